Background: an optimization exercise with open tools, aiming at small area. Do not read the settings as production practice.
Where RTL was checked, it was by simulation tests only, not by an equivalence proof against the original.
Order is by start time. A run may have started before the one above it ended, and the first run may already hold edits.
Some runs may be left out. An edit can pass the tests and still lose a function that they never use.
Only the layout flow was run in runs 3 and 4; the RTL was not checked for function there.
The clock cells of runs 8 to 13 come from the design's own scripts or RTL, not from TritonCTS.
The flow treats the clock pin as an ideal source. Dropping or thinning the clock tree relies on that and would not hold on a real chip.
No activity file was given, so power comes from the tool's default toggle rates.

File: flow/config.mk
export PLATFORM = sky130hd
export DESIGN_NAME = direc
export DESIGN_NICKNAME = direc
export VERILOG_FILES = /design/flow/design.v
export SDC_FILE = /design/flow/constraint.sdc
export NUM_CORES = 4
export LEC_CHECK = 0
export CAP_MARGIN = 20
export CORE_MARGIN = 2
export CORE_UTILIZATION = 40
export SLEW_MARGIN = 20
File: flow/constraint.sdc
create_clock -name core_clock -period 5.0 [get_ports {clk}]
set_input_delay 1.0000 -clock core_clock [delete_from_list [all_inputs] [get_ports {clk}]]
set_output_delay 1.0000 -clock core_clock [all_outputs]
set_load 0.01 [all_outputs]
File: flow/design.v
module change (output1 , input1 , input2 , changed);
input [6:0] input1; 
input [6:0] input2;
input changed;
output [6:0] output1;
reg [6:0] output1;
always@(*) 
begin
if (changed)begin 
output1 = input1;
end else
begin
output1 = input2;
end 
end
endmodule
module clk_generator(clk_1hz,tick,clk,reset);
input clk;
input reset;
output clk_1hz;
output tick;
reg clk_1hz;
reg[24:0]count;
assign tick = (count==6) && !clk_1hz;
always@ (posedge clk)
begin if(reset)begin
count <= 0;
clk_1hz <= 0;
end else if(count==6)begin
count <= 0;
clk_1hz <= ~clk_1hz;
end else begin 
count <= count +1;
clk_1hz <= clk_1hz;
end 
end
endmodule
module clk_generator1(clk_1hz,tick,clk,reset);
input clk;
input reset;
output clk_1hz;
output tick;
reg clk_1hz;
reg[34:0]count;
assign tick = (count==2) && !clk_1hz;
always@ (posedge clk)
begin if(reset)begin
count <= 0;
clk_1hz <= 0;
end else if(count==2)begin
count <= 0;
clk_1hz <= ~clk_1hz;
end else begin 
count <= count +1;
clk_1hz <= clk_1hz;
end 
end
endmodule
module seven_segment_decoder(num,segments);
input[3:0]num;
output[6:0]segments;
reg [6:0] segments;
always@(*)
begin
case (num)
0: segments = ~7'b0111111;  
1: segments = ~7'b0000110;
2: segments = ~7'b1011011;  
3: segments = ~7'b1001111;  
4: segments = ~7'b1100110;  
5: segments = ~7'b1101101;  
6: segments = ~7'b1111101;  
7: segments = ~7'b0000111;  
8: segments = ~7'b1111111;  
9: segments = ~7'b1101111;  
default: segments = 7'b1111111;  
endcase
end
endmodule
module sixty_counter (count,count_complete,clk,en,reset);
input clk,en,reset;
output count_complete;
output [7:0] count;
reg[3:0] tens_counter , units_counter;
assign count = {tens_counter,units_counter};
assign count_complete = en && (units_counter == 9) && (tens_counter == 5);
always @(posedge clk) begin
if(reset) begin 
tens_counter <=0;
units_counter <=0;
end else if (en) begin
if(units_counter == 9) begin 
if(tens_counter==5) begin
units_counter <= 0;
tens_counter <=0;
end else begin 
units_counter <=0;
tens_counter <= tens_counter + 1;
end end else begin
units_counter <=units_counter +1;
end 
end 
end 
endmodule
module twentyfour_counter (count,count_complete,clk,en,reset);
input clk,en,reset;
output count_complete;
output [7:0] count;
reg[3:0] tens_counter , units_counter;
assign count = {tens_counter,units_counter};
assign count_complete = en && (units_counter == 3) && (tens_counter == 2);
always @(posedge clk) begin
if(reset) begin 
tens_counter <=0;
units_counter <=0;
end 
else if (en)
if(units_counter == 9) 
      begin  
      units_counter <=0;
      tens_counter <= tens_counter + 1;
      end  
else if(units_counter == 3 && tens_counter == 2)
     begin
       units_counter <= 0;
       tens_counter <=0;
	   end
 else 
 begin
   units_counter <=units_counter +1;
end 
end 
endmodule
module hrs_mins_secs(output1,secst,secsu,hrs,mins,secs,clk,en,reset);
input [13:0] hrs;
input [13:0] mins;
input [13:0] secs;
input clk;
input en;
input reset;
output [6:0] output1;
output [6:0] secst;
output [6:0] secsu;
reg    [6:0] output1;
reg [32:0] count;
reg    [6:0] secst;
reg    [6:0] secsu;
always@(posedge clk)
if (reset)
begin
output1 <= 7'b0000000;
secst <= 7'b0000000;
secsu <= 7'b0000000;
count <= 1;
end
else if (en)
begin
if (count == 1 )
begin
output1 <=  hrs[13:7] ;
secst <=    hrs[13:7];
count <= count +1 ; 
end 
else if (count == 2 )
begin
output1 <=  7'b0000000 ;
count <= count +1;
end 
else if (count == 5)
begin
output1 <=  hrs [6:0];
secsu <=    hrs [6:0];
count <= count +1;
end else if(count == 6)
begin
output1 <=  7'b0000000 ;
count <= count +1;
end 
else  
if (count ==28) begin
output1 <=  mins [13:7];
count <= count +1;
end 
else if (count == 29) 
begin 
output1 <=  7'b0000000 ;
count <= count +1;
end
else if (count == 34) 
begin 
output1 <=  mins [6:0];
count <= count +1;
end 
else if(count == 35)
begin
output1 <=  7'b0000000 ;
count <= count +1;
end 
if (count == 57) begin
output1 <=  secs [13:7];
count <= count +1;
end 
else if (count == 58) 
begin 
output1 <=  7'b0000000 ;
count <= count +1;
end
else if (count == 62) 
begin 
output1 <=  secs [6:0];
count <= count +1;
end 
else if(count == 63)
begin
output1 <=  7'b0000000 ;
count <= count +1;
end 
else if (count == 900)
begin
count <= 1;
end 
else 
begin  
count <= count +1;
end
end
endmodule
module eclipse(output1,clk,en,reset);
input clk;
input en;
input reset;
output [6:0] output1;
reg    [6:0] output1;
reg [32:0] count;
always@(posedge clk)
if (reset)
begin
output1 <= 7'b0000000;
count <= 1;
end
else if (en)
begin
if (count == 1 )
begin
output1 <= 7'b1111001 ;
count <= count +1 ; 
end 
else if (count == 2 )
begin
output1 <=  7'b0000000 ;
count <= count +1;
end 
else if (count == 5)
begin
output1 <= 7'b0111001;
count <= count +1;
end else if(count == 6)
begin
output1 <=  7'b0000000 ;
count <= count +1;
end 
else  
if (count == 9) begin
output1 <=  7'b0111000;
count <= count +1;
end 
else if (count == 10) 
begin 
output1 <=  7'b0000000 ;
count <= count +1;
end
else if (count == 13) 
begin 
output1 <=  7'b0110000;
count <= count +1;
end 
else if(count == 14)
begin
output1 <=  7'b0000000 ;
count <= count +1;
end 
if (count == 17) begin
output1 <=  7'b1110011;
count <= count +1;
end 
else if (count == 18) 
begin 
output1 <=  7'b0000000 ;
count <= count +1;
end
else if (count == 21) 
begin 
output1 <=  7'b1101101;
count <= count +1;
end 
else if(count == 22)
begin
output1 <=  7'b0000000 ;
count <= count +1;
end 
if (count == 25) begin
output1 <=  7'b1111011;
count <= count +1;
end 
else if (count == 26) 
begin 
output1 <=  7'b0000000 ;
count <= count +1;
end
else if (count == 900)
begin
count <= 1;
end 
else 
begin  
count <= count +1;
end
end
endmodule
module direc (output1,secs_segments,changed,reset,clk);
output [13:0] secs_segments;
output [6:0] output1;
wire [6:0] output2;
wire [6:0] output3;
wire [13:0] secs_segments1;
wire [13:0] mins_segments;
wire [13:0] hours_segments;
input reset;
input clk;
input changed;
wire clk_1hz,clk_min,min_complete,hour_complete,day_complete;
wire sec_tick,min_tick;
wire [7:0] mins,secs,hrs;
wire [6:0] secst , secsu;
wire [6:0] secs_units_segments,secs_tens_segments;
wire [6:0] mins_units_segments,mins_tens_segments;
wire [6:0] hours_units_segments,hours_tens_segments;
assign secs_segments1 = {secs_tens_segments,secs_units_segments};
assign mins_segments = {mins_tens_segments,mins_units_segments};
assign hours_segments = {hours_tens_segments,hours_units_segments};
assign secs_segments = {~secst,~secsu};
clk_generator clk2 (clk_1hz,sec_tick,clk,~reset);
clk_generator1 clk3 (clk_min,min_tick,clk,~reset);
sixty_counter seconds (secs,min_complete,clk,sec_tick,~reset);
sixty_counter minutes (mins,hour_complete,clk,min_complete,~reset);
twentyfour_counter hours (hrs, day_complete,clk,hour_complete,~reset);
seven_segment_decoder secs_units (secs[3:0],secs_units_segments);
seven_segment_decoder secs_tens (secs[7:4],secs_tens_segments);
seven_segment_decoder mins_units (mins[3:0],mins_units_segments);
seven_segment_decoder mins_tens (mins[7:4],mins_tens_segments);
seven_segment_decoder hrs_units (hrs[3:0],hours_units_segments);
seven_segment_decoder hrs_tens (hrs[7:4],hours_tens_segments);
hrs_mins_secs hrs_mins_secs1(output2,secst,secsu,~hours_segments,~mins_segments,~secs_segments1,clk,min_tick,~reset);
eclipse eclipse1(output3,clk,min_tick,~reset);
change change1 (output1 , output3 , output2 , changed);
endmodule
File: flow/run.sh
#!/bin/bash
# synth_recipe.tcl (not shown) runs the flow's synth.tcl, then flattens the netlist and writes it again
# the make line also repeats each setting of config.mk as NAME=value (left out here)
make -C /OpenROAD-flow-scripts/flow DESIGN_CONFIG=/design/flow/config.mk WORK_HOME=/design/flow/orfs CLKGATE_MAP_FILE= SYNTH_SCRIPT=/design/flow/synth_recipe.tcl finish
==> out/qor.yml, run 1 <==
drtIter0Drc: 616
regArea_um2: 4440
dieWidth_um: 173
cts_max_path_buffers: 3
p_int_mw: 3.12
synth_cell_types: 88
slowest_delay_ns: 0.59
syn-cell-area_um2: 11400
layout_commonest_cell: "dfxtp_1"
fin_cells: 1772
drv_slew: 0
gp_congestion: 0.857
detailroute.via_count: 9325
antennaDiodeCount: 0
pre_cts_slack_ns: 1.27
period_share: 0.748
grt_max_degree: 52
p_comb_frac: 0.081
cts_buffers: 25
cp.arrival_ns: 4.20
rr_startpoint: "clk2.count[0]$_SDFF_PP0_"
outcome: "complete, no violations"
cpMaxStageDelayCell: "or2_1"
ys_ff_latch: 222
multi_input_comb_area_um2: 6520
row_count: 61
htreeDepth: 1
setup_viol: 0
rsz0062_at_grt: "false"
fin_area_um2: 12800
path_cells: "inv_1, ha_1, and4bb_2, nand4_2, or2_1, nor2_1, o211ai_1, a21oi_1, inv_1, ha_1, a21oi_1, nor2_1, a211o_1, o2bb2ai_1"
worst_slack_ns: 1.26
fin_hold_ws_ns: 0.450
pwr-share-seq: 0.453
first_global_vias: 8686
max_slew_margin: 0.394
finClkSkew_ns: 0.0160
worst-setup-path-type: "flip-flop to flip-flop"
finalPower_mw: 4.09
cp-end-kind: "flip-flop"
timing.setup.tns_ns: 0
switching_power_mw: 0.969
start_util: 0.409
nFillCells: 2738
cts_tree: "built"
tightest_slew_ns: 0.902
vdd_drop_max_uv: 242
power_leakage_nw: 4.68
ys_seq_area_frac: 0.389
fin_util: 0.460
core_area_um2: 27900
min_period_ns: 3.74
ant_nets: 0
synthCells: 1376
nets: 1426
dr.pass1.iters: 5
cts_setup_buffers: 0
io_pins: 24
drive_gt1_frac: 0.0782
cts_resized: 0
cp_top_family: "simple AND/OR/NAND/NOR gates"
die_area_um2: 29900
layout_common_cells: "dfxtp_1, nor2_1, nand2_1"
dp_hpwl_um: 18300
p_clk_frac: 0.466
cts_hold_buf: 0
critPathLaunchType: "flip-flop"
clock_latency_ns: 0.53
critPathBufInv: 2
placed_cells: 1728
synth_edf_count: 0
area_growth_pct: 12.4
critPathLaunch: "clk2.count[0]$_SDFF_PP0_"
required_ns: 5.46
wl_um: 26100
hold_viol: 0
swShare: 0.237
hp-class: "flip-flop to flip-flop"
drv_cap: 0
powerDensity_nw_per_um2: 318
grt_pass1_wl_um: 44000
post-route-drc-count: 0
synth_area_per_cell_um2: 8.31
synth-main-ff-cell: "dfxtp_1"
fmax_mhz: 267
cp_max_fo: 19
grt_use_total: 0.173
clk_pin_slew_ns: 0.06
die_height_um: 173
async_flop_share: 0
hold_path.startpoint: "eclipse1.output1[0]$_SDFFE_PN0P_"
port_buffers: 23
clockRootBuffer: "clkbuf_16"
cts_sinks: 222
antenna_found_initial: 0
wire_per_inst_um: 14.7
ys_warn_count: 8
grt-ovfl-total: 0
placed_cell_area_um2: 12000
viasPerCell: 5.26
power groups by stage:
stage,registers (mW),logic (mW),clock network (mW)
global placement,1.89,0.329,0
floorplan,1.88,0.235,0
global route,1.86,0.368,2.04
CTS,1.85,0.335,1.96
finish,1.85,0.332,1.90
detailed placement,1.89,0.332,0
flip-flops by register name, indices dropped and copies added, names as in the netlist, 7 cells and up:
name / flops
hrs_mins_secs1.output1: 7
hrs_mins_secs1.secst: 7
hours_units_segments: 7
eclipse1.count: 33
hrs_mins_secs1.secsu: 7
hours_tens_segments: 7
hrs_mins_secs1.count: 33
clk3.count: 35
eclipse1.output1: 7
clk2.count: 25
mins_tens_segments: 7
secs_units_segments: 7
secs_tens_segments: 7
mins_units_segments: 7
path summary, 6_finish.rpt:
check,slack [ns],end,cells after the start
setup / recovery,1.26,mins_tens_segments[5]$_DFF_P_,14
hold / removal,0.45,eclipse1.output1[0]$_SDFFE_PN0P_,2
hold reg to reg,0.45,eclipse1.output1[0]$_SDFFE_PN0P_,2
setup reg to reg,1.26,mins_tens_segments[5]$_DFF_P_,14
logic make-up after synthesis:
| group | share of synthesized area |
|---|---|
| adders and majority gates | 0.0512 |
| xor gates and xnor gates | 0.0888 |
| muxes | 0.0205 |
| and+or+nand+nor | 0.285 |
| DFF | 0.389 |
| AOI/OAI and AO/OA | 0.123 |
| buffers and inverters | 0.0431 |
cell usage after synthesis (3+ instances only):
cell type  number  area, um2
a211o_1         4       35.0
a211oi_1        4       30.0
a21o_1          5       37.5
a21oi_1        66        330
a31oi_1         7       43.8
and2_1         12       75.1
and3_1         22        138
and4_1         12        105
buf_1           3       11.3
buf_2           4       20.0
clkbuf_1       48        180
dfxtp_1       222       4440
ha_1           46        576
inv_1          68        255
mux2_2         11        124
mux2i_1        11        110
nand2_1       126        473
nand2b_1       13       81.3
nand3_1        64        320
nand3b_1        6       45.0
nand4_1        37        231
nor2_1        198        743
nor2b_1         6       37.5
nor3_1         30        150
nor3b_1         3       22.5
nor4_1         35        219
nor4_2          6       75.1
nor4_4          4       85.1
nor4b_1         4       35.0
o2111ai_1       5       43.8
o211a_1         3       30.0
o211ai_1        4       30.0
o21a_1          5       37.5
o21ai_0        50        250
o21ai_1         8       40.0
o221a_2         5       56.3
o221ai_1       12        105
o22ai_1         3       18.8
or2_2           7       43.8
or3_1          21        131
or4_1           5       37.5
xnor2_1        52        455
xor2_1         62        543
routing by layer:
layer,track usage,up-vias,share of wire
met2,0.272,142,0.44
li1,-,4826,-
met4,0.0392,0,0.020
met3,0.0312,32,0.044
met5,0,-,0
met1,0.245,4325,0.50
area by class of cell:
type | count | share of cell area
clock buffers | 34 | 0.0560
clock inverters | 10 | 0.0111
inverters | 70 | 0.0205
multi-input cells | 1027 | 0.507
flip-flops and latches | 222 | 0.346
well taps | 378 | 0.0368
repair buffers | 31 | 0.0222
worst reg2reg max path: cells and delay by family, from the launching register on:
kind                       cells  cell delay, ns
buffers and inverters          2            0.19
DFF                            1            0.34
AOI/OAI and AO/OA              5            1.02
and+or+nand+nor                5            1.73
adders and majority gates      2            0.39
==> inputs of run 2 (changes only) <==
==> flow/design.v (replaced) <==
module direc (output1,secs_segments,changed,reset,clk);
output [13:0] secs_segments;
output [6:0] output1;
input changed;
input reset;
input clk;
reg       ph2;
reg [2:0] ph7;
reg [1:0] ph3;
wire sec_tick  = ~ph2 & ph7[2] & ph7[1];
wire scan_tick = ~ph2 & ph3[1];
always @(posedge clk)
if (!reset) begin
  ph2 <= 1'b0; ph7 <= 3'd0; ph3 <= 2'd0;
end else begin
  ph2 <= ~ph2;
  ph7 <= (ph7[2] & ph7[1]) ? 3'd0 : ph7 + 3'd1;
  ph3 <= {ph3[0], ~ph3[1] & ~ph3[0]};
end
reg [3:0] su, mu, hu;
reg [2:0] st, mt;
reg [1:0] ht;
wire su9 = su[3] & su[0];
wire st5 = st[2] & st[0];
wire mu9 = mu[3] & mu[0];
wire mt5 = mt[2] & mt[0];
wire s_wrap = sec_tick & su9 & st5;
wire m_wrap = s_wrap & mu9 & mt5;
wire h_end  = ht[1] & hu[1] & hu[0];
always @(posedge clk)
if (!reset) begin
  su <= 4'd0; st <= 3'd0; mu <= 4'd0; mt <= 3'd0; hu <= 4'd0; ht <= 2'd0;
end else begin
  if (sec_tick) su <= su9 ? 4'd0 : su + 4'd1;
  if (sec_tick & su9) st <= st5 ? 3'd0 : st + 3'd1;
  if (s_wrap) mu <= mu9 ? 4'd0 : mu + 4'd1;
  if (s_wrap & mu9) mt <= mt5 ? 3'd0 : mt + 3'd1;
  if (m_wrap) begin
    if (hu[3] & hu[0]) begin hu <= 4'd0; ht <= ht + 2'd1; end
    else if (h_end) begin hu <= 4'd0; ht <= 2'd0; end
    else hu <= hu + 4'd1;
  end
end
reg [9:0] pos;
wire pos_end = pos[9] & pos[8] & pos[7] & pos[2];
wire low = ~|pos[9:6];
wire p1  = low & (pos[5:0] == 6'd1);
wire p5  = low & (pos[5:0] == 6'd5);
wire p28 = low & (pos[5:0] == 6'd28);
wire p34 = low & (pos[5:0] == 6'd34);
wire p57 = low & (pos[5:0] == 6'd57);
wire p62 = low & (pos[5:0] == 6'd62);
reg [3:0] dig;
reg [1:0] cap_t;    
reg [3:0] cap_u;    
always @(posedge clk)
if (!reset) begin
  pos <= 10'd1; dig <= 4'd15; cap_t <= 2'd3; cap_u <= 4'd15;
end else if (scan_tick) begin
  pos <= pos_end ? 10'd1 : pos + 10'd1;
  dig <= p1 ? {2'b00, ht} : p5 ? hu : p28 ? {1'b0, mt} : p34 ? mu :
         p57 ? {1'b0, st} : p62 ? su : 4'd15;
  if (p1) cap_t <= ht;
  if (p5) cap_u <= hu;
end
function [6:0] seg;
input [3:0] d;
seg = d == 4'd0 ? 7'b0111111 :
      d == 4'd1 ? 7'b0000110 :
      d == 4'd2 ? 7'b1011011 :
      d == 4'd3 ? 7'b1001111 :
      d == 4'd4 ? 7'b1100110 :
      d == 4'd5 ? 7'b1101101 :
      d == 4'd6 ? 7'b1111101 :
      d == 4'd7 ? 7'b0000111 :
      d == 4'd8 ? 7'b1111111 :
      d == 4'd9 ? 7'b1101111 : 7'b0000000;
endfunction
reg [6:0] ecl;
always @(*) begin
  ecl = 7'b0000000;
  if (low & ~pos[5] & pos[1] & ~pos[0])
    case (pos[4:2])
      3'd0: ecl = 7'b1111001;
      3'd1: ecl = 7'b0111001;
      3'd2: ecl = 7'b0111000;
      3'd3: ecl = 7'b0110000;
      3'd4: ecl = 7'b1110011;
      3'd5: ecl = 7'b1101101;
      3'd6: ecl = 7'b1111011;
      default: ecl = 7'b0000000;
    endcase
end
assign output1 = changed ? ecl : seg(dig);
assign secs_segments = {~(cap_t[1] & cap_t[0] ? 7'b0000000 : seg({2'b00, cap_t})), ~seg(cap_u)};
endmodule
==> out/qor.yml, run 2 <==
rr_startpoint: "pos[1]$_SDFFE_PN0P_"
ys_ff_latch: 46  # -79%
critPathBufInv: 2  # unchanged
finClkSkew_ns: 0.00777  # -0.00827 ns
clock_latency_ns: 0.30  # -0.23 ns
holdPathEnd: "ph3[0]$_SDFF_PN0_"
gp_congestion: 0.869  # +1.3%
die_height_um: 85.7  # -50%
pre_cts_slack_ns: 1.21  # -0.0675 ns
p_clk_frac: 0.385  # -0.081
fin_hold_ws_ns: 0.419  # -0.0313 ns
layout_commonest_cell: "nand2_1"
cts_hold_buf: 0  # unchanged
tightest_slew_ns: 0.724  # -0.179 ns
area_growth_pct: 13.1
yosysMostFrequentCell: "nand2_1"
slowest_delay_ns: 0.61  # +0.02 ns
critPathLaunchType: "primary input"
ys_warn_count: 1  # -7
cts_buffers: 5  # -80%
port_buffers: 23  # unchanged
wl_um: 5770  # -78%
cts_max_path_buffers: 2  # -1
cpMaxStageDelayCell: "clkdlybuf4s50_1"
grt_pass1_wl_um: 9880  # -78%
layout_common_cells: "nand2_1, dfxtp_1, nor2_1"
grt_max_degree: 22  # -58%
powerDensity_nw_per_um2: 241  # -24%
grt_use_total: 0.166  # -0.00680
p_int_mw: 0.553  # -82%
clk_pin_slew_ns: 0.09  # +0.03 ns
synthCells: 350  # -75%
dieWidth_um: 85.7  # -50%
rsz0062_at_grt: "false"
die_area_um2: 7350  # -75%
hp-class: "flip-flop to flip-flop"
synth-main-ff-cell: "dfxtp_1"
swShare: 0.240  # +0.00329
required_ns: 4.00  # -1.46 ns
largest_reg_flops: 10  # -71%
setup_viol: 0  # unchanged
worst_slack_ns: 1.22  # -0.0422 ns
drv_cap: 0  # unchanged
yosysTopAreaCell: "dfxtp_1"
regArea_um2: 921  # -79%
nFillCells: 657  # -76%
ys_seq_area_frac: 0.345  # -0.0442
cts_setup_buffers: 0  # unchanged
min_period_ns: 3.78  # +0.0422 ns
nets: 371  # -74%
switching_power_mw: 0.175  # -82%
synth_area_per_cell_um2: 7.64  # -8.1%
async_flop_share: 0  # unchanged
max_slew_margin: 0.516  # +0.123
antenna_found_initial: 0  # unchanged
antennaDiodeCount: 0  # unchanged
multi_input_comb_area_um2: 1620  # -75%
row_count: 29  # -52%
cp_max_fo: 7  # -12
viasPerCell: 5.55  # +5.4%
drv_slew: 0  # unchanged
vdd_drop_max_uv: 154  # -36%
first_global_vias: 2107  # -76%
hold_viol: 0  # unchanged
drtIter0Drc: 168  # -73%
syn-cell-area_um2: 2670  # -77%
detailroute.via_count: 2419  # -74%
io_pins: 24  # unchanged
cts_tree: "built"
period_share: 0.757  # +0.00843
cpMostUsedCell: "clkdlybuf4s50_1"
start_util: 0.416  # +0.00692
pwr-share-seq: 0.531  # +0.078
cp_top_family: "buffers and inverters"
drive_gt1_frac: 0.0501  # -0.0281
power_leakage_nw: 1.19  # -75%
timing.setup.tns_ns: 0  # unchanged
synthTopCellsByArea: "dfxtp_1, nand2_1, nor2_1"
clockRootBuffer: "clkbuf_8"
synth_edf_count: 0  # unchanged
dp_hpwl_um: 4130  # -77%
r2r_end: "cap_t[1]$_SDFFE_PN1P_"
regMostFlops: "pos"
path_cells: "clkdlybuf4s50_1, nand4_1, o41ai_1, clkdlybuf4s50_1"
synth_commonest_cells: "nand2_1, dfxtp_1, nor2_1"
synth_top_area_share: 0.345  # -0.0442
cts_sinks: 46  # -79%
dr.pass1.iters: 22  # +17
fmax_mhz: 264  # -1.1%
cts_resized: 0  # unchanged
cp.arrival_ns: 2.78  # -1.42 ns
post-route-drc-count: 0  # unchanged
htreeDepth: 2  # +1
p_comb_frac: 0.084  # +0.003
cp-end-kind: "output port"
ant_nets: 0  # unchanged
synth_cell_types: 57  # -35%
hold_path.startpoint: "ph3[0]$_SDFF_PN0_"
worst-setup-path-type: "primary input to output port"
outcome: "complete, no violations"
core_area_um2: 6420  # -77%
grt-ovfl-total: 0  # unchanged
hold_depth: 1  # -1
wire_per_inst_um: 13.2  # -10%
r2r_cells: 6  # -8
rrSetupSlack_ns: 2.80  # +1.54 ns
## run 2: cell types whose count changed after synthesis, sizes merged, moves of 35 or more
cell   change
nor2     -158
a21oi     -42
nand3     -50
xnor2     -45
ha        -36
xor2      -55
inv       -57
nand2     -75
o21ai     -35
dfxtp    -176
nor4      -43
## run 2: cell type report
class / count / area share
clock buffers: 5 / 0.0228
well taps: 77 / 0.0319
clock inverters: 3 / 0.0145
flip-flops and latches: 46 / 0.305
multi-input cells: 270 / 0.535
inverters: 12 / 0.0149
repair buffers: 23 / 0.0762
## run 2: metal layers
layer	vias up	share of wire	global-route usage
met3	8	0.029	0.0327
met4	0	0.013	0.0563
li1	1251	-	-
met5	-	0	0
met2	41	0.44	0.249
met1	1119	0.52	0.238
## run 2: worst reg2reg max path, stage by stage (launching register included)
cell	delay, ns
dfxtp_1	0.37
inv_1	0.09
ha_1	0.30
or4b_2	0.65
nor3_1	0.38
mux2i_1	0.23
nand2_1	0.06
## run 2: cells by family (layout without fill, tap and decap cells)
logic type / count (synthesis) / after routing / synth area share
buf+inv: 34 / 43 / 0.0501
compound gates: 82 / 82 / 0.189
mux: 7 / 7 / 0.0262
fa+ha+maj: 11 / 11 / 0.0506
simple gates: 155 / 155 / 0.291
xor+xnor: 15 / 15 / 0.0492
flops: 46 / 46 / 0.345
## run 2: metrics by stage
| stage | utilization | area (um2) | total power, mW | std cells |
|---|---|---|---|---|
| after global placement | 0.453 | 2910 | 0.456 | 428 |
| final | 0.471 | 3020 | 0.727 | 436 |
| after CTS | 0.471 | 3020 | 0.740 | 436 |
| after floorplan | - | 2670 | 0.435 | 350 |
| after global routing | 0.471 | 3020 | 0.763 | 436 |
| after detailed placement | 0.453 | 2910 | 0.456 | 428 |
## run 2: worst max-delay path by stage
stage | start | to | slack (ns) | cells past startpoint
after global routing | changed | output1[2] | 1.10 | 4
final | changed | output1[2] | 1.22 | 4
after detailed placement | changed | output1[2] | 1.21 | 4
after CTS | changed | output1[2] | 1.22 | 4
after floorplan | pos[6]$_SDFFE_PN0P_ | output1[2] | 2.29 | 4
after global placement | changed | output1[2] | 1.23 | 4
## run 2: power groups by stage
stage | clock network [mW] | registers [mW] | logic (mW)
after floorplan | 0 | 0.389 | 0.0464
after global placement | 0 | 0.395 | 0.0614
after detailed placement | 0 | 0.395 | 0.0610
after CTS | 0.293 | 0.386 | 0.0611
after global routing | 0.305 | 0.388 | 0.0690
final | 0.280 | 0.386 | 0.0609
==> inputs of run 3 (changes only) <==
==> flow/design.v (replaced) <==
module direc (output1,secs_segments,changed,reset,clk);
output [13:0] secs_segments;
output [6:0] output1;
input changed;
input reset;
input clk;
function [6:0] seg;
input [3:0] d;
begin
  seg[0] = d[3] | d[1] | ~(d[2] ^ d[0]);
  seg[1] = ~d[2] | ~(d[1] ^ d[0]);
  seg[2] = d[2] | ~d[1] | d[0];
  seg[3] = d[3] | (~d[2] & ~d[0]) | (d[1] & ~d[0]) | (~d[2] & d[1]) | (d[2] & ~d[1] & d[0]);
  seg[4] = ~d[0] & (~d[2] | d[1]);
  seg[5] = d[3] | (~d[1] & ~d[0]) | (d[2] & ~d[1]) | (d[2] & ~d[0]);
  seg[6] = d[3] | (d[2] ^ d[1]) | (d[1] & ~d[0]);
end
endfunction
reg       ph2;
reg [2:0] ph7;
reg [1:0] ph3;
wire ph7_6 = ph7[2] & ph7[1];
wire sec_tick  = ~ph2 & ph7_6;
wire scan_tick = ~ph2 & ph3[1];
always @(posedge clk)
if (!reset) begin
  ph2 <= 1'b0; ph7 <= 3'd0; ph3 <= 2'd0;
end else begin
  ph2 <= ~ph2;
  ph7[0] <= ~ph7[0] & ~ph7_6;
  ph7[1] <= (ph7[1] ^ ph7[0]) & ~ph7_6;
  ph7[2] <= (ph7[2] ^ (ph7[1] & ph7[0])) & ~ph7_6;
  ph3 <= {ph3[0], ~ph3[1] & ~ph3[0]};
end
reg [3:0] su, mu, hu;
reg [2:0] st, mt;
reg [1:0] ht;
wire e_su = sec_tick;
wire e_st = e_su & su[3] & su[0];
wire e_mu = e_st & st[2] & st[0];
wire e_mt = e_mu & mu[3] & mu[0];
wire e_hu = e_mt & mt[2] & mt[0];
wire e_ht = e_hu & hu[3] & hu[0];
wire h_wrap = e_hu & ht[1] & hu[1] & hu[0];
always @(posedge clk)
if (!reset) begin
  su <= 4'd0; st <= 3'd0; mu <= 4'd0; mt <= 3'd0; hu <= 4'd0; ht <= 2'd0;
end else begin
  su[0] <= su[0] ^ e_su;
  su[1] <= su[1] ^ (e_su & su[0] & ~su[3]);
  su[2] <= su[2] ^ (e_su & su[0] & su[1]);
  su[3] <= su[3] ^ (e_su & su[0] & (su[3] | (su[1] & su[2])));
  st[0] <= st[0] ^ e_st;
  st[1] <= st[1] ^ (e_st & st[0] & ~st[2]);
  st[2] <= st[2] ^ (e_st & st[0] & (st[2] | st[1]));
  mu[0] <= mu[0] ^ e_mu;
  mu[1] <= mu[1] ^ (e_mu & mu[0] & ~mu[3]);
  mu[2] <= mu[2] ^ (e_mu & mu[0] & mu[1]);
  mu[3] <= mu[3] ^ (e_mu & mu[0] & (mu[3] | (mu[1] & mu[2])));
  mt[0] <= mt[0] ^ e_mt;
  mt[1] <= mt[1] ^ (e_mt & mt[0] & ~mt[2]);
  mt[2] <= mt[2] ^ (e_mt & mt[0] & (mt[2] | mt[1]));
  hu[0] <= hu[0] ^ e_hu;
  hu[1] <= hu[1] ^ (e_hu & hu[0] & ~hu[3]);
  hu[2] <= (hu[2] ^ (e_hu & hu[0] & hu[1])) & ~h_wrap;
  hu[3] <= hu[3] ^ (e_hu & hu[0] & (hu[3] | (hu[1] & hu[2])));
  ht[0] <= ht[0] ^ e_ht;
  ht[1] <= (ht[1] | (e_ht & ht[0])) & ~h_wrap;
end
reg [9:0] pos;
wire p_wrap = scan_tick & pos[9] & pos[8] & pos[7] & pos[2];
wire [9:0] pt;
assign pt[0] = scan_tick;
genvar gi;
generate for (gi = 1; gi < 10; gi = gi + 1) begin : g_pt
  assign pt[gi] = scan_tick & (&pos[gi-1:0]);
end endgenerate
wire [9:0] wrap_clr = {3'b111, 4'b0000, 1'b1, 2'b00} & {10{p_wrap}};
wire low = ~|pos[9:6];
wire [5:0] p = pos[5:0];
wire p1  = low & (p == 6'd1);
wire p5  = low & (p == 6'd5);
wire cap = low & (p == 6'd1 | p == 6'd5 | p == 6'd28 | p == 6'd34 | p == 6'd57 | p == 6'd62);
wire [3:0] sel = p == 6'd1  ? {2'b00, ht} :
                 p == 6'd5  ? hu :
                 p == 6'd28 ? {1'b0, mt} :
                 p == 6'd34 ? mu :
                 p == 6'd57 ? {1'b0, st} : su;
reg [3:0] dig;
reg       show;
reg [1:0] cap_t;    
reg [3:0] cap_u;    
always @(posedge clk)
  if (scan_tick & cap) dig <= sel;
always @(posedge clk)
if (!reset) begin
  pos <= 10'd1;
end else begin
  pos <= (pos ^ pt) & ~wrap_clr;
end
always @(posedge clk)
if (!reset) begin
  show <= 1'b0; cap_t <= 2'd3; cap_u <= 4'd15;
end else if (scan_tick) begin
  show <= cap;
  if (p1) cap_t <= ht;
  if (p5) cap_u <= hu;
end
reg [6:0] ecl;
always @(*) begin
  ecl = 7'b0000000;
  if (low & ~p[5] & p[1] & ~p[0])
    case (p[4:2])
      3'd0: ecl = 7'b1111001;
      3'd1: ecl = 7'b0111001;
      3'd2: ecl = 7'b0111000;
      3'd3: ecl = 7'b0110000;
      3'd4: ecl = 7'b1110011;
      3'd5: ecl = 7'b1101101;
      3'd6: ecl = 7'b1111011;
      default: ecl = 7'b0000000;
    endcase
end
wire show_t = show & ~changed;
assign output1 = ({7{changed}} & ecl) | ({7{show_t}} & seg(dig));
wire [6:0] tens_n = {~cap_t[1] | cap_t[0], cap_t[1] | cap_t[0], cap_t[0], cap_t[0],
                     cap_t[1], cap_t[1] & cap_t[0], cap_t[0]};
wire [6:0] units_n = ~seg(cap_u) | {7{cap_u[3] & cap_u[2]}};
assign secs_segments = {tens_n, units_n};
endmodule
==> flow/flow/run.sh (new file) <==
#!/bin/bash
# Layout: the standard flow (standard.sh) with an area-oriented ABC mapping in
# synthesis, unit-size port buffers and a clock tree of clkbuf_4 without dummy loads.
set -euo pipefail
W=$(pwd)
export OWN_WORK=$W
export OWN_ABC_SCRIPT=$W/flow/area.abc
bash standard.sh \
  SYNTH_SCRIPT=$W/flow/own_synth.tcl \
  REMOVE_ABC_BUFFERS=1 \
  "BUFFER_PORTS_ARGS=-buffer_cell sky130_fd_sc_hd__buf_1" \
  "CTS_ARGS=-sink_clustering_enable -repair_clock_nets -dont_use_dummy_load -buf_list sky130_fd_sc_hd__clkbuf_4" \
  finish > $W/make_flow.log 2>&1
==> flow/flow/area.abc (new file) <==
strash
&get -n
&deepsyn -T 20
&put
dch -f
amap
mfs2
strash
dch -f
amap
topo
==> flow/flow/own_synth.tcl (new file) <==
# The standard flow's synthesis (synth_recipe.tcl) with two changes: Yosys does not extract
# half/full adders, and ABC maps for area with the script named by OWN_ABC_SCRIPT.
# Flip-flops are mapped before ABC runs, so the registers are the standard ones.
proc extract_fa {args} {}
proc abc {args} {
  set i [lsearch -exact $args -script]
  if {$i >= 0} {
    lset args [expr {$i + 1}] $::env(OWN_ABC_SCRIPT)
  }
  yosys abc {*}$args
}
source $::env(OWN_WORK)/synth_recipe.tcl
==> flow/standard.sh (new file) <==
#!/bin/bash
# synth_recipe.tcl (not shown) runs the flow's synth.tcl, then flattens the netlist and writes it again
# the make line also repeats each setting of config.mk as NAME=value (left out here)
make -C /OpenROAD-flow-scripts/flow DESIGN_CONFIG=/design/flow/config.mk WORK_HOME=/design/flow/orfs CLKGATE_MAP_FILE= SYNTH_SCRIPT=/design/flow/synth_recipe.tcl "${@:-finish}"
removed: flow/run.sh
==> out/qor.yml, run 3 <==
htreeDepth: 2  # unchanged
cts_buffers: 5  # unchanged
largest_reg_flops: 10  # unchanged
drive_gt1_frac: 0.0196  # -0.0305
max_slew_margin: 0.526  # +0.00959
cts_resized: 0  # unchanged
required_ns: 4.00  # about the same
dieWidth_um: 76.6  # -11%
fin_cells: 376  # -14%
drv_slew: 0  # unchanged
wl_met3_um: 134  # -19%
min_period_ns: 3.12  # -0.662 ns
setup_viol: 0  # unchanged
die_height_um: 76.6  # -11%
core_area_um2: 5110  # -20%
cts_hold_buf: 0  # unchanged
async_flop_share: 0  # unchanged
antenna_found_initial: 0  # unchanged
finClkSkew_ns: 0.0108  # +0.00299 ns
synth_edf_count: 4  # +4
synthTopCellsByArea: "dfxtp_1, nor2_1, clkinv_1"
cts_max_path_buffers: 2  # unchanged
layout_common_cells: "nor2_1, dfxtp_1, clkinv_1"
critPathLaunchType: "flip-flop"
powerDensity_nw_per_um2: 251  # +4.4%
io_pins: 24  # unchanged
port_buffers: 23  # unchanged
grt_max_degree: 25  # +14%
detailroute.via_count: 1837  # -24%
cts_sinks: 47  # +2.2%
period_share: 0.624  # -0.132
area_growth_pct: 9.67
vdd_drop_max_uv: 96.5  # -37%
yosysMostFrequentCell: "nor2_1"
ys_seq_area_frac: 0.465  # +0.120
m1WireLength_um: 2220  # -25%
synth-main-ff-cell: "dfxtp_1"
slowest_delay_ns: 0.56  # -0.05 ns
gp_congestion: 0.822  # -5.4%
hp-class: "flip-flop to flip-flop"
hold_viol: 0  # unchanged
dp_hpwl_um: 3200  # -22%
grt_use_total: 0.151  # -0.0151
tightest_slew_ns: 0.704  # -0.0194 ns
layout_commonest_cell: "nor2_1"
clockRootBuffer: "clkbuf_4"
nets: 311  # -16%
row_count: 26  # -10%
fmax_mhz: 320  # +21%
first_global_vias: 1595  # -24%
power_leakage_nw: 0.775  # -35%
synth_area_per_cell_um2: 7.56  # -0.98%
outcome: "complete, no violations"
timing.setup.tns_ns: 0  # unchanged
syn-cell-area_um2: 2110  # -21%
viasPerCell: 4.89  # -12%
antennaDiodeCount: 0  # unchanged
hold_depth: 1  # unchanged
synth_commonest_cells: "nor2_1, dfxtp_1, clkinv_1"
die_area_um2: 5870  # -20%
wire_per_inst_um: 11.1  # -16%
worst-setup-path-type: "flip-flop to output port"
cts_setup_buffers: 0  # unchanged
dr.pass1.iters: 4  # -82%
r2r_cells: 16  # +10
met2_length_um: 1750  # -32%
ys_ff_latch: 47  # +2.2%
grt-ovfl-total: 0  # unchanged
synth_top_area_share: 0.408  # +0.0635
cp.arrival_ns: 2.12  # -0.66 ns
cp-end-kind: "output port"
post-route-drc-count: 0  # unchanged
top_layer: "met4"
clock_latency_ns: 0.35  # +0.05 ns
grt_pass1_wl_um: 7200  # -27%
ys_warn_count: 1  # unchanged
regMostFlops: "pos"
yosysTopAreaCell: "dfxtp_1"
cpMaxStageDelayCell: "or4_1"
drtIter0Drc: 86  # -49%
critPathBufInv: 1  # -1
drv_cap: 0  # unchanged
path_cells: "or4_1, nor2_1, nand3_1, nor2_1, o21ai_0, o21ai_0, buf_1"
clk_pin_slew_ns: 0.12  # +0.03 ns
cp_top_family: "simple AND/OR/NAND/NOR gates"
cp_max_fo: 5  # -2
synthCells: 279  # -20%
placed_cells: 371  # -13%
finalPower_mw: 0.581  # -20%
path_depth: 7  # +3
wl_um: 4170  # -28%
start_util: 0.413  # -0.00310
synth_cell_types: 30  # -47%
ant_nets: 0  # unchanged
rsz0062_at_grt: "false"
cts_tree: "built"
## run 3: power breakdown
group / internal [mW] / switching [mW] / leakage, nW
Sequential: 0.387 / 0.00508 / 0.386
Combinational: 0.0129 / 0.0257 / 0.366
Clock: 0.0472 / 0.104 / 0.0230
Total: 0.447 / 0.135 / 0.775
## run 3: final timing paths
check | startpoint | endpoint | slack (ns)
setup reg to reg | ph7[2]$_SDFF_PN0_ | hu[2]$_SDFF_PN0_ | 2.17
hold / removal | ph3[0]$_SDFF_PN0_ | ph3[0]$_SDFF_PN0_ | 0.42
hold reg to reg | ph3[0]$_SDFF_PN0_ | ph3[0]$_SDFF_PN0_ | 0.42
setup / recovery | pos[7]$_SDFF_PN0_ | output1[3] | 1.88
## run 3: final cells by class
| cell class | count | area (um2) |
|---|---|---|
| clock buffer | 5 | 37.5 |
| fill | 547 | 2790 |
| inverter | 40 | 150 |
| multi-input combinational | 190 | 963 |
| sequential | 47 | 981 |
| tap | 70 | 87.6 |
| timing repair buffer | 24 | 93.8 |
## run 3: cell families after synthesis
logic type	synth area share
buffers and inverters	0.0783
flip-flops	0.465
AND/OR/NAND/NOR	0.257
AO/OA/AOI/OAI	0.200
## run 3: metrics by stage
stage | cell area (um2) | utilization | hold WS (ns) | worst slack (ns)
5_1_grt | 2310 | 0.453 | 0.437 | 1.69
6_report | 2310 | 0.453 | 0.420 | 1.88
3_3_place_gp | 2280 | 0.446 | 0.398 | 2.07
4_1_cts | 2310 | 0.453 | 0.423 | 1.87
2_1_floorplan | 2090 | - | 0.383 | 2.23
3_5_place_dp | 2280 | 0.446 | 0.404 | 2.03
## run 3: worst register-to-register path, stage by stage (launching register included)
cell,delay (ns)
dfxtp_1,0.36
clkinv_1,0.08
nor3_1,0.25
nand2_1,0.14
nor2b_1,0.23
nand2_1,0.13
clkinv_1,0.09
nand3_1,0.10
clkinv_1,0.10
nand2_1,0.08
nor2_1,0.14
clkinv_1,0.12
nor2b_1,0.17
nand2_1,0.13
nor2_1,0.26
clkinv_1,0.11
o221a_1,0.25
## run 3: per-layer routing
metal  GRT usage  vias up
met5           0        -
met4      0.0600        0
met3      0.0391        6
met2       0.232       28
met1       0.202      799
li1            -     1004
==> inputs of run 4 (changes only) <==
==> flow/design.v (replaced) <==
module direc (output1,secs_segments,changed,reset,clk);
output [13:0] secs_segments;
output [6:0] output1;
input changed;
input reset;
input clk;
reg       ph2;
reg [2:0] ph7;
reg [1:0] ph3;
wire sec_tick  = ~ph2 & ph7[2] & ph7[1];
wire scan_tick = ~ph2 & ph3[1];
always @(posedge clk)
if (!reset) begin
  ph2 <= 1'b0; ph7 <= 3'd0; ph3 <= 2'd0;
end else begin
  ph2 <= ~ph2;
  ph7 <= (ph7[2] & ph7[1]) ? 3'd0 : ph7 + 3'd1;
  ph3 <= {ph3[0], ~ph3[1] & ~ph3[0]};
end
reg [3:0] su, mu;
reg [2:0] st, mt;
wire su9 = su[3] & su[0];
wire st5 = st[2] & st[0];
wire mu9 = mu[3] & mu[0];
wire mt5 = mt[2] & mt[0];
wire s_wrap = sec_tick & su9 & st5;
wire m_wrap = s_wrap & mu9 & mt5;
always @(posedge clk)
if (!reset) begin
  su <= 4'd0; st <= 3'd0; mu <= 4'd0; mt <= 3'd0;
end else begin
  if (sec_tick) su <= su9 ? 4'd0 : su + 4'd1;
  if (sec_tick & su9) st <= st5 ? 3'd0 : st + 3'd1;
  if (s_wrap) mu <= mu9 ? 4'd0 : mu + 4'd1;
  if (s_wrap & mu9) mt <= mt5 ? 3'd0 : mt + 3'd1;
end
reg [9:0] pos;
wire pos_end = pos[9] & pos[8] & pos[7] & pos[2];
wire low = ~|pos[9:6];
wire p1  = low & (pos[5:0] == 6'd1);
wire p5  = low & (pos[5:0] == 6'd5);
wire p28 = low & (pos[5:0] == 6'd28);
wire p34 = low & (pos[5:0] == 6'd34);
wire p57 = low & (pos[5:0] == 6'd57);
wire p62 = low & (pos[5:0] == 6'd62);
reg [1:0] ht;       
reg [3:0] hu;       
reg hp;             
reg hc;             
wire [1:0] ht_now = (ht[1] & ht[0]) ? 2'd0 : (hp & hc) ? (ht[1] ? 2'd0 : ht + 2'd1) : ht;
wire [3:0] hu_now = (hu[3] & hu[2]) ? 4'd0 : hp ? (hc ? 4'd0 : hu + 4'd1) : hu;
reg [3:0] dig;
always @(posedge clk)
if (!reset) begin
  pos <= 10'd1; dig <= 4'd15; ht <= 2'd3; hu <= 4'd15; hp <= 1'b0; hc <= 1'b0;
end else begin
  if (m_wrap) begin
    hp <= 1'b1;
    hc <= (hu[3] & hu[0]) | (ht[1] & hu[1] & hu[0]);
  end
  if (scan_tick) begin
    pos <= pos_end ? 10'd1 : pos + 10'd1;
    dig <= p1 ? {2'b00, ht_now} : p5 ? hu_now : p28 ? {1'b0, mt} : p34 ? mu :
           p57 ? {1'b0, st} : p62 ? su : 4'd15;
    if (p1) ht <= ht_now;
    if (p5) begin hu <= hu_now; if (!m_wrap) hp <= 1'b0; end
  end
end
function [6:0] seg;
input [3:0] d;
seg = d == 4'd0 ? 7'b0111111 :
      d == 4'd1 ? 7'b0000110 :
      d == 4'd2 ? 7'b1011011 :
      d == 4'd3 ? 7'b1001111 :
      d == 4'd4 ? 7'b1100110 :
      d == 4'd5 ? 7'b1101101 :
      d == 4'd6 ? 7'b1111101 :
      d == 4'd7 ? 7'b0000111 :
      d == 4'd8 ? 7'b1111111 :
      d == 4'd9 ? 7'b1101111 : 7'b0000000;
endfunction
reg [6:0] ecl;
always @(*) begin
  ecl = 7'b0000000;
  if (low & ~pos[5] & pos[1] & ~pos[0])
    case (pos[4:2])
      3'd0: ecl = 7'b1111001;
      3'd1: ecl = 7'b0111001;
      3'd2: ecl = 7'b0111000;
      3'd3: ecl = 7'b0110000;
      3'd4: ecl = 7'b1110011;
      3'd5: ecl = 7'b1101101;
      3'd6: ecl = 7'b1111011;
      default: ecl = 7'b0000000;
    endcase
end
assign output1 = changed ? ecl : seg(dig);
assign secs_segments = {~(ht[1] & ht[0] ? 7'b0000000 : seg({2'b00, ht})), ~(hu[3] & hu[2] ? 7'b0000000 : seg(hu))};
endmodule
--- a/flow/flow/run.sh
+++ b/flow/flow/run.sh
@@ -10,4 +10,4 @@
   REMOVE_ABC_BUFFERS=1 \
   "BUFFER_PORTS_ARGS=-buffer_cell sky130_fd_sc_hd__buf_1" \
-  "CTS_ARGS=-sink_clustering_enable -repair_clock_nets -dont_use_dummy_load -buf_list sky130_fd_sc_hd__clkbuf_4" \
+  "CTS_ARGS=-sink_clustering_enable -repair_clock_nets -dont_use_dummy_load -buf_list sky130_fd_sc_hd__clkbuf_8 -sink_clustering_size 64 -sink_clustering_max_diameter 400" \
   finish > $W/make_flow.log 2>&1
==> out/qor.yml, run 4 <==
outcome: "complete, no violations"
period_share: 0.690  # +0.0657
die_height_um: 74.5  # -2.8%
cts_buffers: 5  # unchanged
worst_slack_ns: 1.55  # -0.328 ns
htreeDepth: 2  # unchanged
detailroute.via_count: 1879  # +2.3%
synth_top_area_share: 0.423  # +0.0148
critPathLaunch: "pos[9]$_SDFFE_PN0P_"
synth_area_per_cell_um2: 7.23  # -4.4%
dr.pass1.iters: 4  # unchanged
drv_slew: 0  # unchanged
wire_per_inst_um: 12.0  # +8.2%
worst-setup-path-type: "flip-flop to output port"
synth-main-ff-cell: "dfxtp_1"
cp_top_family: "simple AND/OR/NAND/NOR gates"
io_pins: 24  # unchanged
synthCells: 275  # -1.4%
slowest_delay_ns: 0.52  # -0.04 ns
required_ns: 4.00  # about the same
yosysTopAreaCell: "dfxtp_1"
start_util: 0.418  # +0.00513
port_buffers: 23  # unchanged
layout_common_cells: "nor2_1, dfxtp_1, clkinv_1"
wl_um: 4390  # +5.3%
first_global_vias: 1665  # +4.4%
ys_seq_area_frac: 0.423  # -0.0421
regMostFlops: "pos"
pre_cts_slack_ns: 1.78  # -0.256 ns
critPathBufInv: 3  # +2
hold_viol: 0  # unchanged
fin_hold_ws_ns: 0.406  # -0.0134 ns
cts_sinks: 42  # -11%
synthTopCellsByArea: "dfxtp_1, nor2_1, clkinv_1"
use_met3: 0.0461  # +0.00697
viasPerCell: 5.13  # +5.1%
rsz0062_at_grt: "false"
timing.setup.tns_ns: 0  # unchanged
cts_setup_buffers: 0  # unchanged
dieWidth_um: 74.5  # -2.8%
grt_pass1_wl_um: 7440  # +3.4%
max_slew_margin: 0.340  # -0.186
ys_ff_latch: 42  # -11%
yosysMostFrequentCell: "nor2_1"
antennaDiodeCount: 0  # unchanged
hp-class: "flip-flop to flip-flop"
area_growth_pct: 11.1
async_flop_share: 0  # unchanged
gr-usage-met2: 0.270  # +0.0385
hold_path.startpoint: "ph3[0]$_SDFF_PN0_"
cts_tree: "built"
r2r_cells: 11  # -5
power_leakage_nw: 0.789  # +1.8%
cp-end-kind: "output port"
synth_edf_count: 0  # -4
gp_congestion: 0.891  # +8.4%
fmax_mhz: 290  # -9.5%
rr_startpoint: "pos[9]$_SDFFE_PN0P_"
synth_commonest_cells: "nor2_1, dfxtp_1, clkinv_1"
layout_commonest_cell: "nor2_1"
cp_max_fo: 3  # -2
ant_nets: 0  # unchanged
dp_hpwl_um: 3410  # +6.5%
powerDensity_nw_per_um2: 263  # +4.7%
cts_hold_buf: 0  # unchanged
grt_max_degree: 16  # -36%
nets: 304  # -2.3%
setup_viol: 0  # unchanged
min_period_ns: 3.45  # +0.328 ns
grt-ovfl-total: 0  # unchanged
busiest_layer: "met2"
rrSetupSlack_ns: 1.98  # -0.19 ns
drtIter0Drc: 106  # +23%
path_cells: "or4_1, or2_0, nor3_1, clkinv_1, o21ai_0, clkinv_1, o22ai_1, buf_1"
holdPathEnd: "ph3[0]$_SDFF_PN0_"
synth_cell_types: 30  # unchanged
tightest_slew_ns: 0.980  # +0.276 ns
clk_pin_slew_ns: 0.08  # -0.04 ns
cts_resized: 0  # unchanged
drv_cap: 0  # unchanged
syn-cell-area_um2: 1990  # -5.8%
antenna_found_initial: 0  # unchanged
hold_depth: 1  # unchanged
ys_warn_count: 1  # unchanged
cp.arrival_ns: 2.45  # +0.33 ns
grtUsageMet1: 0.237  # +0.0352
finClkSkew_ns: 0.0157  # +0.00496 ns
cts_max_path_buffers: 2  # unchanged
grt_use_total: 0.176  # +0.0253
post-route-drc-count: 0  # unchanged
clockRootBuffer: "clkbuf_8"
cpMaxStageDelayCell: "or4_1"
r2r_end: "dig[3]$_SDFFE_PN1P_"
die_area_um2: 5550  # -5.5%
cpMostUsedCell: "clkinv_1"
vdd_drop_max_uv: 116  # +20%
core_area_um2: 4750  # -6.9%
clock_latency_ns: 0.29  # -0.06 ns
largest_reg_flops: 10  # unchanged
critPathLaunchType: "flip-flop"
drive_gt1_frac: 0.0167  # -0.00289
row_count: 25  # -3.8%
[run 4: cell types whose count changed after synthesis, sizes merged, moves of 3 or more]
cell	delta
or3	+3
and2	+7
or4	+3
nor2	+6
o22ai	+8
nor3	-4
and3	+4
a22oi	-3
edfxtp	-4
a211oi	-3
clkinv	-8
a21oi	-10
nand2	-3
[run 4: cell type report]
type / count / area [um2]
Multi-Input combinational cell: 197 / 1010
Inverter: 32 / 120
Timing Repair Buffer: 23 / 86.3
Clock buffer: 5 / 68.8
Tap cell: 67 / 83.8
Fill cell: 509 / 2550
Sequential cell: 42 / 841
[run 4: metrics by stage]
| step | total power, mW | utilization | instances | instance area, um2 |
|---|---|---|---|---|
| after floorplan | 0.384 | - | 271 | 1970 |
| after global placement | 0.397 | 0.450 | 361 | 2140 |
| after detailed placement | 0.397 | 0.450 | 361 | 2140 |
| after CTS | 0.589 | 0.464 | 366 | 2210 |
| after global routing | 0.612 | 0.464 | 366 | 2210 |
| final | 0.581 | 0.464 | 366 | 2210 |
[run 4: worst register-to-register path, stage by stage (launching register included)]
cell,delay (ns)
dfxtp_1,0.33
or4_1,0.52
or2_0,0.26
or3_1,0.35
nor2_1,0.14
nand2_1,0.08
nor2_1,0.27
clkinv_1,0.21
a211oi_1,0.32
nor2_1,0.08
a41oi_1,0.21
o21ai_0,0.11
[run 4: report_power, final]
group          switching (mW)  internal, mW  total (mW)
clock network           0.102        0.0900       0.192
registers             0.00687         0.342       0.349
logic                  0.0264        0.0138      0.0401
[run 4: worst max-delay path by stage]
stage	endpoint	slack [ns]	cells after the start
after floorplan	output1[2]	1.91	7
after global placement	output1[5]	1.77	9
after detailed placement	output1[5]	1.78	9
after CTS	output1[2]	1.52	8
after global routing	output1[2]	1.35	8
final	output1[2]	1.55	8
[run 4: routing by layer]
metal	up-vias	share of wire
li1	1009	-
met5	-	0
met4	0	0.015
met1	808	0.51
met3	8	0.044
met2	54	0.43
[run 4: kinds of logic after synthesis]
kind of cell    share of synthesized area
simple gates                        0.311
buf+inv                            0.0699
compound gates                      0.196
flops                               0.423
==> inputs of run 5 (changes only) <==
==> flow/design.v (replaced) <==
module direc (output1,secs_segments,changed,reset,clk);
output [13:0] secs_segments;
output [6:0] output1;
input changed;
input reset;
input clk;
reg       ph2;
reg [2:0] ph7;
reg [1:0] ph3;
wire scan_tick = ~ph2 & ph3[1];
wire sec_inc   = scan_tick & ph7[0];
always @(posedge clk)
if (!reset) begin
  ph2 <= 1'b0; ph7 <= 3'd0; ph3 <= 2'd0;
end else begin
  ph2 <= ~ph2;
  ph7 <= (ph7[2] & ph7[1]) ? 3'd0 : ph7 + 3'd1;
  ph3 <= {ph3[0], ~ph3[1] & ~ph3[0]};
end
reg [3:0] su, mu;
reg [2:0] st, mt;
wire su9 = su[3] & su[0];
wire st5 = st[2] & st[0];
wire mu9 = mu[3] & mu[0];
wire mt5 = mt[2] & mt[0];
wire s_wrap = sec_inc & su9 & st5;
always @(posedge clk)
if (!reset) begin
  su <= 4'd0; st <= 3'd0; mu <= 4'd0; mt <= 3'd0;
end else begin
  if (sec_inc) su <= su9 ? 4'd0 : su + 4'd1;
  if (sec_inc & su9) st <= st5 ? 3'd0 : st + 3'd1;
  if (s_wrap) mu <= mu9 ? 4'd0 : mu + 4'd1;
  if (s_wrap & mu9) mt <= mt5 ? 3'd0 : mt + 3'd1;
end
reg [9:0] pos;
wire pos_end = pos[9] & pos[8] & pos[7] & pos[2];
wire low = ~|pos[9:6];
wire [5:0] p = pos[5:0];
wire p1 = low & (p == 6'd1);
wire p5 = low & (p == 6'd5);
reg [1:0] ht;       
reg [3:0] hu;       
wire new_hour = (mt == 3'd0) & ~mu[3] & ~(mu[2] & mu[1]);
wire tens_carry = (hu[3] & hu[0]) | (ht[1] & hu[1] & hu[0]);
wire units_zero = (hu[3] & hu[0]) | (~ht[1] & ~ht[0] & ~hu[2] & hu[1] & hu[0] & ~mu[2]);
always @(posedge clk)
if (!reset) begin
  pos <= 10'd1; ht <= 2'd3; hu <= 4'd15;
end else if (scan_tick) begin
  pos <= pos_end ? 10'd1 : pos + 10'd1;
  if (p1 & new_hour & tens_carry) ht <= {~ht[1] & ht[0], ~ht[1] & ~ht[0]};
  if (p5 & new_hour) hu <= units_zero ? 4'd0 : hu + 4'd1;
end
function [6:0] seg;
input [3:0] d;
seg = d == 4'd0 ? 7'b0111111 :
      d == 4'd1 ? 7'b0000110 :
      d == 4'd2 ? 7'b1011011 :
      d == 4'd3 ? 7'b1001111 :
      d == 4'd4 ? 7'b1100110 :
      d == 4'd5 ? 7'b1101101 :
      d == 4'd6 ? 7'b1111101 :
      d == 4'd7 ? 7'b0000111 :
      d == 4'd8 ? 7'b1111111 :
      d == 4'd9 ? 7'b1101111 : 7'b0000000;
endfunction
wire [3:0] dig = p == 6'd2  ? {2'b00, ht} :
                 p == 6'd6  ? hu :
                 p == 6'd29 ? {1'b0, mt} :
                 p == 6'd35 ? mu :
                 p == 6'd58 ? {1'b0, st} :
                 p == 6'd63 ? su : 4'd15;
wire [6:0] tim = low ? seg(dig) : 7'b0000000;
reg [6:0] ecl;
always @(*) begin
  ecl = 7'b0000000;
  if (low & ~p[5] & p[1] & ~p[0])
    case (p[4:2])
      3'd0: ecl = 7'b1111001;
      3'd1: ecl = 7'b0111001;
      3'd2: ecl = 7'b0111000;
      3'd3: ecl = 7'b0110000;
      3'd4: ecl = 7'b1110011;
      3'd5: ecl = 7'b1101101;
      3'd6: ecl = 7'b1111011;
      default: ecl = 7'b0000000;
    endcase
end
assign output1 = changed ? ecl : tim;
assign secs_segments = {~(ht[1] & ht[0] ? 7'b0000000 : seg({2'b00, ht})), ~(hu[3] & hu[2] ? 7'b0000000 : seg(hu))};
endmodule
==> out/qor.yml, run 5 <==
power_leakage_nw: 0.692  # -12%
top_layer: "met4"
area_growth_pct: 11.7
drive_gt1_frac: 0.0219  # +0.00518
cts_buffers: 5  # unchanged
cts_sinks: 36  # -14%
min_period_ns: 4.41  # +0.964 ns
grt-ovfl-total: 0  # unchanged
cts_hold_buf: 0  # unchanged
synth_cell_types: 33  # +10%
fmax_mhz: 227  # -22%
cts_tree: "built"
critPathBufInv: 4  # +1
post-route-drc-count: 0  # unchanged
nets: 279  # -8.2%
gp_congestion: 1.01  # +13%
cts_setup_buffers: 0  # unchanged
cp_top_family: "compound AO/OA/AOI/OAI gates"
synth_area_per_cell_um2: 7.12  # -1.5%
dr.pass1.iters: 4  # unchanged
outcome: "complete, no violations"
wire_per_inst_um: 12.7  # +6.3%
start_util: 0.412  # -0.00641
drv_cap: 0  # unchanged
met2_length_um: 1800  # -5.6%
row_count: 24  # -4.0%
htreeDepth: 2  # unchanged
tightest_slew_ns: 0.480  # -0.500 ns
wl_um: 4160  # -5.4%
path_cells: "clkinv_1, nor2_1, clkinv_1, nor4_2, clkinv_1, o22ai_1, nand2_1, o21ai_0, o221ai_1, o21ai_0, o22ai_1, nor2_1, nor2_1, a21oi_1, a211o_1, nand2_1, a21oi_1, buf_1"
setup_viol: 0  # unchanged
regMostFlops: "pos"
detailroute.via_count: 1773  # -5.6%
finalPower_mw: 0.509  # -12%
synth-main-ff-cell: "dfxtp_1"
placed_cell_area_um2: 1910  # -11%
vdd_drop_max_uv: 116  # +0.21%
fin_area_um2: 1990  # -10%
powerDensity_nw_per_um2: 256  # -2.7%
die_height_um: 70.7  # -5.1%
synth_commonest_cells: "nor2_1, clkinv_1, dfxtp_1"
layout_common_cells: "nor2_1, clkinv_1, dfxtp_1"
layout_commonest_cell: "nor2_1"
synth_top_area_share: 0.405  # -0.0181
period_share: 0.883  # +0.193
finClkSkew_ns: 0.0168  # +0.00112 ns
timing.setup.tns_ns: 0  # unchanged
core_area_um2: 4320  # -9.1%
grt_max_degree: 13  # -3
io_pins: 24  # unchanged
synth_edf_count: 0  # unchanged
dieWidth_um: 70.7  # -5.1%
wl_met3_um: 206  # +6.2%
drv_slew: 0  # unchanged
critPathLaunchType: "flip-flop"
max_slew_margin: 0.677  # +0.337
worst_slack_ns: 0.586  # -0.964 ns
clockRootBuffer: "clkbuf_8"
grt_use_total: 0.177  # +0.000512
viasPerCell: 5.44  # +5.9%
ys_ff_latch: 36  # -14%
die_area_um2: 5000  # -9.9%
cts_max_path_buffers: 2  # unchanged
async_flop_share: 0  # unchanged
cp_max_fo: 5  # +2
cts_resized: 0  # unchanged
placed_cells: 321  # -11%
slowest_delay_ns: 0.40  # -0.12 ns
ys_warn_count: 1  # unchanged
dp_hpwl_um: 3230  # -5.3%
worst-setup-path-type: "flip-flop to output port"
yosysTopAreaCell: "dfxtp_1"
m1WireLength_um: 2090  # -6.0%
synthCells: 250  # -9.1%
cpMaxStageDelayCell: "dfxtp_1"
cp-end-kind: "output port"
ant_nets: 0  # unchanged
drtIter0Drc: 102  # -3.8%
antennaDiodeCount: 0  # unchanged
grt_pass1_wl_um: 7080  # -4.8%
cp.arrival_ns: 3.41  # +0.96 ns
fin_hold_ws_ns: 0.404  # -0.00249 ns
rsz0062_at_grt: "false"
yosysMostFrequentCell: "nor2_1"
antenna_found_initial: 0  # unchanged
fin_util: 0.460  # -0.00469
largest_reg_flops: 10  # unchanged
ys_seq_area_frac: 0.405  # -0.0181
clk_pin_slew_ns: 0.07  # about the same
pre_cts_slack_ns: 0.867  # -0.912 ns
required_ns: 4.00  # about the same
clock_latency_ns: 0.28  # about the same
fin_cells: 326  # -11%
port_buffers: 23  # unchanged
hold_viol: 0  # unchanged
hp-class: "flip-flop to flip-flop"
synthTopCellsByArea: "dfxtp_1, nor2_1, clkinv_1"
first_global_vias: 1540  # -7.5%
syn-cell-area_um2: 1780  # -10%
==> run 5: cell count changes in the layout (fill, tap and decap cells not counted), sizes merged, moves of 3 or more <==
cell / delta
dfxtp: -6
nor2: -17
and2: -7
o21ai: -5
nor4: +3
and3: -4
or2: -3
clkinv: +6
nor3: +3
==> run 5: where the power goes <==
part           switching [mW]  internal, mW
clock network          0.0907        0.0896
registers             0.00507         0.293
logic                  0.0206        0.0102
total                   0.116         0.393
==> run 5: logic make-up after synthesis <==
family / Yosys count / synth area share
simple gates: 110 / 0.279
flops: 36 / 0.405
compound gates: 62 / 0.226
buf+inv: 42 / 0.0907
==> run 5: layout make-up <==
class | instances | area [um2]
fill | 468 | 2340
multi-input combinational | 172 | 905
sequential | 36 | 721
inverter | 38 | 143
timing repair buffer | 23 | 86.3
clock buffer | 5 | 68.8
tap | 52 | 65.1
==> run 5: path summary, 6_finish.rpt <==
kind	from	to	slack, ns	depth (start not counted)
worst max-delay path	pos[4]$_SDFFE_PN0P_	output1[4]	0.59	18
worst min-delay path	ph3[0]$_SDFF_PN0_	ph3[0]$_SDFF_PN0_	0.40	1
worst max register to register	ph3[1]$_SDFF_PN0_	mt[2]$_SDFFE_PN0P_	2.37	13
worst min register to register	ph3[0]$_SDFF_PN0_	ph3[0]$_SDFF_PN0_	0.40	1
==> run 5: layer usage <==
metal  global-route usage  up-vias
met5                    0        -
met4               0.0776        0
met2                0.260       50
met1                0.243      791
met3               0.0470        6
li1                     -      926
==> inputs of run 6 (changes only) <==
==> flow/run.sh (new file) <==
#!/bin/bash
# synth_recipe.tcl (not shown) runs the flow's synth.tcl, then flattens the netlist and writes it again
# the make line also repeats each setting of config.mk as NAME=value (left out here)
make -C /OpenROAD-flow-scripts/flow DESIGN_CONFIG=/design/flow/config.mk WORK_HOME=/design/flow/orfs CLKGATE_MAP_FILE= SYNTH_SCRIPT=/design/flow/synth_recipe.tcl finish
removed: flow/flow/run.sh
removed: flow/flow/area.abc
removed: flow/flow/own_synth.tcl
removed: flow/standard.sh
==> out/qor.yml, run 6 <==
async_flop_share: 0  # unchanged
cp-end-kind: "output port"
yosysTopAreaCell: "dfxtp_1"
synth-main-ff-cell: "dfxtp_1"
synthCells: 314  # +26%
largest_reg_flops: 10  # unchanged
finClkSkew_ns: 0.00479  # -0.0121 ns
hold_viol: 0  # unchanged
post-route-drc-count: 0  # unchanged
start_util: 0.417  # +0.00534
worst-setup-path-type: "flip-flop to output port"
nets: 340  # +22%
yosys.area_share.simple: 0.332  # +0.0535
wire_per_inst_um: 13.4  # +4.8%
synthMuxAreaShare: 0.0160  # +0.0160
regMostFlops: "pos"
viasPerCell: 5.53  # +1.7%
yosysMostFrequentCell: "nand2_1"
max_slew_margin: 0.415  # -0.261
cts_buffers: 5  # unchanged
placed_cell_area_um2: 2720  # +42%
synth_compound_area_frac: 0.179  # -0.0463
placed_cells: 392  # +22%
clock_latency_ns: 0.29  # about the same
fmax_mhz: 240  # +6.0%
tightest_slew_ns: 0.875  # +0.395 ns
setup_viol: 0  # unchanged
ys_ff_latch: 36  # unchanged
area_growth_pct: 12.8
required_ns: 4.00  # about the same
clockRootBuffer: "clkbuf_8"
fin_cells: 400  # +23%
antennaDiodeCount: 0  # unchanged
antenna_found_initial: 0  # unchanged
fin_area_um2: 2820  # +42%
synth_commonest_cells: "nand2_1, dfxtp_1, nor2_1"
hp-class: "flip-flop to flip-flop"
syn-cell-area_um2: 2500  # +40%
drv_cap: 0  # unchanged
ant_nets: 0  # unchanged
synthTopCellsByArea: "dfxtp_1, ha_1, nand2_1"
drtIter0Drc: 152  # +49%
period_share: 0.833  # -0.0499
synth_top_area_share: 0.288  # -0.116
dr.pass1.iters: 4  # unchanged
power_leakage_nw: 1.04  # +50%
synth-xor-area-share: 0.0561  # +0.0561
synth_cell_types: 64  # +94%
dp_hpwl_um: 3950  # +22%
clk_pin_slew_ns: 0.07  # about the same
first_global_vias: 2091  # +36%
cts_max_path_buffers: 2  # unchanged
cts_sinks: 36  # unchanged
die_area_um2: 6890  # +38%
die_height_um: 83.0  # +17%
row_count: 28  # +17%
layout_common_cells: "nand2_1, dfxtp_1, nor2_1"
vdd_drop_max_uv: 132  # +13%
ys_seq_area_frac: 0.288  # -0.116
port_buffers: 23  # unchanged
powerDensity_nw_per_um2: 199  # -22%
layout_commonest_cell: "nand2_1"
cts_hold_buf: 0  # unchanged
cts_setup_buffers: 0  # unchanged
detailroute.via_count: 2213  # +25%
outcome: "complete, no violations"
synth_top_family_by_area: "simple AND/OR/NAND/NOR gates"
critPathLaunchType: "flip-flop"
cts_tree: "built"
ys_warn_count: 1  # unchanged
cts_resized: 0  # unchanged
dieWidth_um: 83.0  # +17%
grt_use_total: 0.165  # -0.0114
synth_area_per_cell_um2: 7.96  # +12%
gp_congestion: 0.812  # -20%
synth_fa_ha_area_frac: 0.0691  # +0.0691
cp.arrival_ns: 3.16  # -0.25 ns
synth_edf_count: 0  # unchanged
htreeDepth: 2  # unchanged
min_period_ns: 4.16  # -0.250 ns
cp_max_fo: 20  # +15
grt_max_degree: 27  # +14
grt-ovfl-total: 0  # unchanged
wl_um: 5350  # +29%
drive_gt1_frac: 0.0800  # +0.0581
grt_pass1_wl_um: 9600  # +36%
io_pins: 24  # unchanged
timing.setup.tns_ns: 0  # unchanged
fin_util: 0.471  # +0.0108
core_area_um2: 5990  # +39%
drv_slew: 0  # unchanged
rsz0062_at_grt: "false"
-- run 6: changes by cell type in the layout (fill, tap and decap cells not counted), moves of 11 or more --
cell and change:
buf_1 -23, clkdlybuf4s50_1 +23, clkinv_1 -38, ha_1 +13, nand2_1 +18, nand3_1 +15, nor2_1 -17, nor3_1 -13
xnor2_1 +11
-- run 6: critical path, cell delays in order (launching register included) --
cell and delay (ns):
dfxtp_1 0.83, nand3_2 0.27, or2_1 0.34, o22a_1 0.20, nand3_1 0.23, a21oi_1 0.10
nand2b_1 0.15, a32o_1 0.27, clkdlybuf4s50_1 0.48
-- run 6: final cells by class --
type                       instances  area, um2
clock inverter                     2       15.0
sequential                        36        721
timing repair buffer              24        238
clock buffer                       6       82.6
inverter                          10       37.5
multi-input combinational        247       1630
tap                               75       93.8
fill                             625       3170
-- run 6: path summary, 6_finish.rpt --
check,startpoint,end,slack (ns),cells past startpoint
worst min register to register,ph3[0]$_SDFF_PN0_,ph3[0]$_SDFF_PN0_,0.41,1
worst max-delay path,pos[2]$_SDFFE_PN0P_,output1[5],0.84,8
worst max register to register,ph3[1]$_SDFF_PN0_,ht[1]$_SDFFE_PN1P_,2.85,6
worst min-delay path,ph3[0]$_SDFF_PN0_,ph3[0]$_SDFF_PN0_,0.41,1
-- run 6: cell families (layout without fill, tap and decap cells) --
logic type / Yosys count / in the layout
xor+xnor: 16 / 16
fa+ha+maj: 14 / 14
buf+inv: 31 / 42
compound gates: 60 / 60
simple gates: 153 / 153
flops: 36 / 36
mux: 4 / 4
-- run 6: power breakdown --
part / internal [mW] / switching (mW) / leakage, nW
registers: 0.293 / 0.00798 / 0.292
clock network: 0.111 / 0.108 / 0.0434
logic: 0.0192 / 0.0202 / 0.701
total: 0.424 / 0.137 / 1.04
-- run 6: routing by layer --
layer,vias to the layer above,share of wire,global-route usage
met2,43,0.46,0.261
met4,0,0.029,0.0820
li1,1127,-,-
met3,13,0.033,0.0298
met1,1030,0.47,0.216
met5,-,0,0
-- run 6: metrics by stage --
step	hold slack (ns)	total power, mW	worst slack, ns
2_1_floorplan	0.389	0.333	2.09
4_1_cts	0.416	0.571	0.830
3_3_place_gp	0.395	0.347	1.06
3_5_place_dp	0.405	0.347	1.03
6_report	0.412	0.560	0.836
5_1_grt	0.446	0.586	0.621
==> inputs of run 7 (changes only) <==
==> flow/flow/run.sh (new file) <==
#!/bin/bash
# Layout: the standard flow (standard.sh) with an area-oriented ABC mapping in
# synthesis, unit-size port buffers, and one clock buffer for all flip-flops in
# place of the clock tree. make's output goes to make_flow.log; each ORFS step
# keeps its own log under orfs/logs.
set -euo pipefail
W=$(pwd)
export OWN_WORK=$W
export OWN_ABC_SCRIPT=$W/flow/area.abc
export ONE_CLOCK_BUFFER=sky130_fd_sc_hd__clkbuf_16
bash standard.sh \
  SYNTH_SCRIPT=$W/flow/own_synth.tcl \
  REMOVE_ABC_BUFFERS=1 \
  "BUFFER_PORTS_ARGS=-buffer_cell sky130_fd_sc_hd__buf_1" \
  PRE_CTS_TCL=$W/flow/one_clock_buffer.tcl \
  finish > $W/make_flow.log 2>&1
==> flow/flow/area.abc (new file) <==
strash
&get -n
&deepsyn -T 20
&put
dch -f
amap
mfs2
strash
dch -f
amap
topo
==> flow/flow/one_clock_buffer.tcl (new file) <==
# PRE_CTS hook: instead of TritonCTS's H-tree, one clock buffer at the centre of
# the flip-flops drives every clock pin (the design has few registers). Every
# register's clock then comes through the same buffer and net.
proc clock_tree_synthesis {args} {
  set block [ord::get_db_block]
  set dbu [$block getDbUnitsPerMicron]
  set sx 0.0
  set sy 0.0
  set n 0
  foreach inst [$block getInsts] {
    if {[string match "sky130_fd_sc_hd__*df*" [[$inst getMaster] getName]]} {
      set bb [$inst getBBox]
      set sx [expr {$sx + ([$bb xMin] + [$bb xMax]) / 2.0}]
      set sy [expr {$sy + ([$bb yMin] + [$bb yMax]) / 2.0}]
      incr n
    }
  }
  set x [expr {$sx / $n / $dbu}]
  set y [expr {$sy / $n / $dbu}]
  puts "one clock buffer for $n flip-flops at ($x, $y)"
  insert_buffer -buffer_cell $::env(ONE_CLOCK_BUFFER) -net clk -location [list $x $y] \
    -buffer_name clkbuf_root -net_name clk_root
  [[ord::get_db_block] findNet clk_root] setSigType CLOCK
}
==> flow/flow/own_synth.tcl (new file) <==
# The standard flow's synthesis (synth_recipe.tcl) with two changes: Yosys does not extract
# half/full adders, and ABC maps for area with the script named by OWN_ABC_SCRIPT.
# Flip-flops are mapped before ABC runs, so the registers are the standard ones.
proc extract_fa {args} {}
proc abc {args} {
  set i [lsearch -exact $args -script]
  if {$i >= 0} {
    lset args [expr {$i + 1}] $::env(OWN_ABC_SCRIPT)
  }
  yosys abc {*}$args
}
source $::env(OWN_WORK)/synth_recipe.tcl
==> flow/standard.sh (new file) <==
#!/bin/bash
# synth_recipe.tcl (not shown) runs the flow's synth.tcl, then flattens the netlist and writes it again
# the make line also repeats each setting of config.mk as NAME=value (left out here)
make -C /OpenROAD-flow-scripts/flow DESIGN_CONFIG=/design/flow/config.mk WORK_HOME=/design/flow/orfs CLKGATE_MAP_FILE= SYNTH_SCRIPT=/design/flow/synth_recipe.tcl "${@:-finish}"
removed: flow/run.sh
==> out/qor.yml, run 7 <==
gp_congestion: 1.01  # +24%
start_util: 0.412  # -0.00534
async_flop_share: 0  # unchanged
ys_ff_latch: 36  # unchanged
port_buffers: 23  # unchanged
die_height_um: 70.7  # -15%
synth_commonest_cells: "nor2_1, clkinv_1, dfxtp_1"
synth-xor-area-share: 0  # -0.0561
placed_cells: 321  # -18%
dp_hpwl_um: 3230  # -18%
ys_warn_count: 1  # unchanged
yosysMostFrequentCell: "nor2_1"
yosysTopAreaCell: "dfxtp_1"
yosys.area_share.simple: 0.279  # -0.0535
synthCells: 250  # -20%
dieWidth_um: 70.7  # -15%
synthTopCellsByArea: "dfxtp_1, nor2_1, clkinv_1"
row_count: 24  # -14%
synth-main-ff-cell: "dfxtp_1"
synth_area_per_cell_um2: 7.12  # -11%
synth_top_family_by_area: "simple AND/OR/NAND/NOR gates"
outcome: "aborted with a tool error"
synth_cell_types: 33  # -48%
synthMuxAreaShare: 0  # -0.0160
synth_top_area_share: 0.405  # +0.116
error: "Error: cts.tcl, 36 invalid command name \"NULL\""
io_pins: 24  # unchanged
ys_seq_area_frac: 0.405  # +0.116
haltStage: "clock tree synthesis"
synth_compound_area_frac: 0.226  # +0.0463
synth_edf_count: 0  # unchanged
syn-cell-area_um2: 1780  # -29%
synth_fa_ha_area_frac: 0  # -0.0691
[run 7: cell count changes after synthesis, moves of 7 or more]
cell / change
clkinv_1: +38
inv_1: -10
o22ai_1: +7
nor2b_1: -7
nand3_1: -15
nor3_1: +13
xnor2_1: -11
clkbuf_1: -12
nor2_1: +17
ha_1: -13
nand2_1: -18
and2_1: -10
[run 7: how the worst max path moves through the flow]
stage / startpoint / endpoint / slack (ns) / cells past startpoint
2_1_floorplan: pos[3]$_SDFFE_PN0P_ / output1[4] / 1.32 / 16
3_3_place_gp: pos[2]$_SDFFE_PN0P_ / output1[4] / 0.77 / 17
3_5_place_dp: pos[2]$_SDFFE_PN0P_ / output1[4] / 0.87 / 17
[run 7: cells by family after synthesis]
group           after synthesis
buf+inv                      42
flops                        36
compound gates               62
simple gates                110
[run 7: power groups by stage]
stage                     Clock [mW]  Combinational, mW  Sequential, mW
after detailed placement           0             0.0308           0.304
after global placement             0             0.0308           0.304
after floorplan                    0             0.0203           0.304
[run 7: stage by stage]
stage / hold WS [ns] / area, um2 / setup WS, ns / power, mW
3_5_place_dp: 0.395 / 1910 / 0.867 / 0.335
3_3_place_gp: 0.391 / 1910 / 0.774 / 0.335
2_1_floorplan: 0.383 / 1760 / 1.32 / 0.324
==> inputs of run 8 (changes only) <==
==> flow/flow/run.sh (replaced) <==
#!/bin/bash
# Layout: the standard flow (standard.sh) with an area-oriented ABC mapping in
# synthesis, unit-size port buffers, and in place of the clock tree one clock
# buffer for each of CLOCK_GROUPS groups of flip-flops (one_clock_buffer.tcl). make's output goes to make_flow.log; each ORFS step
# keeps its own log under orfs/logs.
set -euo pipefail
W=$(pwd)
export OWN_WORK=$W
export OWN_ABC_SCRIPT=$W/flow/area.abc
export CLOCK_BUFFER=sky130_fd_sc_hd__clkbuf_8
export CLOCK_GROUPS=2
bash standard.sh \
  SYNTH_SCRIPT=$W/flow/own_synth.tcl \
  REMOVE_ABC_BUFFERS=1 \
  "BUFFER_PORTS_ARGS=-buffer_cell sky130_fd_sc_hd__buf_1" \
  PRE_CTS_TCL=$W/flow/one_clock_buffer.tcl \
  finish > $W/make_flow.log 2>&1
==> flow/flow/one_clock_buffer.tcl (replaced) <==
# PRE_CTS hook: in place of TritonCTS's H-tree, the flip-flops are split into
# CLOCK_GROUPS groups by position (halving along the wider side) and one clock
# buffer at each group's centre drives the group's clock pins. Every register's
# clock comes from the clock port through exactly one buffer.
proc clock_groups {items n} {
  if {$n <= 1 || [llength $items] < 2} { return [list $items] }
  set xs [lmap it $items {lindex $it 1}]
  set ys [lmap it $items {lindex $it 2}]
  set dx [expr {[tcl::mathfunc::max {*}$xs] - [tcl::mathfunc::min {*}$xs]}]
  set dy [expr {[tcl::mathfunc::max {*}$ys] - [tcl::mathfunc::min {*}$ys]}]
  set k [expr {$dx >= $dy ? 1 : 2}]
  set sorted [lsort -real -index $k $items]
  set h [expr {[llength $sorted] / 2}]
  set m [expr {$n / 2}]
  return [concat [clock_groups [lrange $sorted 0 [expr {$h - 1}]] $m] \
                 [clock_groups [lrange $sorted $h end] [expr {$n - $m}]]]
}

proc clock_tree_synthesis {args} {
  set block [ord::get_db_block]
  set dbu [$block getDbUnitsPerMicron]
  set items {}
  foreach pin [get_pins -of_objects [get_nets clk]] {
    set bb [[[sta::sta_to_db_pin $pin] getInst] getBBox]
    lappend items [list $pin [expr {([$bb xMin] + [$bb xMax]) / 2.0 / $dbu}] \
                             [expr {([$bb yMin] + [$bb yMax]) / 2.0 / $dbu}]]
  }
  foreach group [clock_groups $items $::env(CLOCK_GROUPS)] {
    set pins [lmap it $group {lindex $it 0}]
    set x [expr {[tcl::mathop::+ {*}[lmap it $group {lindex $it 1}]] / [llength $group]}]
    set y [expr {[tcl::mathop::+ {*}[lmap it $group {lindex $it 2}]] / [llength $group]}]
    set buf [insert_buffer -buffer_cell $::env(CLOCK_BUFFER) -net clk -load_pins $pins \
      -location [list $x $y] -buffer_name clkbuf_root -net_name clk_root]
    puts "clock buffer [get_full_name $buf] at ($x, $y) for [llength $pins] clock pins"
  }
}
==> out/qor.yml, run 8 <==
start_util: 0.412  # unchanged
cpMostUsedCell: "nor2_1"
viasPerCell: 5.43
min_period_ns: 4.39
synthTopCellsByArea: "dfxtp_1, nor2_1, clkinv_1"
dp_hpwl_um: 3230  # unchanged
synth_cell_types: 33  # unchanged
row_count: 24  # unchanged
power_leakage_nw: 0.670
timing.setup.tns_ns: 0
gp_congestion: 1.01  # unchanged
vdd_drop_max_uv: 113
critPathLaunch: "pos[2]$_SDFFE_PN0P_"
finClkSkew_ns: 0.00449
antenna_found_initial: 0
ys_ff_latch: 36  # unchanged
die_height_um: 70.7  # unchanged
grt_pass1_wl_um: 6960
antennaDiodeCount: 0
die_area_um2: 5000
outcome: "complete, no violations"
max_slew_margin: 0.680
worst_slack_ns: 0.607
fin_hold_ws_ns: 0.414
period_share: 0.879
finalPower_mw: 0.442
port_buffers: 23  # unchanged
io_pins: 24  # unchanged
layout_commonest_cell: "nor2_1"
drtIter0Drc: 94
wire_per_inst_um: 12.7
fin_area_um2: 1940
regMostFlops: "pos"
grt_use_total: 0.163
syn-cell-area_um2: 1780  # unchanged
yosysMostFrequentCell: "nor2_1"
grt-ovfl-total: 0
tightest_slew_ns: 0.476
hold_viol: 0
first_global_vias: 1501
ys_seq_area_frac: 0.405  # unchanged
synthCells: 250  # unchanged
hp-class: "flip-flop to flip-flop"
path_cells: "nor2_1, clkinv_1, nor4_1, clkinv_1, o22ai_1, nand2_1, o21ai_0, o221ai_1, o21ai_0, o22ai_1, nor2_1, nor2_1, a21oi_1, a211o_1, nand2_1, a21oi_1, buf_1"
ant_nets: 0
core_area_um2: 4320
cp_max_fo: 12
cp.arrival_ns: 3.39
powerDensity_nw_per_um2: 228
layout_common_cells: "nor2_1, clkinv_1, dfxtp_1"
slowest_delay_ns: 0.46
drv_slew: 0
async_flop_share: 0  # unchanged
pre_cts_slack_ns: 0.867  # unchanged
hold_path.startpoint: "ph3[0]$_SDFF_PN0_"
ys_warn_count: 1  # unchanged
cp_top_family: "compound AO/OA/AOI/OAI gates"
synth_commonest_cells: "nor2_1, clkinv_1, dfxtp_1"
setup_viol: 0
worst-setup-path-type: "flip-flop to output port"
synth_area_per_cell_um2: 7.12  # unchanged
cpMaxStageDelayCell: "dfxtp_1"
cts_setup_buffers: 0
synth_top_area_share: 0.405  # unchanged
required_ns: 4.00
drv_cap: 0
detailroute.via_count: 1754
clk_pin_slew_ns: 0.11
placed_cell_area_um2: 1910  # unchanged
cts_resized: 0
nets: 276
synth-main-ff-cell: "dfxtp_1"
cp-end-kind: "output port"
wl_um: 4090
clock_latency_ns: 0.17
fmax_mhz: 228
area_growth_pct: 8.99
dr.pass1.iters: 5
drive_gt1_frac: 0.00738
rsz0062_at_grt: "false"
largest_reg_flops: 10
critPathBufInv: 3
cts_hold_buf: 0
critPathLaunchType: "flip-flop"
synth_edf_count: 0  # unchanged
yosysTopAreaCell: "dfxtp_1"
dieWidth_um: 70.7  # unchanged
rr_startpoint: "ph3[1]$_SDFF_PN0_"
post-route-drc-count: 0
grt_max_degree: 19
[run 8: cell counts after synthesis]
Identical to the previous run, type by type.
[run 8: kinds of logic after synthesis]
group / after synthesis / synth area share
buffers and inverters: 42 / 0.0907
AO/OA/AOI/OAI: 62 / 0.226
flip-flops: 36 / 0.405
AND/OR/NAND/NOR: 110 / 0.279
[run 8: power breakdown]
part	switching (mW)	internal, mW
clock	0.0759	0.0375
combinational	0.0206	0.0102
sequential	0.00503	0.293
total	0.102	0.340
[run 8: layout make-up, clock buffers not listed]
| cell class | count | area (um2) |
|---|---|---|
| well taps | 52 | 65.1 |
| inverters | 38 | 143 |
| repair buffers | 23 | 86.3 |
| fillers | 466 | 2380 |
| flip-flops and latches | 36 | 721 |
| multi-input cells | 172 | 898 |
[run 8: worst paths after layout]
check | slack (ns) | cells after the start | to
min reg2reg | 0.41 | 1 | ph3[0]$_SDFF_PN0_
max | 0.61 | 17 | output1[4]
min | 0.41 | 1 | ph3[0]$_SDFF_PN0_
max reg2reg | 2.35 | 13 | mt[2]$_SDFFE_PN0P_
[run 8: through the flow]
step                      instances   util
after floorplan                 246      -
after global placement          321  0.442
after detailed placement        321  0.442
after CTS                       323  0.449
after global routing            323  0.449
final                           323  0.449
[run 8: metal layers]
layer	track usage	up-vias	share of wire
met5	0	-	0
met4	0.0356	0	0.021
met3	0.00997	7	0.043
met2	0.253	44	0.42
met1	0.248	786	0.52
li1	-	917	-
==> inputs of run 9 (changes only) <==
--- a/flow/flow/run.sh
+++ b/flow/flow/run.sh
@@ -8,6 +8,6 @@
 export OWN_WORK=$W
 export OWN_ABC_SCRIPT=$W/flow/area.abc
-export CLOCK_BUFFER=sky130_fd_sc_hd__clkbuf_8
-export CLOCK_GROUPS=2
+export CLOCK_BUFFER=sky130_fd_sc_hd__clkbuf_4
+export CLOCK_GROUPS=4
 bash standard.sh \
   SYNTH_SCRIPT=$W/flow/own_synth.tcl \
==> out/qor.yml, run 9 <==
rsz0062_at_grt: "false"
drv_slew: 0  # unchanged
dieWidth_um: 70.7  # unchanged
die_area_um2: 5000  # unchanged
cp_max_fo: 12  # unchanged
cts_setup_buffers: 0  # unchanged
antenna_found_initial: 0  # unchanged
largest_reg_flops: 10  # unchanged
rr_startpoint: "ph3[1]$_SDFF_PN0_"
vdd_drop_max_uv: 150  # +32%
grt_pass1_wl_um: 7030  # +1.1%
core_area_um2: 4320  # unchanged
ys_ff_latch: 36  # unchanged
fmax_mhz: 228  # +0.10%
dr.pass1.iters: 4  # -1
synth_edf_count: 0  # unchanged
drtIter0Drc: 85  # -9.6%
worst-setup-path-type: "flip-flop to output port"
synth_cell_types: 33  # unchanged
layout_common_cells: "nor2_1, clkinv_1, dfxtp_1"
top_layer: "met4"
yosysTopAreaCell: "dfxtp_1"
hp-class: "flip-flop to flip-flop"
max_slew_margin: 0.677  # -0.00324
area_growth_pct: 9.14
r2r_cells: 13  # unchanged
cts_resized: 0  # unchanged
ys_seq_area_frac: 0.405  # unchanged
wl_met3_um: 234  # +31%
port_buffers: 23  # unchanged
hold_depth: 1  # unchanged
critPathLaunchType: "flip-flop"
wl_um: 4090  # -0.15%
regMostFlops: "pos"
synth_commonest_cells: "nor2_1, clkinv_1, dfxtp_1"
hold_viol: 0  # unchanged
outcome: "complete, no violations"
worst_slack_ns: 0.612  # +0.00440 ns
pre_cts_slack_ns: 0.867  # unchanged
layout_commonest_cell: "nor2_1"
ys_warn_count: 1  # unchanged
viasPerCell: 5.39  # -0.67%
async_flop_share: 0  # unchanged
io_pins: 24  # unchanged
drv_cap: 0  # unchanged
synthTopCellsByArea: "dfxtp_1, nor2_1, clkinv_1"
setup_viol: 0  # unchanged
antennaDiodeCount: 0  # unchanged
cp.arrival_ns: 3.39  # about the same
synth-main-ff-cell: "dfxtp_1"
yosysMostFrequentCell: "nor2_1"
clock_latency_ns: 0.16  # about the same
drive_gt1_frac: 0.0147  # +0.00727
gp_congestion: 1.01  # unchanged
cts_hold_buf: 0  # unchanged
met2_length_um: 1700  # -0.41%
synthCells: 250  # unchanged
post-route-drc-count: 0  # unchanged
synth_top_area_share: 0.405  # unchanged
row_count: 24  # unchanged
die_height_um: 70.7  # unchanged
detailroute.via_count: 1753  # -0.057%
critPathLaunch: "pos[2]$_SDFFE_PN0P_"
finClkSkew_ns: 0.0119  # +0.00738 ns
powerDensity_nw_per_um2: 226  # -0.80%
grt_use_total: 0.165  # +0.00237
cp-end-kind: "output port"
start_util: 0.412  # unchanged
ant_nets: 0  # unchanged
clk_pin_slew_ns: 0.10  # about the same
grt-ovfl-total: 0  # unchanged
tightest_slew_ns: 0.481  # +0.00482 ns
period_share: 0.878  # -0.000880
synth_area_per_cell_um2: 7.12  # unchanged
required_ns: 4.00  # about the same
nets: 278  # +0.72%
wire_per_inst_um: 12.6  # -0.76%
nFillCells: 469  # +0.64%
m1WireLength_um: 2060  # -2.9%
hold_path.startpoint: "ph3[0]$_SDFF_PN0_"
power_leakage_nw: 0.674  # +0.60%
dp_hpwl_um: 3230  # unchanged
fin_hold_ws_ns: 0.411  # -0.00342 ns
syn-cell-area_um2: 1780  # unchanged
first_global_vias: 1517  # +1.1%
min_period_ns: 4.39  # -0.00440 ns
timing.setup.tns_ns: 0  # unchanged
grt_max_degree: 13  # -6
## run 9: cell counts after synthesis
No cell type changed its count.
## run 9: worst paths after layout
| check | to | slack [ns] |
|---|---|---|
| max | output1[4] | 0.61 |
| max reg2reg | mt[2]$_SDFFE_PN0P_ | 2.38 |
| min | ph3[0]$_SDFF_PN0_ | 0.41 |
| min reg2reg | ph3[0]$_SDFF_PN0_ | 0.41 |
## run 9: power breakdown
part | switching (mW) | internal (mW)
Sequential | 0.00498 | 0.293
Combinational | 0.0205 | 0.0102
Clock | 0.0723 | 0.0383
## run 9: area by class of cell, clock buffers not listed
cell class / instances / area, um2 / share of cell area
inverters: 38 / 143 / 0.0734
multi-input cells: 172 / 898 / 0.462
flip-flops and latches: 36 / 721 / 0.371
well taps: 52 / 65.1 / 0.0335
repair buffers: 23 / 86.3 / 0.0444
## run 9: kinds of logic (layout without fill, tap and decap cells)
logic type,after synthesis,after routing,share of synthesized area
simple gates,110,110,0.279
compound gates,62,62,0.226
buf+inv,42,65,0.0907
flops,36,36,0.405
## run 9: critical path, stage by stage, from the launching register on
cell and delay [ns]:
dfxtp_1 0.46, nor2_1 0.28, clkinv_1 0.15, nor4_1 0.31, clkinv_1 0.22, o22ai_1 0.15
nand2_1 0.06, o21ai_0 0.09, o221ai_1 0.13, o21ai_0 0.20, o22ai_1 0.18, nor2_1 0.24
nor2_1 0.09, a21oi_1 0.16, a211o_1 0.14, nand2_1 0.05, a21oi_1 0.15, buf_1 0.16
## run 9: metal layers
metal	vias to the layer above	track usage
met5	-	0
met4	0	0.0377
met3	10	0.0199
met2	46	0.254
met1	771	0.247
li1	926	-
## run 9: per-stage QoR
| step | area, um2 | cells | power (mW) | utilization |
|---|---|---|---|---|
| finish | 1940 | 325 | 0.439 | 0.449 |
| global route | 1940 | 325 | 0.460 | 0.449 |
| CTS | 1940 | 325 | 0.417 | 0.449 |
| detailed placement | 1910 | 321 | 0.335 | 0.442 |
| global placement | 1910 | 321 | 0.335 | 0.442 |
| floorplan | 1760 | 246 | 0.324 | - |
==> inputs of run 10 (changes only) <==
==> flow/flow/run.sh (replaced) <==
#!/bin/bash
# Layout: the standard flow (standard.sh) with three changes:
# - synthesis maps the logic with three area-oriented ABC scripts and keeps the
#   smallest result (own_synth.tcl); flip-flops are mapped as standard;
# - the port buffers are buf_1;
# - in place of the clock tree, one clock buffer drives each of CLOCK_GROUPS
#   groups of flip-flops (one_clock_buffer.tcl).
# make's output goes to make_flow.log; each ORFS step keeps its log in orfs/logs.
set -euo pipefail
W=$(pwd)
export OWN_WORK=$W
export OWN_ABC_SCRIPTS="$W/flow/abc_a.abc $W/flow/abc_b.abc $W/flow/abc_c.abc"
export CLOCK_BUFFER=sky130_fd_sc_hd__clkbuf_4
export CLOCK_GROUPS=4
bash standard.sh \
  SYNTH_SCRIPT=$W/flow/own_synth.tcl \
  REMOVE_ABC_BUFFERS=1 \
  "BUFFER_PORTS_ARGS=-buffer_cell sky130_fd_sc_hd__buf_1" \
  PRE_CTS_TCL=$W/flow/one_clock_buffer.tcl \
  finish > $W/make_flow.log 2>&1
==> flow/flow/abc_a.abc (new file) <==
strash
&get -n
&deepsyn -T 20
&put
dch -f
amap
mfs2
strash
dch -f
amap
topo
==> flow/flow/abc_b.abc (new file) <==
strash
&get -n
&deepsyn -T 20
&put
dch -f
amap
mfs2
strash
&get -n
&deepsyn -T 10
&put
dch -f
amap
mfs2
strash
dch -f
amap
topo
==> flow/flow/abc_c.abc (new file) <==
strash
dch -f
if -K 4 -a
mfs2 -W 10
strash
dch -f
amap
mfs2
strash
dch -f
amap
topo
==> flow/flow/own_synth.tcl (replaced) <==
# The standard flow's synthesis (synth_recipe.tcl) with two changes: Yosys does not extract
# half/full adders, and ABC maps for area: each script in OWN_ABC_SCRIPTS is tried
# on the same logic and the mapping with the smallest cell area is kept.
# Flip-flops are mapped before ABC runs, so the registers are the standard ones.
proc extract_fa {args} {}
proc abc {args} {
  set i [lsearch -exact $args -script]
  set j [lsearch -exact $args -liberty]
  set lib [lindex $args [expr {$j + 1}]]
  yosys design -save own_pre_abc
  set best ""
  set best_area 0
  foreach script $::env(OWN_ABC_SCRIPTS) {
    yosys design -load own_pre_abc
    lset args [expr {$i + 1}] $script
    yosys abc {*}$args
    set out [tee -q -s result.string stat -liberty $lib]
    regexp {Chip area for (?:top )?module '[^']*': ([0-9.]+)} $out -> area
    puts "OWN abc script $script: area $area"
    if {$best eq "" || $area < $best_area} {
      set best $script
      set best_area $area
      yosys design -save own_best_abc
    }
  }
  puts "OWN abc script kept: $best (area $best_area)"
  yosys design -load own_best_abc
}
source $::env(OWN_WORK)/synth_recipe.tcl
removed: flow/flow/area.abc
==> out/qor.yml, run 10 <==
dp_hpwl_um: 3230  # unchanged
synth_top_family_by_area: "simple AND/OR/NAND/NOR gates"
ys_ff_latch: 36  # unchanged
layout_commonest_cell: "nor2_1"
antennaDiodeCount: 0  # unchanged
tightest_slew_ns: 0.481  # unchanged
cp-end-kind: "output port"
hp-class: "flip-flop to flip-flop"
worst_slack_ns: 0.612  # unchanged
dieWidth_um: 70.7  # unchanged
synth_commonest_cells: "nor2_1, clkinv_1, dfxtp_1"
powerDensity_nw_per_um2: 226  # unchanged
met2_length_um: 1700  # unchanged
area_growth_pct: 9.14  # unchanged
cts_setup_buffers: 0  # unchanged
wl_met3_um: 234  # unchanged
die_height_um: 70.7  # unchanged
grt_use_total: 0.165  # unchanged
gp_congestion: 1.01  # unchanged
critPathLaunchType: "flip-flop"
period_share: 0.878  # unchanged
power_leakage_nw: 0.674  # unchanged
clk_pin_slew_ns: 0.10  # about the same
nets: 278  # unchanged
antenna_found_initial: 0  # unchanged
max_slew_margin: 0.677  # unchanged
min_period_ns: 4.39  # unchanged
syn-cell-area_um2: 1780  # unchanged
synthMuxAreaShare: 0  # unchanged
yosysTopAreaCell: "dfxtp_1"
m1WireLength_um: 2060  # unchanged
timing.setup.tns_ns: 0  # unchanged
largest_reg_flops: 10  # unchanged
synth_top_area_share: 0.405  # unchanged
start_util: 0.412  # unchanged
synth_edf_count: 0  # unchanged
finClkSkew_ns: 0.0119  # unchanged
ant_nets: 0  # unchanged
wire_per_inst_um: 12.6  # unchanged
synth-xor-area-share: 0  # unchanged
drv_cap: 0  # unchanged
first_global_vias: 1517  # unchanged
grt-ovfl-total: 0  # unchanged
cp.arrival_ns: 3.39  # about the same
outcome: "complete, no violations"
placed_cell_area_um2: 1910  # unchanged
regMostFlops: "pos"
vdd_drop_max_uv: 150  # unchanged
synth-main-ff-cell: "dfxtp_1"
clock_latency_ns: 0.16  # about the same
grt_pass1_wl_um: 7030  # unchanged
grt_max_degree: 13  # unchanged
ys_seq_area_frac: 0.405  # unchanged
async_flop_share: 0  # unchanged
detailroute.via_count: 1753  # unchanged
synth_fa_ha_area_frac: 0  # unchanged
synth_area_per_cell_um2: 7.12  # unchanged
top_layer: "met4"
io_pins: 24  # unchanged
layout_common_cells: "nor2_1, clkinv_1, dfxtp_1"
synthCells: 250  # unchanged
fmax_mhz: 228  # unchanged
row_count: 24  # unchanged
cts_resized: 0  # unchanged
die_area_um2: 5000  # unchanged
pre_cts_slack_ns: 0.867  # unchanged
setup_viol: 0  # unchanged
required_ns: 4.00  # about the same
wl_um: 4090  # unchanged
rsz0062_at_grt: "false"
synth_cell_types: 33  # unchanged
post-route-drc-count: 0  # unchanged
synthTopCellsByArea: "dfxtp_1, nor2_1, clkinv_1"
dr.pass1.iters: 4  # unchanged
port_buffers: 23  # unchanged
drive_gt1_frac: 0.0147  # unchanged
drv_slew: 0  # unchanged
cp_max_fo: 12  # unchanged
yosysMostFrequentCell: "nor2_1"
synth_compound_area_frac: 0.226  # unchanged
hold_viol: 0  # unchanged
cts_hold_buf: 0  # unchanged
fin_area_um2: 1940  # unchanged
viasPerCell: 5.39  # unchanged
drtIter0Drc: 85  # unchanged
worst-setup-path-type: "flip-flop to output port"
ys_warn_count: 1  # unchanged
yosys.area_share.simple: 0.279  # unchanged
core_area_um2: 4320  # unchanged
[run 10: cell counts after synthesis]
Identical to the previous run, type by type.
[run 10: final cells by class, clock buffers not listed]
cell class	instances	area [um2]
fill	469	2380
inverter	38	143
multi-input combinational	172	898
sequential	36	721
tap	52	65.1
timing repair buffer	23	86.3
[run 10: path summary, 6_finish.rpt]
kind | startpoint | cells past startpoint | slack, ns | to
min | ph3[0]$_SDFF_PN0_ | 1 | 0.41 | ph3[0]$_SDFF_PN0_
max | pos[2]$_SDFFE_PN0P_ | 17 | 0.61 | output1[4]
max reg2reg | ph3[1]$_SDFF_PN0_ | 13 | 2.38 | mt[2]$_SDFFE_PN0P_
min reg2reg | ph3[0]$_SDFF_PN0_ | 1 | 0.41 | ph3[0]$_SDFF_PN0_
[run 10: cells by family after synthesis]
family	after synthesis
DFF	36
buffers and inverters	42
AOI/OAI and AO/OA	62
and+or+nand+nor	110
[run 10: power by group]
group,internal (mW),switching [mW],leakage (nW)
clock network,0.0383,0.0723,0.0184
registers,0.293,0.00498,0.292
logic,0.0102,0.0205,0.364
[run 10: per-stage QoR]
stage / util / hold WS (ns) / instances / total power [mW]
final: 0.449 / 0.411 / 325 / 0.439
after floorplan: - / 0.383 / 246 / 0.324
after global routing: 0.449 / 0.431 / 325 / 0.460
after detailed placement: 0.442 / 0.395 / 321 / 0.335
after CTS: 0.449 / 0.398 / 325 / 0.417
after global placement: 0.442 / 0.391 / 321 / 0.335
[run 10: critical path: stages, from the launching register on]
cell,delay [ns]
dfxtp_1,0.46
nor2_1,0.28
clkinv_1,0.15
nor4_1,0.31
clkinv_1,0.22
o22ai_1,0.15
nand2_1,0.06
o21ai_0,0.09
o221ai_1,0.13
o21ai_0,0.20
o22ai_1,0.18
nor2_1,0.24
nor2_1,0.09
a21oi_1,0.16
a211o_1,0.14
nand2_1,0.05
a21oi_1,0.15
buf_1,0.16
[run 10: layer usage]
metal	track usage	vias to the layer above
met5	0	-
met3	0.0199	10
met4	0.0377	0
li1	-	926
met2	0.254	46
met1	0.247	771
==> inputs of run 11 (changes only) <==
--- a/flow/design.v
+++ b/flow/design.v
@@ -25,15 +25,34 @@
 wire mt5 = mt[2] & mt[0];
 wire s_wrap = sec_inc & su9 & st5;
+wire e_st = sec_inc & su9;
+wire e_mu = e_st & st5;
+wire e_mt = e_mu & mu9;
 always @(posedge clk)
 if (!reset) begin
   su <= 4'd0; st <= 3'd0; mu <= 4'd0; mt <= 3'd0;
 end else begin
-  if (sec_inc) su <= su9 ? 4'd0 : su + 4'd1;
-  if (sec_inc & su9) st <= st5 ? 3'd0 : st + 3'd1;
-  if (s_wrap) mu <= mu9 ? 4'd0 : mu + 4'd1;
-  if (s_wrap & mu9) mt <= mt5 ? 3'd0 : mt + 3'd1;
+  su[0] <= su[0] ^ sec_inc;
+  su[1] <= su[1] ^ (sec_inc & su[0] & ~su[3]);
+  su[2] <= su[2] ^ (sec_inc & su[0] & su[1]);
+  su[3] <= su[3] ^ (sec_inc & su[0] & (su[3] | (su[1] & su[2])));
+  st[0] <= st[0] ^ e_st;
+  st[1] <= st[1] ^ (e_st & st[0] & ~st[2]);
+  st[2] <= st[2] ^ (e_st & st[0] & (st[2] | st[1]));
+  mu[0] <= mu[0] ^ e_mu;
+  mu[1] <= mu[1] ^ (e_mu & mu[0] & ~mu[3]);
+  mu[2] <= mu[2] ^ (e_mu & mu[0] & mu[1]);
+  mu[3] <= mu[3] ^ (e_mu & mu[0] & (mu[3] | (mu[1] & mu[2])));
+  mt[0] <= mt[0] ^ e_mt;
+  mt[1] <= mt[1] ^ (e_mt & mt[0] & ~mt[2]);
+  mt[2] <= mt[2] ^ (e_mt & mt[0] & (mt[2] | mt[1]));
 end
 reg [9:0] pos;
 wire pos_end = pos[9] & pos[8] & pos[7] & pos[2];
+wire [9:0] pos_t;
+assign pos_t[0] = scan_tick;
+genvar gi;
+generate for (gi = 1; gi < 10; gi = gi + 1) begin : g_pos_t
+  assign pos_t[gi] = scan_tick & (&pos[gi-1:0]);
+end endgenerate
 wire low = ~|pos[9:6];
 wire [5:0] p = pos[5:0];
@@ -46,8 +65,10 @@
 wire units_zero = (hu[3] & hu[0]) | (~ht[1] & ~ht[0] & ~hu[2] & hu[1] & hu[0] & ~mu[2]);
 always @(posedge clk)
+if (!reset) pos <= 10'd1;
+else pos <= (pos ^ pos_t) & ~({3'b111, 4'b0000, 1'b1, 2'b00} & {10{scan_tick & pos_end}});
+always @(posedge clk)
 if (!reset) begin
-  pos <= 10'd1; ht <= 2'd3; hu <= 4'd15;
+  ht <= 2'd3; hu <= 4'd15;
 end else if (scan_tick) begin
-  pos <= pos_end ? 10'd1 : pos + 10'd1;
   if (p1 & new_hour & tens_carry) ht <= {~ht[1] & ht[0], ~ht[1] & ~ht[0]};
   if (p5 & new_hour) hu <= units_zero ? 4'd0 : hu + 4'd1;
==> out/qor.yml, run 11 <==
outcome: "complete, no violations"
die_area_um2: 4920  # -1.5%
hp-class: "flip-flop to flip-flop"
grt_max_degree: 19  # +6
drv_cap: 0  # unchanged
synth_edf_count: 0  # unchanged
cp_top_family: "compound AO/OA/AOI/OAI gates"
path_cells: "clkinv_1, nor2b_1, nand2_1, or3_1, o2111a_1, o221ai_1, nor2b_1, o21ai_0, o21ai_0, clkinv_1, o22ai_1, buf_1"
grt_use_total: 0.162  # -0.00321
port_buffers: 23  # unchanged
ys_seq_area_frac: 0.411  # +0.00665
wl_um: 4060  # -0.78%
synth_area_per_cell_um2: 7.36  # +3.3%
clock_latency_ns: 0.17  # about the same
tightest_slew_ns: 0.558  # +0.0775 ns
cp-end-kind: "output port"
ys_warn_count: 1  # unchanged
grt-ovfl-total: 0  # unchanged
period_share: 0.809  # -0.0688
layout_commonest_cell: "nor2_1"
synth_commonest_cells: "nor2_1, dfxtp_1, clkinv_1"
synth_top_area_share: 0.411  # +0.00665
timing.setup.tns_ns: 0  # unchanged
antenna_found_initial: 0  # unchanged
synthTopCellsByArea: "dfxtp_1, nor2_1, nor3_1"
die_height_um: 70.2  # -0.76%
fmax_mhz: 247  # +8.5%
ant_nets: 0  # unchanged
power_leakage_nw: 0.690  # +2.3%
layout_common_cells: "nor2_1, dfxtp_1, clkinv_1"
first_global_vias: 1490  # -1.8%
finClkSkew_ns: 0.0141  # +0.00226 ns
cts_setup_buffers: 0  # unchanged
regMostFlops: "pos"
rsz0062_at_grt: "false"
min_period_ns: 4.04  # -0.344 ns
required_ns: 4.00  # about the same
syn-cell-area_um2: 1750  # -1.6%
multi_input_comb_area_um2: 922  # +2.6%
cts_hold_buf: 0  # unchanged
critPathLaunchType: "flip-flop"
yosysTopAreaCell: "dfxtp_1"
dp_hpwl_um: 3090  # -4.4%
core_area_um2: 4290  # -0.69%
drv_slew: 0  # unchanged
cp_max_fo: 6  # -6
largest_reg_flops: 10  # unchanged
detailroute.via_count: 1724  # -1.7%
setup_viol: 0  # unchanged
io_pins: 24  # unchanged
synthCells: 238  # -4.8%
max_slew_margin: 0.624  # -0.0522
cpMaxStageDelayCell: "dfxtp_1"
cp.arrival_ns: 3.04  # -0.35 ns
area_growth_pct: 9.71
dieWidth_um: 70.2  # -0.76%
slowest_delay_ns: 0.44  # -0.02 ns
wire_per_inst_um: 12.9  # +2.7%
critPathBufInv: 3  # unchanged
hold_viol: 0  # unchanged
drtIter0Drc: 117  # +38%
row_count: 24  # unchanged
placed_cells: 310  # -3.4%
viasPerCell: 5.49  # +1.8%
synth_cell_types: 32  # -3.0%
worst-setup-path-type: "flip-flop to output port"
fin_cells: 314  # -3.4%
antennaDiodeCount: 0  # unchanged
fin_area_um2: 1920  # -1.1%
placed_cell_area_um2: 1890  # -1.1%
clk_pin_slew_ns: 0.10  # about the same
synth-main-ff-cell: "dfxtp_1"
vdd_drop_max_uv: 127  # -16%
nets: 267  # -4.0%
powerDensity_nw_per_um2: 228  # +1.0%
async_flop_share: 0  # unchanged
gp_congestion: 0.852  # -16%
finalPower_mw: 0.439  # about the same
cts_resized: 0  # unchanged
fin_hold_ws_ns: 0.413  # +0.00255 ns
nFillCells: 446  # -4.9%
post-route-drc-count: 0  # unchanged
ys_ff_latch: 36  # unchanged
drive_gt1_frac: 0.0191  # +0.00443
grt_pass1_wl_um: 6830  # -2.8%
yosysMostFrequentCell: "nor2_1"
regArea_um2: 721  # unchanged
dr.pass1.iters: 5  # +1
start_util: 0.408  # -0.00382
==> run 11: where the power goes <==
| part | internal [mW] | leakage (nW) | switching (mW) |
|---|---|---|---|
| Combinational | 0.00977 | 0.379 | 0.0187 |
| Clock | 0.0384 | 0.0184 | 0.0738 |
| Sequential | 0.293 | 0.292 | 0.00552 |
| Total | 0.341 | 0.690 | 0.0979 |
==> run 11: worst register-to-register path, stage by stage, from the launching register on <==
cell and delay (ns):
dfxtp_1 0.34, nor2b_1 0.24, clkinv_1 0.22, nor3_1 0.38, and2_0 0.31, nand4_1 0.22
nor2b_1 0.24, nand2_1 0.12, nor2_1 0.16, o21ai_0 0.10, a21oi_1 0.11
==> run 11: metrics by stage <==
stage | util | setup slack (ns)
global placement | 0.441 | 1.15
detailed placement | 0.441 | 1.19
CTS | 0.448 | 1.18
floorplan | - | 1.56
finish | 0.448 | 0.956
global route | 0.448 | 0.630
==> run 11: layout make-up, clock buffers not listed <==
| cell class | count | area share |
|---|---|---|
| repair buffers | 24 | 0.0488 |
| multi-input cells | 174 | 0.480 |
| well taps | 52 | 0.0339 |
| inverters | 24 | 0.0469 |
| flip-flops and latches | 36 | 0.375 |
==> run 11: kinds of logic (layout without fill, tap and decap cells) <==
logic type | Yosys count | after routing | synth area share
compound gates | 59 | 59 | 0.223
buf+inv | 28 | 52 | 0.0621
flops | 36 | 36 | 0.411
simple gates | 115 | 115 | 0.304
==> run 11: worst paths after layout <==
kind,slack (ns),to,cells past startpoint,startpoint
setup reg to reg,2.51,mt[1]$_SDFF_PN0_,10,ph3[1]$_SDFF_PN0_
hold / removal,0.41,ph3[0]$_SDFF_PN0_,1,ph3[0]$_SDFF_PN0_
hold reg to reg,0.41,ph3[0]$_SDFF_PN0_,1,ph3[0]$_SDFF_PN0_
setup / recovery,0.96,output1[4],12,pos[2]$_SDFF_PN0_
==> run 11: per-layer routing <==
metal | wire (um) | global-route usage | vias up | part of all wire
met4 | 29 | 0.0150 | 0 | 0.0071
met3 | 219 | 0.0144 | 2 | 0.054
met1 | 2070 | 0.242 | 781 | 0.51
li1 | - | - | 893 | -
met5 | 0 | 0 | - | 0
met2 | 1740 | 0.263 | 48 | 0.43
==> inputs of run 12 (changes only) <==
==> flow/flow/abc_c.abc (replaced) <==
strash
&get -n
&deepsyn -T 20
&put
dch -f
amap
mfs2
strash
dch -f
amap
mfs2
strash
dch -f
amap
topo
==> out/qor.yml, run 12 <==
synthTopCellsByArea: "dfxtp_1, nor2_1, clkinv_1"
wl_um: 4060  # about the same
powerDensity_nw_per_um2: 227  # -0.38%
synth-main-ff-cell: "dfxtp_1"
period_share: 0.796  # -0.0129
ys_seq_area_frac: 0.412  # +0.000589
area_growth_pct: 9.73  # about the same
drtIter0Drc: 88  # -25%
nets: 273  # +2.2%
core_area_um2: 4290  # unchanged
layout_common_cells: "nor2_1, dfxtp_1, clkinv_1"
drv_slew: 0  # unchanged
required_ns: 4.00  # about the same
yosysTopAreaCell: "dfxtp_1"
grt_use_total: 0.167  # +0.00499
hold_viol: 0  # unchanged
start_util: 0.407  # -0.000583
dieWidth_um: 70.1  # about the same
port_buffers: 23  # unchanged
post-route-drc-count: 0  # unchanged
die_height_um: 70.1  # about the same
power_leakage_nw: 0.684  # -0.77%
dp_hpwl_um: 3170  # +2.4%
first_global_vias: 1545  # +3.7%
yosysMostFrequentCell: "nor2_1"
critPathLaunchType: "flip-flop"
clk_pin_slew_ns: 0.09  # about the same
layout_commonest_cell: "nor2_1"
grt_pass1_wl_um: 6980  # +2.2%
drive_gt1_frac: 0.0187  # -0.000427
min_period_ns: 3.98  # -0.0645 ns
fin_cells: 320  # +1.9%
fmax_mhz: 251  # +1.6%
clock_latency_ns: 0.16  # about the same
grt_max_degree: 19  # unchanged
cts_resized: 0  # unchanged
regMostFlops: "pos"
max_slew_margin: 0.635  # +0.0111
tightest_slew_ns: 0.543  # -0.0149 ns
die_area_um2: 4920  # -0.13%
wire_per_inst_um: 12.7  # -1.8%
vdd_drop_max_uv: 141  # +11%
synth_area_per_cell_um2: 7.17  # -2.6%
antennaDiodeCount: 0  # unchanged
synth_commonest_cells: "nor2_1, dfxtp_1, clkinv_1"
ys_ff_latch: 36  # unchanged
cp.arrival_ns: 2.98  # -0.06 ns
finClkSkew_ns: 0.0114  # -0.00277 ns
cp-end-kind: "output port"
cts_hold_buf: 0  # unchanged
setup_viol: 0  # unchanged
grt-ovfl-total: 0  # unchanged
synth_cell_types: 30  # -6.3%
ys_warn_count: 1  # unchanged
worst-setup-path-type: "flip-flop to output port"
hp-class: "flip-flop to flip-flop"
dr.pass1.iters: 4  # -1
largest_reg_flops: 10  # unchanged
drv_cap: 0  # unchanged
synth_edf_count: 0  # unchanged
cp_max_fo: 7  # +1
synthCells: 244  # +2.5%
detailroute.via_count: 1766  # +2.4%
viasPerCell: 5.52  # +0.52%
cts_setup_buffers: 0  # unchanged
synth_top_area_share: 0.412  # +0.000589
syn-cell-area_um2: 1750  # -0.14%
async_flop_share: 0  # unchanged
row_count: 24  # unchanged
io_pins: 24  # unchanged
outcome: "complete, no violations"
ant_nets: 0  # unchanged
gp_congestion: 0.878  # +3.0%
rsz0062_at_grt: "false"
antenna_found_initial: 0  # unchanged
placed_cells: 316  # +1.9%
timing.setup.tns_ns: 0  # unchanged
-- run 12: changes by cell type in the layout (fill, tap and decap cells not counted), moves of 2 or more --
cell      before  now
clkinv_1      24   32
o21ai_0       14   20
nor2b_1        7    4
nand2_1       22   20
o221ai_1       3    1
or3_1          2    0
-- run 12: cells by family (layout without fill, tap and decap cells) --
group	after synthesis	in the layout	share of synthesized area
AND/OR/NAND/NOR	109	109	0.283
AO/OA/AOI/OAI	62	62	0.221
flip-flops	36	36	0.412
buffers and inverters	36	60	0.0794
XOR/XNOR	1	1	0.00501
-- run 12: worst paths after layout --
check | slack [ns] | cells past startpoint | start | endpoint
max | 1.02 | 13 | pos[4]$_SDFF_PN0_ | output1[2]
min | 0.42 | 1 | ph3[1]$_SDFF_PN0_ | ph3[0]$_SDFF_PN0_
max reg2reg | 2.57 | 14 | ph3[1]$_SDFF_PN0_ | pos[9]$_SDFF_PN0_
min reg2reg | 0.42 | 1 | ph3[1]$_SDFF_PN0_ | ph3[0]$_SDFF_PN0_
-- run 12: per-stage QoR --
step                hold WS (ns)  worst slack [ns]  cell area [um2]  utilization  power, mW
finish                     0.418              1.02             1920        0.447      0.436
global route               0.445             0.659             1920        0.447      0.458
CTS                        0.404              1.22             1920        0.447      0.414
detailed placement         0.404              1.23             1890        0.440      0.332
global placement           0.400              1.27             1890        0.440      0.332
floorplan                  0.383              1.53             1730            -      0.322
-- run 12: worst max-delay path, cell delays in order (launching register included) --
cell and delay [ns]:
dfxtp_1 0.45, clkinv_1 0.12, nor2_1 0.14, clkinv_1 0.10, or4_1 0.55, o22ai_1 0.19, nor3_1 0.10, nor3_1 0.29
or2_0 0.27, o21ai_0 0.12, o21ai_0 0.11, a21o_1 0.12, o21a_1 0.11, buf_1 0.15
-- run 12: layout make-up, clock buffers not listed --
type	instances	area (um2)
fill	463	2370
tap	52	65.1
inverter	32	120
timing repair buffer	24	93.8
multi-input combinational	172	890
sequential	36	721
-- run 12: report_power, final --
part           internal, mW  switching, mW
Combinational       0.00952         0.0181
Clock                0.0383         0.0726
Sequential            0.293        0.00530
Total                 0.340         0.0960
-- run 12: metal layers --
layer  track usage  up-vias  share of wire  wire length, um
li1              -      910              -                -
met1         0.247      813           0.51             2070
met2         0.270       37           0.43             1760
met3        0.0101        6          0.036              145
met4        0.0321        0          0.021               86
met5             0        -              0                0
==> inputs of run 13 (changes only) <==
--- a/flow/design.v
+++ b/flow/design.v
@@ -23,6 +23,4 @@
 wire st5 = st[2] & st[0];
 wire mu9 = mu[3] & mu[0];
-wire mt5 = mt[2] & mt[0];
-wire s_wrap = sec_inc & su9 & st5;
 wire e_st = sec_inc & su9;
 wire e_mu = e_st & st5;
==> out/qor.yml, run 13 <==
synth_top_area_share: 0.412  # unchanged
wire_per_inst_um: 12.7  # unchanged
synthTopCellsByArea: "dfxtp_1, nor2_1, clkinv_1"
synth_area_per_cell_um2: 7.17  # unchanged
gp_congestion: 0.878  # unchanged
first_global_vias: 1545  # unchanged
hold_depth: 1  # unchanged
dr.pass1.iters: 4  # unchanged
cp.arrival_ns: 2.98  # about the same
vdd_drop_max_uv: 141  # unchanged
finClkSkew_ns: 0.0114  # unchanged
dp_hpwl_um: 3170  # unchanged
critPathBufInv: 3  # unchanged
cpMaxStageDelayCell: "or4_1"
ys_warn_count: 1  # unchanged
rr_startpoint: "ph3[1]$_SDFF_PN0_"
required_ns: 4.00  # about the same
timing.setup.tns_ns: 0  # unchanged
die_height_um: 70.1  # unchanged
synthCells: 244  # unchanged
layout_common_cells: "nor2_1, dfxtp_1, clkinv_1"
cp_top_family: "simple AND/OR/NAND/NOR gates"
async_flop_share: 0  # unchanged
clock_latency_ns: 0.16  # about the same
rsz0062_at_grt: "false"
synth_commonest_cells: "nor2_1, dfxtp_1, clkinv_1"
fin_hold_ws_ns: 0.418  # unchanged
min_period_ns: 3.98  # unchanged
core_area_um2: 4290  # unchanged
fmax_mhz: 251  # unchanged
pre_cts_slack_ns: 1.23  # unchanged
cts_hold_buf: 0  # unchanged
antenna_found_initial: 0  # unchanged
drtIter0Drc: 88  # unchanged
nFillCells: 463  # unchanged
hold_viol: 0  # unchanged
yosysMostFrequentCell: "nor2_1"
cts_resized: 0  # unchanged
cp-end-kind: "output port"
wl_um: 4060  # unchanged
setup_viol: 0  # unchanged
rrSetupSlack_ns: 2.57  # about the same
syn-cell-area_um2: 1750  # unchanged
max_slew_margin: 0.635  # unchanged
path_cells: "clkinv_1, nor2_1, clkinv_1, or4_1, o22ai_1, nor3_1, nor3_1, or2_0, o21ai_0, o21ai_0, a21o_1, o21a_1, buf_1"
detailroute.via_count: 1766  # unchanged
outcome: "complete, no violations"
dieWidth_um: 70.1  # unchanged
synth-main-ff-cell: "dfxtp_1"
ys_seq_area_frac: 0.412  # unchanged
grt_pass1_wl_um: 6980  # unchanged
r2r_end: "pos[9]$_SDFF_PN0_"
synth_cell_types: 30  # unchanged
yosysTopAreaCell: "dfxtp_1"
start_util: 0.407  # unchanged
hp-class: "flip-flop to flip-flop"
post-route-drc-count: 0  # unchanged
worst-setup-path-type: "flip-flop to output port"
antennaDiodeCount: 0  # unchanged
grt_max_degree: 19  # unchanged
largest_reg_flops: 10  # unchanged
worst_slack_ns: 1.02  # unchanged
grt-ovfl-total: 0  # unchanged
cts_setup_buffers: 0  # unchanged
clk_pin_slew_ns: 0.09  # about the same
power_leakage_nw: 0.684  # unchanged
row_count: 24  # unchanged
grt_use_total: 0.167  # unchanged
ys_ff_latch: 36  # unchanged
cp_max_fo: 7  # unchanged
drv_slew: 0  # unchanged
viasPerCell: 5.52  # unchanged
nets: 273  # unchanged
regMostFlops: "pos"
slowest_delay_ns: 0.55  # about the same
finalPower_mw: 0.436  # unchanged
holdPathEnd: "ph3[0]$_SDFF_PN0_"
period_share: 0.796  # unchanged
tightest_slew_ns: 0.543  # unchanged
port_buffers: 23  # unchanged
hold_path.startpoint: "ph3[1]$_SDFF_PN0_"
drv_cap: 0  # unchanged
io_pins: 24  # unchanged
ant_nets: 0  # unchanged
synth_edf_count: 0  # unchanged
area_growth_pct: 9.73  # unchanged
layout_commonest_cell: "nor2_1"
powerDensity_nw_per_um2: 227  # unchanged
drive_gt1_frac: 0.0187  # unchanged
r2r_cells: 14  # unchanged
critPathLaunchType: "flip-flop"
die_area_um2: 4920  # unchanged
run 13: per-stage QoR:
step	util	instance area [um2]	cells
final	0.447	1920	320
after global routing	0.447	1920	320
after CTS	0.447	1920	320
after detailed placement	0.440	1890	316
after global placement	0.440	1890	316
after floorplan	-	1730	240
run 13: power breakdown:
group          internal [mW]  leakage [nW]  switching [mW]
logic                0.00952         0.374          0.0181
clock network         0.0383        0.0184          0.0726
registers              0.293         0.292         0.00530
run 13: logic make-up after synthesis:
group           count (synthesis)  synth area share
compound gates                 62             0.221
flops                          36             0.412
xor+xnor                        1           0.00501
simple gates                  109             0.283
buf+inv                        36            0.0794
run 13: worst register-to-register path, delay by kind of cell (launching register included):
| kind | cells | cell delay (ns) |
|---|---|---|
| buffers and inverters | 2 | 0.26 |
| flip-flops | 1 | 0.34 |
| AND/OR/NAND/NOR | 12 | 1.79 |
run 13: area by class of cell, clock buffers not listed:
type / count / area (um2) / area share
well taps: 52 / 65.1 / 0.0339
repair buffers: 24 / 93.8 / 0.0489
inverters: 32 / 120 / 0.0626
multi-input cells: 172 / 890 / 0.463
flip-flops and latches: 36 / 721 / 0.375
run 13: how the worst max path moves through the flow:
stage | start | endpoint | slack [ns] | cells past startpoint
6_report | pos[4]$_SDFF_PN0_ | output1[2] | 1.02 | 13
5_1_grt | pos[4]$_SDFF_PN0_ | output1[2] | 0.66 | 13
4_1_cts | pos[4]$_SDFF_PN0_ | output1[2] | 1.22 | 13
3_5_place_dp | pos[4]$_SDFF_PN0_ | output1[2] | 1.23 | 13
3_3_place_gp | pos[4]$_SDFF_PN0_ | output1[3] | 1.27 | 12
2_1_floorplan | pos[4]$_SDFF_PN0_ | output1[2] | 1.53 | 12
run 13: per-layer routing:
layer  up-vias  wire length [um]  track usage
li1        910                 -            -
met1       813              2070        0.247
met2        37              1760        0.270
met3         6               145       0.0101
met4         0                86       0.0321
met5         -                 0            0

separate check: timing with driven ports:
The flow's constraints put no driver on any port. The routed layouts listed below were extracted and timed again, unchanged, in two steps.
Step 1: set_driving_cell puts a clkbuf_16 on clk and a buf_2 on each other input, an assumption about the parent block.
Step 2, shift: input delay + t, output delay - t, t = (earliest + latest rising clock arrival at the registers) / 2. This alone moves slack from input paths to output paths.
Three values: ideal ports, drivers, drivers and shift; two values: the first two.
run	t (ns)	setup slack, ns	worst data-port slew with drivers (ns)
run 1	0.577	1.258 / 1.258 / 1.258	0.04
run 2	0.328	1.216 / 1.193 / 1.193	0.03
run 3	0.367	1.878 / 1.852 / 1.991	0.03
run 4	0.309	1.550 / 1.521 / 1.716	0.03
run 5	0.299	0.586 / 0.561 / 0.860	0.03
run 6	0.316	0.836 / 0.808 / 1.024	0.03
run 8	0.201	0.607 / 0.571 / 0.772	0.03
run 9	0.203	0.612 / 0.565 / 0.768	0.03
run 10	0.203	0.612 / 0.565 / 0.768	0.03
run 11	0.204	0.956 / 0.910 / 1.114	0.03
run 12	0.205	1.020 / 0.974 / 1.179	0.03
run 13	0.205	1.020 / 0.974 / 1.179	0.03
After both steps setup and hold are still met in every run listed. The setup slack of run 2, which loses most, moves by -0.023 ns with the drivers and by -0.023 ns with both steps.
